Background: an optimization exercise with open tools, aiming at small area and a short achievable clock period. Do not read the settings as production practice.
In this exercise RTL edits were held to simulation tests only and were not proved equivalent to the original.
Runs are listed by start time; runs that overlapped did not see each other's results, and the first one shown may already differ from the original design.
Some runs may be left out. An edit can pass the tests and still lose a function that they never use.
The clock cells of runs 4 to 9 come from the design's own scripts or RTL, not from TritonCTS.
No driver is modelled on the clock port, so clock power and skew are understated where the tree is cut down; a real chip needs a root buffer or a tree.
Power and IR drop assume default switching activity.

**run.sh**
```bash
#!/bin/bash
# synth_recipe.tcl (not shown) runs the flow's synth.tcl, then flattens the netlist and writes it again
# the make line also repeats each setting of config.mk as NAME=value (left out here)
make -C /OpenROAD-flow-scripts/flow DESIGN_CONFIG=/design/flow/config.mk WORK_HOME=/design/flow/orfs CLKGATE_MAP_FILE= SYNTH_SCRIPT=/design/flow/synth_recipe.tcl finish
```
**config.mk**
```make
export PLATFORM = sky130hd
export DESIGN_NAME = sort_top
export DESIGN_NICKNAME = sort_top
export VERILOG_FILES = /design/flow/design.v
export SDC_FILE = /design/flow/constraint.sdc
export NUM_CORES = 4
export LEC_CHECK = 0
export CAP_MARGIN = 20
export CORE_MARGIN = 2
export CORE_UTILIZATION = 40
export SLEW_MARGIN = 20
```
**constraint.sdc**
```tcl
create_clock -name core_clock -period 44.0 [get_ports {clk}]
set_input_delay 8.8000 -clock core_clock [delete_from_list [all_inputs] [get_ports {clk}]]
set_output_delay 8.8000 -clock core_clock [all_outputs]
set_load 0.01 [all_outputs]
```
**design.v**
```verilog
module sort_top (
  input             clk,
  input      [31:0] a, b, c, d, e, f,
  output reg [31:0] m, n, o, p, q, r
);
  reg  [31:0] a_q, b_q, c_q, d_q, e_q, f_q;
  wire [31:0] m_w, n_w, o_w, p_w, q_w, r_w;
  always @(posedge clk) begin
    a_q <= a; b_q <= b; c_q <= c; d_q <= d; e_q <= e; f_q <= f;
    m <= m_w; n <= n_w; o <= o_w; p <= p_w; q <= q_w; r <= r_w;
  end
  sort u_sort (
    .a(a_q), .b(b_q), .c(c_q), .d(d_q), .e(e_q), .f(f_q),
    .m(m_w), .n(n_w), .o(o_w), .p(p_w), .q(q_w), .r(r_w)
  );
endmodule

module sort(
  input [31:0]a,b,c,d,e,f,
  output reg [31:0]m,n,o,p,q,r);
  reg [31:0]mem[5:0];
  reg [31:0]t;
  always@(*)
    begin
      mem[0]=a;
      mem[1]=b;
      mem[2]=c;
      mem[3]=d;
      mem[4]=e;
      mem[5]=f;
      for(int i=0;i<6;i++)
        begin
          for(int j=0;j<5;j++)
            begin
              if(mem[j]<mem[j+1])
                begin
                  t = mem[j];
                  mem[j]=mem[j+1];
                  mem[j+1]=t;
                end
            end
        end
      m=mem[0];
      n=mem[1];
      o=mem[2];
      p=mem[3];
      q=mem[4];
      r=mem[5];
    end
endmodule
```
==> flow_metrics.py, run 1 <==
metrics = {
    "global_route": {
        "grt_pass1_vias": 56922,
        "met2_usage": 0.647,
        "overflow": 0,
        "use_met1": 0.447,
        "grt_pass1_wl_mm": 372,
        "grt_max_degree": 67,
        "antenna_found_initial": 9,
        "grt_busiest_layer": "met2",
        "use_met3": 0.0584,
        "grtUsageTotal": 0.385,
    },
    "floorplan": {
        "initial_core_util": 0.404,
        "core_area_mm2": 0.126,
        "ios": 385,
        "fp.dieW_um": 361,
        "die_h_um": 361,
        "dieArea_mm2": 0.130,
        "rows": 130,
    },
    "final_layout": {
        "layoutNonFillerInstCount": 10807,
        "syn2layout_area_growth_pct": 41.8,
        "layout.nets": 10208,
        "drive_above_1_share": 0.232,
        "layout_common_cells": "buf_4, a21oi_1, ha_1",
        "layout_commonest_cell": "buf_4",
    },
    "drt": {
        "drtAntennaViolNets": 0,
        "first_iter_violations": 5932,
        "via_per_inst": 5.71,
        "wl_per_cell_um": 24.5,
        "dr.pass1.iters": 7,
        "drc_errors": 0,
        "num_vias": 61709,
        "wl_mm": 265,
    },
    "yosys": {
        "syn_nets": 8354,
        "synth-seq-cells": 384,
        "ys.flop_type": "dfxtp_1",
        "syn_avg_cell_area_um2": 7.00,
        "synth_area_mm2": 0.0509,
        "synth_cell_type_count": 96,
        "synth.yosys.seq_area_share": 0.151,
        "synth_edf_count": 0,
        "synthArstFlopShare": 0,
        "synthCells": 7270,
        "yosysWarnings": 3,
    },
    "timing": {
        "slew_viol_final": 0,
        "max_slew_margin": 0.173,
        "worst_pin_slew_ps": 1230,
        "fmax_mhz": 23.9,
        "timing.final.crit_share": 0.952,
        "setup_viol": 0,
        "hold_viol": 0,
        "period_needed_ps": 41910,
        "skew_ps": 29.0,
    },
    "status": {
        "outcome": "no timing/DRC/antenna violations",
    },
    "place": {
        "dp_hpwl_mm": 231,
        "port_buffers": 384,
        "dp_cells": 10636,
        "gp_congestion": 1.09,
    },
    "job": {
        "maxCapViolations": 0,
    },
    "cts": {
        "ctsHoldBuffers": 0,
        "clkTransAtPathRegs_ps": 60,
        "htreeDepth": 2,
        "cts_buffer_depth": 3,
        "cts.sinks": 384,
        "clock-root-buffer": "clkbuf_16",
        "insertion_delay_ps": 620,
        "cts_buffers": 40,
        "cts_tree": "yes",
    },
    "min_path": {
        "hp-class": "flop to flop",
    },
    "critical_path": {
        "crit_path_start_kind": "flop",
        "critPathKind": "flop to flop",
        "cp.arrival_ps": 42420,
        "endpoint_kind": "flop",
        "crit_path_frequent_cell": "o21ai_0",
        "cpPeakStageDelay_ps": 890,
        "required_ps": 44510,
        "cpMaxStageDelayCell": "o21ai_0",
        "critPathMaxFanout": 53,
    },
}
-- critical path: cells and delay by family (launching register included) --
kind            cells  cell delay [ps]
buf+inv            33             5560
simple gates       61             8650
flops               1              330
mux                 4              950
compound gates    106            21650
fa+ha+maj          15             4500
-- layout make-up --
class	instances	area, µm²
Clock inverter	8	86.3
Clock buffer	62	1220
Inverter	459	1720
Multi-Input combinational cell	6083	41300
Antenna cell	5	12.5
Timing Repair Buffer	2156	18000
Tap cell	1650	2060
Sequential cell	384	7690
Fill cell	12133	53800
-- cell families (layout without fill, tap and decap cells) --
group,after synthesis,after routing,share of synthesized area
compound gates,2413,2420,0.271
fa+ha+maj,895,895,0.220
buf+inv,812,2685,0.0613
flops,384,384,0.151
mux,481,481,0.0957
other cells,0,5,0
simple gates,2285,2287,0.201
-- path summary, 6_finish.rpt --
path | cells after the start | slack, ps | from | endpoint
max | 219 | 2090 | b_q[30] | r[2]
min | 10 | 1870 | f_q[23] | q[23]
min reg2reg | 10 | 1870 | f_q[23] | q[23]
max reg2reg | 219 | 2090 | b_q[30] | r[2]
-- sequential cells by signal, indices dropped and copies added, names as in the netlist --
| register | flops |
|---|---|
| c_q | 32 |
| b_q | 32 |
| r | 32 |
| o | 32 |
| e_q | 32 |
| f_q | 32 |
| a_q | 32 |
| m | 32 |
| d_q | 32 |
| q | 32 |
| p | 32 |
| n | 32 |
-- synth_stat cells, drive strengths merged (9+ instances only) --
cell | n | share of area
nand2 | 781 | 0.058
a21oi | 1008 | 0.10
a31o | 10 | 0.0017
nand3 | 47 | 0.0046
a22oi | 10 | 0.0015
a2111oi | 10 | 0.0018
nor2b | 135 | 0.017
a31oi | 34 | 0.0044
inv | 459 | 0.034
a21o | 166 | 0.024
o31ai | 30 | 0.0052
nand4 | 178 | 0.022
o21a | 25 | 0.0037
o211ai | 22 | 0.0034
dfxtp | 384 | 0.15
o221ai | 9 | 0.0017
nor4 | 22 | 0.0027
mux2 | 36 | 0.0081
nand2b | 114 | 0.014
o21ai | 880 | 0.087
clkbuf | 275 | 0.020
nor2 | 852 | 0.063
a221oi | 18 | 0.0033
and4 | 21 | 0.0036
buf | 78 | 0.0072
nor3 | 44 | 0.0044
ha | 891 | 0.22
or2 | 18 | 0.0022
or3 | 22 | 0.0027
a211oi | 57 | 0.0090
a221o | 11 | 0.0022
and2 | 20 | 0.0025
mux2i | 445 | 0.088
o22ai | 10 | 0.0014
or4 | 10 | 0.0015
a211o | 14 | 0.0024
o2111ai | 10 | 0.0021
-- through the flow --
step | area (µm²) | hold WS, ps | setup WS [ps] | TNS, ps | utilization
2_1_floorplan | 50900 | 1190 | 136 | 0 | -
4_1_cts | 70200 | 1820 | 27.4 | 0 | 0.557
3_5_place_dp | 68800 | 1790 | -839 | -52220 | 0.546
6_report | 72100 | 1870 | 2090 | 0 | 0.573
3_3_place_gp | 68800 | 1760 | -202 | -11910 | 0.546
5_1_grt | 72100 | 1950 | -475 | -28580 | 0.573
-- repair_timing --
item / 4_1_cts / 5_1_grt
cloned: 0 / 17
pin swaps: 1 / 37
setup endpoints to repair: 64 / 96
setup buffers: 1 / 78
resized for setup: 17 / 294
-- per-layer routing --
layer	up-vias	part of all wire
met4	2	0.089
li1	29847	-
met5	-	0.000049
met3	747	0.073
met1	28397	0.39
met2	2716	0.45
Power of run 1 is left out: the tool's default activity adds up to more than one toggle a clock period on the data nets, which glitch-free logic cannot reach.
==> run 2: changes to the inputs <==
==> design.v (replaced) <==
module sort_top (
  input             clk,
  input      [31:0] a, b, c, d, e, f,
  output reg [31:0] m, n, o, p, q, r
);
  reg  [31:0] a_q, b_q, c_q, d_q, e_q, f_q;
  wire [31:0] m_w, n_w, o_w, p_w, q_w, r_w;
  always @(posedge clk) begin
    a_q <= a; b_q <= b; c_q <= c; d_q <= d; e_q <= e; f_q <= f;
    m <= m_w; n <= n_w; o <= o_w; p <= p_w; q <= q_w; r <= r_w;
  end
  sort u_sort (
    .a(a_q), .b(b_q), .c(c_q), .d(d_q), .e(e_q), .f(f_q),
    .m(m_w), .n(n_w), .o(o_w), .p(p_w), .q(q_w), .r(r_w)
  );
endmodule

module sort(
  input  [31:0] a, b, c, d, e, f,
  output [31:0] m, n, o, p, q, r);
  wire [31:0] x [0:5];
  assign x[0] = a; assign x[1] = b; assign x[2] = c;
  assign x[3] = d; assign x[4] = e; assign x[5] = f;
  wire [31:0] nx [0:5];
  genvar gi, gj, gk;
  generate
    for (gi = 0; gi < 6; gi = gi + 1) begin : g_inv
      assign nx[gi] = ~x[gi];
    end
  endgenerate
  wire [5:0] lt [0:5];
  generate
    for (gi = 0; gi < 6; gi = gi + 1) begin : g_row
      for (gj = 0; gj < 6; gj = gj + 1) begin : g_col
        if (gj > gi) begin : g_cmp
          sort_lt32 u_lt (.u(x[gi]), .nu(nx[gi]), .v(x[gj]), .nv(nx[gj]),
                          .lt(lt[gi][gj]));
        end else begin : g_no
          assign lt[gi][gj] = 1'b0;
        end
      end
    end
  endgenerate
  reg [5:0] ahead [0:5];
  reg [5:0] sel [0:5];    
  reg [2:0] pos;
  integer i, j, k;
  always @(*) begin
    for (i = 0; i < 6; i = i + 1) ahead[i] = 6'd0;
    for (i = 0; i < 6; i = i + 1)
      for (j = i + 1; j < 6; j = j + 1) begin
        ahead[i][j] = lt[i][j];
        ahead[j][i] = ~lt[i][j];
      end
    for (k = 0; k < 6; k = k + 1) sel[k] = 6'd0;
    for (i = 0; i < 6; i = i + 1) begin
      pos = 3'd0;
      for (j = 0; j < 6; j = j + 1)
        pos = pos + ahead[i][j];
      for (k = 0; k < 6; k = k + 1)
        sel[k][i] = (pos == k);
    end
  end
  wire [31:0] y [0:5];
  generate
    for (gk = 0; gk < 6; gk = gk + 1) begin : g_out
      for (gi = 0; gi < 32; gi = gi + 1) begin : g_bit
        sort_pick6 u_pick (.s(sel[gk]),
          .x({x[5][gi], x[4][gi], x[3][gi], x[2][gi], x[1][gi], x[0][gi]}),
          .y(y[gk][gi]));
      end
    end
  endgenerate
  assign m = y[0]; assign n = y[1]; assign o = y[2];
  assign p = y[3]; assign q = y[4]; assign r = y[5];
endmodule
module sort_lt32(input [31:0] u, nu, v, nv, output lt);
  wire [32:0] bw;
  sort_nand2 u_b0 (.a(nu[0]), .b(v[0]), .y(bw[1]));
  wire gn1, pn1;
  sort_nor2  u_g1 (.a(nu[1]), .b(v[1]), .y(pn1));
  sort_nand2 u_p1 (.a(nu[1]), .b(v[1]), .y(gn1));
  sort_oai21 u_b1 (.a1(pn1), .a2(bw[1]), .b1(gn1), .y(bw[2]));
  wire g2, p2;
  sort_nor2  u_g2 (.a(u[2]), .b(nv[2]), .y(g2));
  sort_nand2 u_p2 (.a(u[2]), .b(nv[2]), .y(p2));
  sort_oai21 u_b2 (.a1(g2), .a2(bw[2]), .b1(p2), .y(bw[3]));
  wire gn3, pn3;
  sort_nor2  u_g3 (.a(nu[3]), .b(v[3]), .y(pn3));
  sort_nand2 u_p3 (.a(nu[3]), .b(v[3]), .y(gn3));
  sort_oai21 u_b3 (.a1(pn3), .a2(bw[3]), .b1(gn3), .y(bw[4]));
  wire g4, p4;
  sort_nor2  u_g4 (.a(u[4]), .b(nv[4]), .y(g4));
  sort_nand2 u_p4 (.a(u[4]), .b(nv[4]), .y(p4));
  sort_oai21 u_b4 (.a1(g4), .a2(bw[4]), .b1(p4), .y(bw[5]));
  wire gn5, pn5;
  sort_nor2  u_g5 (.a(nu[5]), .b(v[5]), .y(pn5));
  sort_nand2 u_p5 (.a(nu[5]), .b(v[5]), .y(gn5));
  sort_oai21 u_b5 (.a1(pn5), .a2(bw[5]), .b1(gn5), .y(bw[6]));
  wire g6, p6;
  sort_nor2  u_g6 (.a(u[6]), .b(nv[6]), .y(g6));
  sort_nand2 u_p6 (.a(u[6]), .b(nv[6]), .y(p6));
  sort_oai21 u_b6 (.a1(g6), .a2(bw[6]), .b1(p6), .y(bw[7]));
  wire gn7, pn7;
  sort_nor2  u_g7 (.a(nu[7]), .b(v[7]), .y(pn7));
  sort_nand2 u_p7 (.a(nu[7]), .b(v[7]), .y(gn7));
  sort_oai21 u_b7 (.a1(pn7), .a2(bw[7]), .b1(gn7), .y(bw[8]));
  wire g8, p8;
  sort_nor2  u_g8 (.a(u[8]), .b(nv[8]), .y(g8));
  sort_nand2 u_p8 (.a(u[8]), .b(nv[8]), .y(p8));
  sort_oai21 u_b8 (.a1(g8), .a2(bw[8]), .b1(p8), .y(bw[9]));
  wire gn9, pn9;
  sort_nor2  u_g9 (.a(nu[9]), .b(v[9]), .y(pn9));
  sort_nand2 u_p9 (.a(nu[9]), .b(v[9]), .y(gn9));
  sort_oai21 u_b9 (.a1(pn9), .a2(bw[9]), .b1(gn9), .y(bw[10]));
  wire g10, p10;
  sort_nor2  u_g10 (.a(u[10]), .b(nv[10]), .y(g10));
  sort_nand2 u_p10 (.a(u[10]), .b(nv[10]), .y(p10));
  sort_oai21 u_b10 (.a1(g10), .a2(bw[10]), .b1(p10), .y(bw[11]));
  wire gn11, pn11;
  sort_nor2  u_g11 (.a(nu[11]), .b(v[11]), .y(pn11));
  sort_nand2 u_p11 (.a(nu[11]), .b(v[11]), .y(gn11));
  sort_oai21 u_b11 (.a1(pn11), .a2(bw[11]), .b1(gn11), .y(bw[12]));
  wire g12, p12;
  sort_nor2  u_g12 (.a(u[12]), .b(nv[12]), .y(g12));
  sort_nand2 u_p12 (.a(u[12]), .b(nv[12]), .y(p12));
  sort_oai21 u_b12 (.a1(g12), .a2(bw[12]), .b1(p12), .y(bw[13]));
  wire gn13, pn13;
  sort_nor2  u_g13 (.a(nu[13]), .b(v[13]), .y(pn13));
  sort_nand2 u_p13 (.a(nu[13]), .b(v[13]), .y(gn13));
  sort_oai21 u_b13 (.a1(pn13), .a2(bw[13]), .b1(gn13), .y(bw[14]));
  wire g14, p14;
  sort_nor2  u_g14 (.a(u[14]), .b(nv[14]), .y(g14));
  sort_nand2 u_p14 (.a(u[14]), .b(nv[14]), .y(p14));
  sort_oai21 u_b14 (.a1(g14), .a2(bw[14]), .b1(p14), .y(bw[15]));
  wire gn15, pn15;
  sort_nor2  u_g15 (.a(nu[15]), .b(v[15]), .y(pn15));
  sort_nand2 u_p15 (.a(nu[15]), .b(v[15]), .y(gn15));
  sort_oai21 u_b15 (.a1(pn15), .a2(bw[15]), .b1(gn15), .y(bw[16]));
  wire g16, p16;
  sort_nor2  u_g16 (.a(u[16]), .b(nv[16]), .y(g16));
  sort_nand2 u_p16 (.a(u[16]), .b(nv[16]), .y(p16));
  sort_oai21 u_b16 (.a1(g16), .a2(bw[16]), .b1(p16), .y(bw[17]));
  wire gn17, pn17;
  sort_nor2  u_g17 (.a(nu[17]), .b(v[17]), .y(pn17));
  sort_nand2 u_p17 (.a(nu[17]), .b(v[17]), .y(gn17));
  sort_oai21 u_b17 (.a1(pn17), .a2(bw[17]), .b1(gn17), .y(bw[18]));
  wire g18, p18;
  sort_nor2  u_g18 (.a(u[18]), .b(nv[18]), .y(g18));
  sort_nand2 u_p18 (.a(u[18]), .b(nv[18]), .y(p18));
  sort_oai21 u_b18 (.a1(g18), .a2(bw[18]), .b1(p18), .y(bw[19]));
  wire gn19, pn19;
  sort_nor2  u_g19 (.a(nu[19]), .b(v[19]), .y(pn19));
  sort_nand2 u_p19 (.a(nu[19]), .b(v[19]), .y(gn19));
  sort_oai21 u_b19 (.a1(pn19), .a2(bw[19]), .b1(gn19), .y(bw[20]));
  wire g20, p20;
  sort_nor2  u_g20 (.a(u[20]), .b(nv[20]), .y(g20));
  sort_nand2 u_p20 (.a(u[20]), .b(nv[20]), .y(p20));
  sort_oai21 u_b20 (.a1(g20), .a2(bw[20]), .b1(p20), .y(bw[21]));
  wire gn21, pn21;
  sort_nor2  u_g21 (.a(nu[21]), .b(v[21]), .y(pn21));
  sort_nand2 u_p21 (.a(nu[21]), .b(v[21]), .y(gn21));
  sort_oai21 u_b21 (.a1(pn21), .a2(bw[21]), .b1(gn21), .y(bw[22]));
  wire g22, p22;
  sort_nor2  u_g22 (.a(u[22]), .b(nv[22]), .y(g22));
  sort_nand2 u_p22 (.a(u[22]), .b(nv[22]), .y(p22));
  sort_oai21 u_b22 (.a1(g22), .a2(bw[22]), .b1(p22), .y(bw[23]));
  wire gn23, pn23;
  sort_nor2  u_g23 (.a(nu[23]), .b(v[23]), .y(pn23));
  sort_nand2 u_p23 (.a(nu[23]), .b(v[23]), .y(gn23));
  sort_oai21 u_b23 (.a1(pn23), .a2(bw[23]), .b1(gn23), .y(bw[24]));
  wire g24, p24;
  sort_nor2  u_g24 (.a(u[24]), .b(nv[24]), .y(g24));
  sort_nand2 u_p24 (.a(u[24]), .b(nv[24]), .y(p24));
  sort_oai21 u_b24 (.a1(g24), .a2(bw[24]), .b1(p24), .y(bw[25]));
  wire gn25, pn25;
  sort_nor2  u_g25 (.a(nu[25]), .b(v[25]), .y(pn25));
  sort_nand2 u_p25 (.a(nu[25]), .b(v[25]), .y(gn25));
  sort_oai21 u_b25 (.a1(pn25), .a2(bw[25]), .b1(gn25), .y(bw[26]));
  wire g26, p26;
  sort_nor2  u_g26 (.a(u[26]), .b(nv[26]), .y(g26));
  sort_nand2 u_p26 (.a(u[26]), .b(nv[26]), .y(p26));
  sort_oai21 u_b26 (.a1(g26), .a2(bw[26]), .b1(p26), .y(bw[27]));
  wire gn27, pn27;
  sort_nor2  u_g27 (.a(nu[27]), .b(v[27]), .y(pn27));
  sort_nand2 u_p27 (.a(nu[27]), .b(v[27]), .y(gn27));
  sort_oai21 u_b27 (.a1(pn27), .a2(bw[27]), .b1(gn27), .y(bw[28]));
  wire g28, p28;
  sort_nor2  u_g28 (.a(u[28]), .b(nv[28]), .y(g28));
  sort_nand2 u_p28 (.a(u[28]), .b(nv[28]), .y(p28));
  sort_oai21 u_b28 (.a1(g28), .a2(bw[28]), .b1(p28), .y(bw[29]));
  wire gn29, pn29;
  sort_nor2  u_g29 (.a(nu[29]), .b(v[29]), .y(pn29));
  sort_nand2 u_p29 (.a(nu[29]), .b(v[29]), .y(gn29));
  sort_oai21 u_b29 (.a1(pn29), .a2(bw[29]), .b1(gn29), .y(bw[30]));
  wire g30, p30;
  sort_nor2  u_g30 (.a(u[30]), .b(nv[30]), .y(g30));
  sort_nand2 u_p30 (.a(u[30]), .b(nv[30]), .y(p30));
  sort_oai21 u_b30 (.a1(g30), .a2(bw[30]), .b1(p30), .y(bw[31]));
  wire gn31, pn31;
  sort_nor2  u_g31 (.a(nu[31]), .b(v[31]), .y(pn31));
  sort_nand2 u_p31 (.a(nu[31]), .b(v[31]), .y(gn31));
  sort_oai21 u_b31 (.a1(pn31), .a2(bw[31]), .b1(gn31), .y(bw[32]));
  assign lt = bw[32];
endmodule
module sort_pick6(input [5:0] s, input [5:0] x, output y);
  wire lo_n, hi_n;
  sort_aoi222 u_lo (.a1(s[0]), .a2(x[0]), .b1(s[1]), .b2(x[1]), .c1(s[2]), .c2(x[2]), .y(lo_n));
  sort_aoi222 u_hi (.a1(s[3]), .a2(x[3]), .b1(s[4]), .b2(x[4]), .c1(s[5]), .c2(x[5]), .y(hi_n));
  sort_nand2 u_or (.a(lo_n), .b(hi_n), .y(y));
endmodule
module sort_aoi222(input a1, a2, b1, b2, c1, c2, output y);
  assign y = ~((a1 & a2) | (b1 & b2) | (c1 & c2));
endmodule
module sort_oai21(input a1, a2, b1, output y);
  assign y = ~((a1 | a2) & b1);
endmodule
module sort_nand2(input a, b, output y);
  assign y = ~(a & b);
endmodule
module sort_nor2(input a, b, output y);
  assign y = ~(a | b);
endmodule
--- a/config.mk
+++ b/config.mk
@@ -9,3 +9,5 @@
 export CORE_MARGIN = 2
 export CORE_UTILIZATION = 40
 export SLEW_MARGIN = 20
+export SYNTH_HIERARCHICAL = 1
+export SYNTH_MINIMUM_KEEP_SIZE = 0
==> flow_metrics.py, run 2 <==
metrics = {
    "cts": {
        "cts_resized": 0,
        "cts_buffers": 40,
        "cts_tree": "yes",
        "postCtsSetupBuffers": 0,
        "cts.sinks": 384,
        "htreeDepth": 2,
        "insertion_delay_ps": 590,
        "ctsHoldBuffers": 0,
        "clock-root-buffer": "clkbuf_16",
        "cts_buffer_depth": 3,
        "clkTransAtPathRegs_ps": 60,
    },
    "final_layout": {
        "layout_common_cells": "nand2_1, o21ai_1, nor2_1",
        "drive_above_1_share": 0.0449,
        "fin_area_mm2": 0.0260,
        "layout_commonest_cell": "nand2_1",
        "multiInputGateArea_mm2": 0.0113,
        "fillCellCount": 4429,
        "syn2layout_area_growth_pct": 33.4,
        "seqCellArea_mm2": 0.00769,
        "layout.nets": 3286,
    },
    "timing": {
        "hold_viol": 0,
        "setup_viol": 0,
        "rsz0062_at_grt": "false",
        "timing.final.crit_share": 0.238,
        "worst_pin_slew_ps": 1410,
        "slew_viol_final": 0,
        "period_needed_ps": 10460,
        "worst_slack_ps": 33540,
        "fmax_mhz": 95.6,
        "skew_ps": 36.8,
        "max_slew_margin": 0.0590,
        "tns_ps": 0,
    },
    "yosys": {
        "syn_nets": 2824,
        "syn_avg_cell_area_um2": 7.47,
        "synthCells": 2607,
        "yosysWarnings": 12,
        "synth_area_mm2": 0.0195,
    },
    "power_and_ir_drop": {
        "total_power_uw": 1760,
        "ir_drop_mv": 0.0435,
        "seqPwrFrac": 0.294,
        "power.internal_uw": 1030,
        "clkPwrFrac": 0.202,
        "p_leak_uw": 0.0111,
        "p_sw_frac": 0.416,
        "powerDensity_mw_per_mm2": 67.7,
        "p_comb_frac": 0.504,
        "p_switching_uw": 732,
    },
    "drt": {
        "num_vias": 24071,
        "wl_per_cell_um": 26.2,
        "dr.pass1.iters": 17,
        "wl_mm": 97.4,
        "drtAntennaViolNets": 0,
        "drc_errors": 0,
        "first_iter_violations": 6378,
        "via_per_inst": 6.48,
    },
    "place": {
        "port_buffers": 384,
        "gp_congestion": 0.929,
        "dp_hpwl_mm": 63.4,
        "place_ws_ps": 34250,
        "detailed_place.area_mm2": 0.0246,
    },
    "critical_path": {
        "path_depth": 1,
        "critPathMaxFanout": 1,
        "cp.arrival_ps": 1660,
        "r2r_end": "n[1]",
        "crit_path_start_kind": "flop",
        "required_ps": 35200,
        "r2r_cells": 41,
        "critPathKind": "flop to output port",
        "cpPeakStageDelay_ps": 600,
        "cpMaxStageDelayCell": "clkdlybuf4s50_1",
        "cp-startpoint": "o[10]",
        "reg2reg_setup_slack_ps": 34860,
        "crit_buf_inv": 1,
        "rr_startpoint": "f_q[0]",
        "endpoint_kind": "output port",
        "cp-endpoint": "o[10]",
        "cp_top_family": "buffers and inverters",
        "crit_chain": "clkdlybuf4s50_1",
    },
    "global_route": {
        "grt_max_degree": 33,
        "grt_pass1_wl_mm": 139,
        "grtUsageTotal": 0.367,
        "overflow": 0,
        "grt_busiest_layer": "met2",
        "use_met3": 0.110,
        "grt_pass1_vias": 21910,
        "antenna_found_initial": 4,
        "use_met1": 0.485,
        "met2_usage": 0.548,
    },
    "floorplan": {
        "die_h_um": 225,
        "fp.dieW_um": 225,
        "core_area_mm2": 0.0478,
        "dieArea_mm2": 0.0504,
        "initial_core_util": 0.407,
        "rows": 80,
        "ios": 385,
    },
    "job": {
        "maxCapViolations": 0,
    },
    "min_path": {
        "hp-class": "flop to flop",
    },
    "status": {
        "outcome": "no timing/DRC/antenna violations",
    },
}
## run 2: cell type report
| cell class | count | area share |
|---|---|---|
| multi-input combinational | 2046 | 0.436 |
| sequential | 384 | 0.296 |
| timing repair buffer | 420 | 0.159 |
| clock buffer | 49 | 0.0430 |
| tap | 615 | 0.0296 |
| inverter | 177 | 0.0256 |
| clock inverter | 20 | 0.00968 |
| antenna | 3 | 0.000289 |
## run 2: metrics by stage
stage	hold slack, ps	utilization	instances
CTS	654	0.542	3710
finish	679	0.543	3714
floorplan	570	-	2607
global route	698	0.543	3712
global placement	634	0.513	3639
detailed placement	644	0.513	3641
## run 2: tightest hold or removal path: cells and delay by family, from the launching register on
| family | cells | cell delay (ps) |
|---|---|---|
| AO/OA/AOI/OAI | 1 | 130 |
| flip-flops | 1 | 450 |
| AND/OR/NAND/NOR | 1 | 80 |
## run 2: power groups by stage
stage	clock, µW	combinational, µW	sequential (µW)
after floorplan	0	333	555
after global placement	0	834	518
after detailed placement	0	836	522
after CTS	359	840	516
after global routing	371	904	526
final	355	888	517
## run 2: worst min-delay path by stage
stage	from	end	slack, ps	depth (start not counted)
4_1_cts	f_q[4]	p[4]	650	2
3_5_place_dp	f_q[2]	q[2]	640	2
2_1_floorplan	f_q[10]	m[10]	570	2
3_3_place_gp	f_q[20]	m[20]	630	2
6_report	f_q[2]	p[2]	680	2
5_1_grt	f_q[2]	q[2]	700	2
## run 2: layer usage
metal	vias to the layer above	part of all wire
li1	10658	-
met1	10961	0.38
met2	2064	0.42
met3	388	0.15
met4	0	0.051
met5	-	0
==> run 3: changes to the inputs <==
==> design.v (replaced) <==
module sort_top (
  input             clk,
  input      [31:0] a, b, c, d, e, f,
  output reg [31:0] m, n, o, p, q, r
);
  reg  [31:0] a_q, b_q, c_q, d_q, e_q, f_q;
  wire [31:0] m_w, n_w, o_w, p_w, q_w, r_w;
  always @(posedge clk) begin
    a_q <= a; b_q <= b; c_q <= c; d_q <= d; e_q <= e; f_q <= f;
    m <= m_w; n <= n_w; o <= o_w; p <= p_w; q <= q_w; r <= r_w;
  end
  sort u_sort (
    .a(a_q), .b(b_q), .c(c_q), .d(d_q), .e(e_q), .f(f_q),
    .m(m_w), .n(n_w), .o(o_w), .p(p_w), .q(q_w), .r(r_w)
  );
endmodule

module sort(
  input  [31:0] a, b, c, d, e, f,
  output [31:0] m, n, o, p, q, r);
  wire [31:0] x [0:5];
  assign x[0] = a; assign x[1] = b; assign x[2] = c;
  assign x[3] = d; assign x[4] = e; assign x[5] = f;
  localparam [31:0] INV_U = 32'hbaebaebb;
  wire [31:0] nx [0:5];
  genvar gi, gj, gk;
  generate
    for (gi = 0; gi < 6; gi = gi + 1) begin : g_inv
      assign nx[gi] = ~x[gi];
    end
  endgenerate
  wire [5:0] lt [0:5];
  generate
    for (gi = 0; gi < 6; gi = gi + 1) begin : g_row
      for (gj = 0; gj < 6; gj = gj + 1) begin : g_col
        if (gj > gi) begin : g_cmp
          sort_lt32 u_lt (.u(x[gi]), .v(x[gj]),
                          .n((nx[gi] & INV_U) | (nx[gj] & ~INV_U)),
                          .lt(lt[gi][gj]));
        end else begin : g_no
          assign lt[gi][gj] = 1'b0;
        end
      end
    end
  endgenerate
  reg [5:0] ahead [0:5];
  reg [5:0] sel [0:5];    
  reg [2:0] pos;
  integer i, j, k;
  always @(*) begin
    for (i = 0; i < 6; i = i + 1) ahead[i] = 6'd0;
    for (i = 0; i < 6; i = i + 1)
      for (j = i + 1; j < 6; j = j + 1) begin
        ahead[i][j] = lt[i][j];
        ahead[j][i] = ~lt[i][j];
      end
    for (k = 0; k < 6; k = k + 1) sel[k] = 6'd0;
    for (i = 0; i < 6; i = i + 1) begin
      pos = 3'd0;
      for (j = 0; j < 6; j = j + 1)
        pos = pos + ahead[i][j];
      for (k = 0; k < 6; k = k + 1)
        sel[k][i] = (pos == k);
    end
  end
  wire [31:0] y [0:5];
  generate
    for (gk = 0; gk < 6; gk = gk + 1) begin : g_out
      for (gi = 0; gi < 32; gi = gi + 1) begin : g_bit
        sort_pick6 u_pick (.s(sel[gk]),
          .x({x[5][gi], x[4][gi], x[3][gi], x[2][gi], x[1][gi], x[0][gi]}),
          .y(y[gk][gi]));
      end
    end
  endgenerate
  assign m = y[0]; assign n = y[1]; assign o = y[2];
  assign p = y[3]; assign q = y[4]; assign r = y[5];
endmodule
module sort_lt32(input [31:0] u, v, n, output lt);
  wire [32:0] bw;
  sort_nand2 u_b0 (.a(n[0]), .b(v[0]), .y(bw[1]));
  wire gn1, pn1;
  sort_nor2  u_g1 (.a(n[1]), .b(v[1]), .y(pn1));
  sort_nand2 u_p1 (.a(n[1]), .b(v[1]), .y(gn1));
  sort_oai21 u_b1 (.a1(pn1), .a2(bw[1]), .b1(gn1), .y(bw[2]));
  wire g2, p2;
  sort_nor2  u_g2 (.a(u[2]), .b(n[2]), .y(g2));
  sort_nand2 u_p2 (.a(u[2]), .b(n[2]), .y(p2));
  sort_oai21 u_b2 (.a1(g2), .a2(bw[2]), .b1(p2), .y(bw[3]));
  wire gn3, pn3;
  sort_nor2  u_g3 (.a(n[3]), .b(v[3]), .y(pn3));
  sort_nand2 u_p3 (.a(n[3]), .b(v[3]), .y(gn3));
  sort_oai21 u_b3 (.a1(pn3), .a2(bw[3]), .b1(gn3), .y(bw[4]));
  sort_aoi222 u_b4 (.a1(n[4]), .a2(v[4]), .b1(n[4]), .b2(bw[4]), .c1(v[4]), .c2(bw[4]), .y(bw[5]));
  wire gn5, pn5;
  sort_nor2  u_g5 (.a(n[5]), .b(v[5]), .y(pn5));
  sort_nand2 u_p5 (.a(n[5]), .b(v[5]), .y(gn5));
  sort_oai21 u_b5 (.a1(pn5), .a2(bw[5]), .b1(gn5), .y(bw[6]));
  wire g6, p6;
  sort_nor2  u_g6 (.a(u[6]), .b(n[6]), .y(g6));
  sort_nand2 u_p6 (.a(u[6]), .b(n[6]), .y(p6));
  sort_oai21 u_b6 (.a1(g6), .a2(bw[6]), .b1(p6), .y(bw[7]));
  wire gn7, pn7;
  sort_nor2  u_g7 (.a(n[7]), .b(v[7]), .y(pn7));
  sort_nand2 u_p7 (.a(n[7]), .b(v[7]), .y(gn7));
  sort_oai21 u_b7 (.a1(pn7), .a2(bw[7]), .b1(gn7), .y(bw[8]));
  wire g8, p8;
  sort_nor2  u_g8 (.a(u[8]), .b(n[8]), .y(g8));
  sort_nand2 u_p8 (.a(u[8]), .b(n[8]), .y(p8));
  sort_oai21 u_b8 (.a1(g8), .a2(bw[8]), .b1(p8), .y(bw[9]));
  wire gn9, pn9;
  sort_nor2  u_g9 (.a(n[9]), .b(v[9]), .y(pn9));
  sort_nand2 u_p9 (.a(n[9]), .b(v[9]), .y(gn9));
  sort_oai21 u_b9 (.a1(pn9), .a2(bw[9]), .b1(gn9), .y(bw[10]));
  sort_aoi222 u_b10 (.a1(n[10]), .a2(v[10]), .b1(n[10]), .b2(bw[10]), .c1(v[10]), .c2(bw[10]), .y(bw[11]));
  wire gn11, pn11;
  sort_nor2  u_g11 (.a(n[11]), .b(v[11]), .y(pn11));
  sort_nand2 u_p11 (.a(n[11]), .b(v[11]), .y(gn11));
  sort_oai21 u_b11 (.a1(pn11), .a2(bw[11]), .b1(gn11), .y(bw[12]));
  wire g12, p12;
  sort_nor2  u_g12 (.a(u[12]), .b(n[12]), .y(g12));
  sort_nand2 u_p12 (.a(u[12]), .b(n[12]), .y(p12));
  sort_oai21 u_b12 (.a1(g12), .a2(bw[12]), .b1(p12), .y(bw[13]));
  wire gn13, pn13;
  sort_nor2  u_g13 (.a(n[13]), .b(v[13]), .y(pn13));
  sort_nand2 u_p13 (.a(n[13]), .b(v[13]), .y(gn13));
  sort_oai21 u_b13 (.a1(pn13), .a2(bw[13]), .b1(gn13), .y(bw[14]));
  wire g14, p14;
  sort_nor2  u_g14 (.a(u[14]), .b(n[14]), .y(g14));
  sort_nand2 u_p14 (.a(u[14]), .b(n[14]), .y(p14));
  sort_oai21 u_b14 (.a1(g14), .a2(bw[14]), .b1(p14), .y(bw[15]));
  wire gn15, pn15;
  sort_nor2  u_g15 (.a(n[15]), .b(v[15]), .y(pn15));
  sort_nand2 u_p15 (.a(n[15]), .b(v[15]), .y(gn15));
  sort_oai21 u_b15 (.a1(pn15), .a2(bw[15]), .b1(gn15), .y(bw[16]));
  sort_aoi222 u_b16 (.a1(n[16]), .a2(v[16]), .b1(n[16]), .b2(bw[16]), .c1(v[16]), .c2(bw[16]), .y(bw[17]));
  wire gn17, pn17;
  sort_nor2  u_g17 (.a(n[17]), .b(v[17]), .y(pn17));
  sort_nand2 u_p17 (.a(n[17]), .b(v[17]), .y(gn17));
  sort_oai21 u_b17 (.a1(pn17), .a2(bw[17]), .b1(gn17), .y(bw[18]));
  wire g18, p18;
  sort_nor2  u_g18 (.a(u[18]), .b(n[18]), .y(g18));
  sort_nand2 u_p18 (.a(u[18]), .b(n[18]), .y(p18));
  sort_oai21 u_b18 (.a1(g18), .a2(bw[18]), .b1(p18), .y(bw[19]));
  wire gn19, pn19;
  sort_nor2  u_g19 (.a(n[19]), .b(v[19]), .y(pn19));
  sort_nand2 u_p19 (.a(n[19]), .b(v[19]), .y(gn19));
  sort_oai21 u_b19 (.a1(pn19), .a2(bw[19]), .b1(gn19), .y(bw[20]));
  wire g20, p20;
  sort_nor2  u_g20 (.a(u[20]), .b(n[20]), .y(g20));
  sort_nand2 u_p20 (.a(u[20]), .b(n[20]), .y(p20));
  sort_oai21 u_b20 (.a1(g20), .a2(bw[20]), .b1(p20), .y(bw[21]));
  wire gn21, pn21;
  sort_nor2  u_g21 (.a(n[21]), .b(v[21]), .y(pn21));
  sort_nand2 u_p21 (.a(n[21]), .b(v[21]), .y(gn21));
  sort_oai21 u_b21 (.a1(pn21), .a2(bw[21]), .b1(gn21), .y(bw[22]));
  sort_aoi222 u_b22 (.a1(n[22]), .a2(v[22]), .b1(n[22]), .b2(bw[22]), .c1(v[22]), .c2(bw[22]), .y(bw[23]));
  wire gn23, pn23;
  sort_nor2  u_g23 (.a(n[23]), .b(v[23]), .y(pn23));
  sort_nand2 u_p23 (.a(n[23]), .b(v[23]), .y(gn23));
  sort_oai21 u_b23 (.a1(pn23), .a2(bw[23]), .b1(gn23), .y(bw[24]));
  wire g24, p24;
  sort_nor2  u_g24 (.a(u[24]), .b(n[24]), .y(g24));
  sort_nand2 u_p24 (.a(u[24]), .b(n[24]), .y(p24));
  sort_oai21 u_b24 (.a1(g24), .a2(bw[24]), .b1(p24), .y(bw[25]));
  wire gn25, pn25;
  sort_nor2  u_g25 (.a(n[25]), .b(v[25]), .y(pn25));
  sort_nand2 u_p25 (.a(n[25]), .b(v[25]), .y(gn25));
  sort_oai21 u_b25 (.a1(pn25), .a2(bw[25]), .b1(gn25), .y(bw[26]));
  wire g26, p26;
  sort_nor2  u_g26 (.a(u[26]), .b(n[26]), .y(g26));
  sort_nand2 u_p26 (.a(u[26]), .b(n[26]), .y(p26));
  sort_oai21 u_b26 (.a1(g26), .a2(bw[26]), .b1(p26), .y(bw[27]));
  wire gn27, pn27;
  sort_nor2  u_g27 (.a(n[27]), .b(v[27]), .y(pn27));
  sort_nand2 u_p27 (.a(n[27]), .b(v[27]), .y(gn27));
  sort_oai21 u_b27 (.a1(pn27), .a2(bw[27]), .b1(gn27), .y(bw[28]));
  sort_aoi222 u_b28 (.a1(n[28]), .a2(v[28]), .b1(n[28]), .b2(bw[28]), .c1(v[28]), .c2(bw[28]), .y(bw[29]));
  wire gn29, pn29;
  sort_nor2  u_g29 (.a(n[29]), .b(v[29]), .y(pn29));
  sort_nand2 u_p29 (.a(n[29]), .b(v[29]), .y(gn29));
  sort_oai21 u_b29 (.a1(pn29), .a2(bw[29]), .b1(gn29), .y(bw[30]));
  wire g30, p30;
  sort_nor2  u_g30 (.a(u[30]), .b(n[30]), .y(g30));
  sort_nand2 u_p30 (.a(u[30]), .b(n[30]), .y(p30));
  sort_oai21 u_b30 (.a1(g30), .a2(bw[30]), .b1(p30), .y(bw[31]));
  wire gn31, pn31;
  sort_nor2  u_g31 (.a(n[31]), .b(v[31]), .y(pn31));
  sort_nand2 u_p31 (.a(n[31]), .b(v[31]), .y(gn31));
  sort_oai21 u_b31 (.a1(pn31), .a2(bw[31]), .b1(gn31), .y(bw[32]));
  assign lt = bw[32];
endmodule
module sort_pick6(input [5:0] s, input [5:0] x, output y);
  wire lo_n, hi_n;
  sort_aoi222 u_lo (.a1(s[0]), .a2(x[0]), .b1(s[1]), .b2(x[1]), .c1(s[2]), .c2(x[2]), .y(lo_n));
  sort_aoi222 u_hi (.a1(s[3]), .a2(x[3]), .b1(s[4]), .b2(x[4]), .c1(s[5]), .c2(x[5]), .y(hi_n));
  sort_nand2 u_or (.a(lo_n), .b(hi_n), .y(y));
endmodule
module sort_aoi222(input a1, a2, b1, b2, c1, c2, output y);
  assign y = ~((a1 & a2) | (b1 & b2) | (c1 & c2));
endmodule
module sort_oai21(input a1, a2, b1, output y);
  assign y = ~((a1 | a2) & b1);
endmodule
module sort_nand2(input a, b, output y);
  assign y = ~(a & b);
endmodule
module sort_nor2(input a, b, output y);
  assign y = ~(a | b);
endmodule
==> flow/run.sh (new file) <==
#!/bin/bash
# Layout flow: the standard flow (standard.sh), with
#  - the smallest buffer (buf_1) as the port buffers,
#  - CTS without dummy loads and with larger sink clusters.
# Each tool's output goes to the ORFS logs under orfs/logs; make's to standard.log.
set -e
cat >> config.mk <<'EOC'
export BUFFER_PORTS_ARGS = -buffer_cell sky130_fd_sc_hd__buf_1
export CTS_ARGS = -sink_clustering_enable -repair_clock_nets -dont_use_dummy_load -sink_clustering_size 25 -sink_clustering_max_diameter 150
EOC
bash standard.sh > standard.log 2>&1
==> standard.sh (new file) <==
#!/bin/bash
# synth_recipe.tcl (not shown) runs the flow's synth.tcl, then flattens the netlist and writes it again
# the make line also repeats each setting of config.mk as NAME=value (left out here)
make -C /OpenROAD-flow-scripts/flow DESIGN_CONFIG=/design/flow/config.mk WORK_HOME=/design/flow/orfs CLKGATE_MAP_FILE= SYNTH_SCRIPT=/design/flow/synth_recipe.tcl "${@:-finish}"
--- a/config.mk
+++ b/config.mk
@@ -11,3 +11,5 @@
 export SLEW_MARGIN = 20
 export SYNTH_HIERARCHICAL = 1
 export SYNTH_MINIMUM_KEEP_SIZE = 0
+export BUFFER_PORTS_ARGS = -buffer_cell sky130_fd_sc_hd__buf_1
+export CTS_ARGS = -sink_clustering_enable -repair_clock_nets -dont_use_dummy_load -sink_clustering_size 25 -sink_clustering_max_diameter 150
removed: run.sh
==> flow_metrics.py, run 3 <==
metrics = {
    "drt": {
        "num_vias": 23004,
        "drc_errors": 0,
        "dr_wl_met3_mm": 12.1,
        "wl_met1_mm": 34.7,
        "dr.max_layer_used": "met4",
        "via_per_inst": 6.54,
        "dr.pass1.iters": 22,
        "wl_met2_mm": 40.2,
        "wl_mm": 91.7,
        "first_iter_violations": 6239,
        "wl_per_cell_um": 26.1,
        "drtAntennaViolNets": 0,
    },
    "cts": {
        "ctsHoldBuffers": 0,
        "clock-root-buffer": "clkbuf_16",
        "cts_tree": "yes",
        "htreeDepth": 1,
        "cts_resized": 0,
        "postCtsSetupBuffers": 0,
        "clkTransAtPathRegs_ps": 100,
        "cts.sinks": 384,
        "cts_buffers": 19,
        "cts_buffer_depth": 3,
        "insertion_delay_ps": 570,
    },
    "power_and_ir_drop": {
        "p_switching_uw": 679,
        "power.internal_uw": 772,
        "p_leak_uw": 0.00942,
        "powerDensity_mw_per_mm2": 64.7,
        "seqPwrFrac": 0.360,
        "ir_drop_mv": 0.0406,
        "clkPwrFrac": 0.129,
        "total_power_uw": 1450,
        "p_sw_frac": 0.468,
        "p_comb_frac": 0.511,
    },
    "final_layout": {
        "layoutNonFillerInstCount": 3516,
        "layout_commonest_cell": "nand2_1",
        "fin_area_mm2": 0.0224,
        "layout_common_cells": "nand2_1, a222oi_1, o21ai_1, nor2_1",
        "drive_above_1_share": 0.0324,
        "syn2layout_area_growth_pct": 16.5,
        "layout.nets": 3119,
    },
    "critical_path": {
        "crit_chain": "buf_1",
        "cp_top_family": "flip-flops",
        "crit_buf_inv": 1,
        "required_ps": 35200,
        "critPathKind": "flop to output port",
        "cp.arrival_ps": 1240,
        "cpPeakStageDelay_ps": 480,
        "crit_path_start_kind": "flop",
        "cpMaxStageDelayCell": "dfxtp_1",
        "endpoint_kind": "output port",
        "critPathMaxFanout": 1,
    },
    "yosys": {
        "synth_compound_area_frac": 0.340,
        "synth-seq-cells": 384,
        "synth_top_cell_by_area": "dfxtp_1",
        "yosys.area_share.simple": 0.207,
        "netlist_top_cells_count": "nand2_1, a222oi_1, nor2_1, o21ai_1, dfxtp_1",
        "synthCells": 2457,
        "yosys-mux-area-fraction": 0,
        "synth_top_area_share": 0.399,
        "ys_top_cells_by_area": "dfxtp_1, a222oi_1, nand2_1",
        "syn_nets": 2674,
        "yosys.area_share.adder": 0.0203,
        "synth_cell_type_count": 12,
        "synth_top_family_by_area": "compound AO/OA/AOI/OAI gates",
        "syn_avg_cell_area_um2": 7.85,
        "synth_area_mm2": 0.0193,
        "synth_edf_count": 0,
        "yosysMostFrequentCell": "nand2_1",
        "ys.flop_type": "dfxtp_1",
        "synthArstFlopShare": 0,
        "yosysWarnings": 12,
        "synth.yosys.seq_area_share": 0.399,
        "synth_xor_area_frac": 0,
    },
    "job": {
        "maxCapViolations": 0,
    },
    "place": {
        "gp_congestion": 0.923,
        "dp_hpwl_mm": 59.8,
        "dp_cells": 3496,
        "detailed_place.area_mm2": 0.0220,
        "place_ws_ps": 34620,
        "port_buffers": 384,
    },
    "global_route": {
        "grtUsageTotal": 0.347,
        "antenna_found_initial": 0,
        "grt_pass1_vias": 20790,
        "grt_pass1_wl_mm": 132,
        "grt_max_degree": 33,
        "overflow": 0,
    },
    "timing": {
        "setup_viol": 0,
        "worst_slack_ps": 33960,
        "max_slew_margin": 0.0893,
        "hold_viol": 0,
        "timing.final.crit_share": 0.228,
        "skew_ps": 59.8,
        "rsz0062_at_grt": "false",
        "fmax_mhz": 99.6,
        "worst_pin_slew_ps": 1370,
        "period_needed_ps": 10040,
        "slew_viol_final": 0,
        "tns_ps": 0,
    },
    "floorplan": {
        "rows": 80,
        "dieArea_mm2": 0.0500,
        "initial_core_util": 0.405,
        "core_area_mm2": 0.0476,
        "ios": 385,
        "die_h_um": 224,
        "fp.dieW_um": 224,
    },
    "status": {
        "outcome": "no timing/DRC/antenna violations",
    },
    "min_path": {
        "hp-class": "flop to flop",
    },
}
-- run 3: cell types whose count changed in the layout (fill, tap and decap cells not counted), sizes merged, moves of 9 or more --
cell and change:
nand2 -75, a222oi +75, clkdlybuf4s50 -384, buf +388, o21ai -75, clkbuf -30, clkinv -9, nor2 -75
-- run 3: area by class of cell --
cell class | instances | area (µm²)
Multi-Input combinational cell | 1896 | 11100
Fill cell | 4747 | 25200
Antenna cell | 1 | 2.50
Sequential cell | 384 | 7690
Timing Repair Buffer | 424 | 1740
Inverter | 177 | 664
Clock buffer | 19 | 475
Tap cell | 615 | 769
-- run 3: per-stage QoR --
step           hold WS [ps]   util
2_1_floorplan           570      -
3_3_place_gp            635  0.461
3_5_place_dp            643  0.461
4_1_cts                 669  0.471
5_1_grt                 701  0.471
6_report                688  0.471
-- run 3: layer usage --
| metal | track usage | up-vias |
|---|---|---|
| met5 | 0 | - |
| met4 | 0.151 | 0 |
| met3 | 0.0868 | 315 |
| met2 | 0.546 | 1828 |
| met1 | 0.451 | 10495 |
| li1 | - | 10366 |
-- run 3: power groups by stage --
| stage | logic [µW] | clock network, µW | registers [µW] |
|---|---|---|---|
| 3_3_place_gp | 701 | 0 | 525 |
| 3_5_place_dp | 701 | 0 | 528 |
| 4_1_cts | 704 | 191 | 521 |
| 6_report | 742 | 187 | 522 |
| 5_1_grt | 768 | 202 | 532 |
| 2_1_floorplan | 337 | 0 | 556 |
-- run 3: final timing paths --
| path | from | end | slack (ps) | depth (start not counted) |
|---|---|---|---|---|
| hold / removal | a_q[4] | n[4] | 690 | 2 |
| setup / recovery | o[3] | o[3] | 33960 | 1 |
| hold reg to reg | a_q[4] | n[4] | 690 | 2 |
| setup reg to reg | d_q[1] | q[3] | 34420 | 41 |
-- run 3: cells by family after synthesis --
family,count (synthesis)
buffers and inverters,177
AOI/OAI and AO/OA,849
and+or+nand+nor,1023
adders and majority gates,24
DFF,384
-- run 3: modules after synthesis, one instance, submodules excluded, excerpt --
| module | flip-flops and latches | copies in the design | cell area [µm²] |
|---|---|---|---|
| sort | 0 | 1 | 1340 |
| sort_nor2 | 0 | 390 | 3.75 |
| sort_nand2 | 0 | 597 | 3.75 |
| sort_oai21 | 0 | 390 | 5.00 |
| sort_top | 384 | 1 | 7690 |
| sort_aoi222 | 0 | 459 | 10.0 |
==> run 4: changes to the inputs <==
==> flow/run.sh (replaced) <==
#!/bin/bash
# Layout flow: the standard flow (standard.sh) with two changes:
#  - the port buffers are the smallest buffer, buf_1;
#  - the clock tree is a two-level tree of clkbuf_16 built by flow/cts_hook.tcl
#    (run as ORFS's PRE_CTS hook) instead of TritonCTS.
# ORFS writes each tool's log under orfs/logs/; make's output goes to standard.log.
set -e
HERE=$(pwd)
cat >> config.mk <<EOC
export BUFFER_PORTS_ARGS = -buffer_cell sky130_fd_sc_hd__buf_1
export PRE_CTS_TCL = $HERE/flow/cts_hook.tcl
EOC
bash standard.sh > standard.log 2>&1
==> flow/clock_tree.tcl (new file) <==
# Two-level clock tree built by hand, in place of TritonCTS.
# The clock port drives NROOT root buffers; each root buffer drives a group of
# leaf buffers; each leaf buffer drives a cluster of flip-flops. Clusters come
# from k-means on the flip-flops' placed positions, so every flip-flop sees
# the same two buffer stages.
proc ct_kmeans {pts k iters} {
  # pts: list of {x y}; returns list of cluster index per point
  set n [llength $pts]
  set sorted [lsort -real -index 0 $pts]
  set cents {}
  for {set i 0} {$i < $k} {incr i} {
    lappend cents [lindex $sorted [expr {int(($i + 0.5) * $n / $k)}]]
  }
  set asg {}
  for {set it 0} {$it < $iters} {incr it} {
    set asg {}
    foreach p $pts {
      set best 0; set bd 1e30; set ci 0
      foreach c $cents {
        set d [expr {abs([lindex $p 0] - [lindex $c 0]) + abs([lindex $p 1] - [lindex $c 1])}]
        if {$d < $bd} { set bd $d; set best $ci }
        incr ci
      }
      lappend asg $best
    }
    set sx [lrepeat $k 0.0]; set sy [lrepeat $k 0.0]; set sn [lrepeat $k 0]
    foreach p $pts a $asg {
      lset sx $a [expr {[lindex $sx $a] + [lindex $p 0]}]
      lset sy $a [expr {[lindex $sy $a] + [lindex $p 1]}]
      lset sn $a [expr {[lindex $sn $a] + 1}]
    }
    set nc {}
    for {set i 0} {$i < $k} {incr i} {
      if {[lindex $sn $i] > 0} {
        lappend nc [list [expr {[lindex $sx $i] / [lindex $sn $i]}] [expr {[lindex $sy $i] / [lindex $sn $i]}]]
      } else { lappend nc [lindex $cents $i] }
    }
    set cents $nc
  }
  return [list $asg $cents]
}

# Assign each point to the nearest centre that still has room (at most cap
# points per centre), most constrained points first.
proc ct_balance {pts cents cap} {
  set k [llength $cents]
  set order {}
  set i 0
  foreach p $pts {
    set ds {}
    foreach c $cents {
      lappend ds [expr {abs([lindex $p 0] - [lindex $c 0]) + abs([lindex $p 1] - [lindex $c 1])}]
    }
    set s [lsort -real $ds]
    lappend order [list $i [expr {[lindex $s 1] - [lindex $s 0]}] $ds]
    incr i
  }
  set asg [lrepeat [llength $pts] 0]
  set cnt [lrepeat $k 0]
  foreach e [lsort -real -decreasing -index 1 $order] {
    lassign $e i regret ds
    set best -1; set bd 1e30
    for {set c 0} {$c < $k} {incr c} {
      if {[lindex $cnt $c] < $cap && [lindex $ds $c] < $bd} { set bd [lindex $ds $c]; set best $c }
    }
    lset asg $i $best
    lset cnt $best [expr {[lindex $cnt $best] + 1}]
  }
  return $asg
}

proc ct_build {nleaf nroot rootcell leafcell} {
  set db [ord::get_db]
  set block [ord::get_db_block]
  set clknet [$block findNet clk]
  set sinks {}
  set pts {}
  foreach it [$clknet getITerms] {
    lappend sinks $it
    set inst [$it getInst]
    set bb [$inst getBBox]
    lappend pts [list [expr {([$bb xMin] + [$bb xMax]) / 2.0}] [expr {([$bb yMin] + [$bb yMax]) / 2.0}]]
  }
  puts "clock_tree: [llength $sinks] sinks"
  lassign [ct_kmeans $pts $nleaf 30] asg cents
  set asg [ct_balance $pts $cents [expr {int(ceil(1.15 * [llength $pts] / $nleaf))}]]
  # move each leaf to the centroid of the flip-flops it ended up with
  set sx [lrepeat $nleaf 0.0]; set sy [lrepeat $nleaf 0.0]; set sn [lrepeat $nleaf 0]
  foreach p $pts a $asg {
    lset sx $a [expr {[lindex $sx $a] + [lindex $p 0]}]
    lset sy $a [expr {[lindex $sy $a] + [lindex $p 1]}]
    lset sn $a [expr {[lindex $sn $a] + 1}]
  }
  set cents {}
  for {set i 0} {$i < $nleaf} {incr i} {
    lappend cents [list [expr {[lindex $sx $i] / max(1, [lindex $sn $i])}] [expr {[lindex $sy $i] / max(1, [lindex $sn $i])}]]
  }
  lassign [ct_kmeans $cents $nroot 30] rasg rcents
  set rm [$db findMaster $rootcell]
  set lm [$db findMaster $leafcell]
  set roots {}
  for {set r 0} {$r < $nroot} {incr r} {
    set inst [odb::dbInst_create $block $rm "ctree_root_$r"]
    set c [lindex $rcents $r]
    $inst setLocation [expr {int([lindex $c 0])}] [expr {int([lindex $c 1])}]
    $inst setPlacementStatus PLACED
    set net [odb::dbNet_create $block "ctree_rnet_$r"]
    $net setSigType CLOCK
    [$inst findITerm A] connect $clknet
    [$inst findITerm X] connect $net
    lappend roots $net
  }
  set leaves {}
  for {set l 0} {$l < $nleaf} {incr l} {
    set inst [odb::dbInst_create $block $lm "ctree_leaf_$l"]
    set c [lindex $cents $l]
    $inst setLocation [expr {int([lindex $c 0])}] [expr {int([lindex $c 1])}]
    $inst setPlacementStatus PLACED
    set net [odb::dbNet_create $block "ctree_lnet_$l"]
    $net setSigType CLOCK
    [$inst findITerm A] connect [lindex $roots [lindex $rasg $l]]
    [$inst findITerm X] connect $net
    lappend leaves $net
  }
  foreach it $sinks a $asg {
    $it disconnect
    $it connect [lindex $leaves $a]
  }
  set counts [lrepeat $nleaf 0]
  foreach a $asg { lset counts $a [expr {[lindex $counts $a] + 1}] }
  puts "clock_tree: $nroot roots, $nleaf leaves, flops per leaf: $counts"
}
==> flow/cts_hook.tcl (new file) <==
# PRE_CTS hook: build a two-level clock tree by hand (clock_tree.tcl) and
# skip TritonCTS. The clock port drives 4 root clkbuf_16, each driving a
# group of the 20 leaf clkbuf_16; each leaf drives a balanced cluster of
# flip-flops. Every flip-flop's clock goes through exactly two buffers.
source [file join [file dirname [info script]] clock_tree.tcl]
ct_build 20 4 sky130_fd_sc_hd__clkbuf_16 sky130_fd_sc_hd__clkbuf_16
set_propagated_clock [all_clocks]
proc clock_tree_synthesis {args} {
  puts "clock_tree_synthesis skipped: the clock tree was built by cts_hook.tcl"
}
--- a/config.mk
+++ b/config.mk
@@ -12,4 +12,4 @@
 export SYNTH_HIERARCHICAL = 1
 export SYNTH_MINIMUM_KEEP_SIZE = 0
 export BUFFER_PORTS_ARGS = -buffer_cell sky130_fd_sc_hd__buf_1
-export CTS_ARGS = -sink_clustering_enable -repair_clock_nets -dont_use_dummy_load -sink_clustering_size 25 -sink_clustering_max_diameter 150
+export PRE_CTS_TCL = /design/flow/flow/cts_hook.tcl
==> flow_metrics.py, run 4 <==
metrics = {
    "critical_path": {
        "endpoint_kind": "output port",
        "required_ps": 35200,
        "crit_path_start_kind": "flop",
        "crit_chain": "buf_1",
        "crit_buf_inv": 1,
        "cp.arrival_ps": 970,
        "critPathMaxFanout": 1,
        "cp_top_family": "flip-flops",
        "cpPeakStageDelay_ps": 460,
        "critPathKind": "flop to output port",
        "cpMaxStageDelayCell": "dfxtp_1",
    },
    "final_layout": {
        "postLayoutCoreUtil": 0.474,
        "layoutNonFillerInstCount": 3520,
        "diodes": 0,
        "layout_common_cells": "nand2_1, a222oi_1, o21ai_1, nor2_1",
        "drive_above_1_share": 0.0341,
        "layout.nets": 3124,
        "fin_area_mm2": 0.0226,
        "layout_commonest_cell": "nand2_1",
        "syn2layout_area_growth_pct": 17.1,
    },
    "yosys": {
        "yosysWarnings": 12,
        "synthArstFlopShare": 0,
        "netlist_top_cells_count": "nand2_1, a222oi_1, nor2_1, o21ai_1, dfxtp_1",
        "synth_edf_count": 0,
        "ys.flop_type": "dfxtp_1",
        "syn_avg_cell_area_um2": 7.85,
        "synth_area_mm2": 0.0193,
        "synth_cell_type_count": 12,
        "syn_nets": 2674,
        "synth_top_area_share": 0.399,
        "ys_top_cells_by_area": "dfxtp_1, a222oi_1, nand2_1",
        "yosysMostFrequentCell": "nand2_1",
        "synth-seq-cells": 384,
        "synth.yosys.seq_area_share": 0.399,
        "synthCells": 2457,
        "synth_top_cell_by_area": "dfxtp_1",
    },
    "timing": {
        "slew_viol_final": 0,
        "setup_viol": 0,
        "period_needed_ps": 9770,
        "timing.final.crit_share": 0.222,
        "max_slew_margin": 0.116,
        "skew_ps": 36.8,
        "tns_ps": 0,
        "rsz0062_at_grt": "false",
        "fmax_mhz": 102,
        "hold_viol": 0,
        "worst_pin_slew_ps": 1330,
    },
    "power_and_ir_drop": {
        "powerDensity_mw_per_mm2": 64.9,
        "ir_drop_mv": 0.0366,
        "total_power_uw": 1470,
        "p_leak_uw": 0.00948,
    },
    "global_route": {
        "grt_pass1_vias": 20837,
        "grt_pass1_wl_mm": 131,
        "grtUsageTotal": 0.342,
        "antenna_found_initial": 0,
        "grt_max_degree": 33,
        "overflow": 0,
    },
    "drt": {
        "via_per_inst": 6.54,
        "wl_mm": 91.2,
        "dr.pass1.iters": 19,
        "num_vias": 23012,
        "drc_errors": 0,
        "wl_per_cell_um": 25.9,
        "drtAntennaViolNets": 0,
        "first_iter_violations": 6045,
    },
    "floorplan": {
        "rows": 80,
        "initial_core_util": 0.405,
        "fp.dieW_um": 224,
        "dieArea_mm2": 0.0500,
        "core_area_mm2": 0.0476,
        "die_h_um": 224,
        "ios": 385,
    },
    "cts": {
        "insertion_delay_ps": 340,
        "cts_resized": 0,
        "clkTransAtPathRegs_ps": 90,
        "postCtsSetupBuffers": 0,
        "ctsHoldBuffers": 0,
    },
    "status": {
        "outcome": "no timing/DRC/antenna violations",
    },
    "place": {
        "dp_cells": 3496,
        "gp_congestion": 0.923,
        "port_buffers": 384,
        "dp_hpwl_mm": 59.8,
        "detailed_place.area_mm2": 0.0220,
    },
    "min_path": {
        "hp-class": "flop to flop",
    },
    "job": {
        "maxCapViolations": 0,
    },
}
## run 4: cells by family (layout without fill, tap and decap cells)
family	after synthesis	in the layout	share of synthesized area
buf+inv	177	625	0.0345
fa+ha+maj	24	24	0.0203
flops	384	384	0.399
simple gates	1023	1023	0.207
compound gates	849	849	0.340
## run 4: final cells by class
cell class	instances	area (µm²)
plain buffers	24	601
fillers	4731	25100
inverters	177	664
multi-input cells	1896	11100
flip-flops and latches	384	7690
well taps	615	769
repair buffers	424	1740
## run 4: where the power goes
part / internal [µW] / leakage [µW] / switching, µW
clock: 97.7 / 0.000296 / 106
sequential: 455 / 0.00323 / 67.0
combinational: 240 / 0.00595 / 499
total: 793 / 0.00948 / 673
## run 4: final timing paths
| check | startpoint | endpoint | slack (ps) | cells after the start |
|---|---|---|---|---|
| worst max-delay path | o[3] | o[3] | 34230 | 1 |
| worst min-delay path | f_q[14] | n[14] | 660 | 2 |
| worst max register to register | b_q[1] | q[3] | 34360 | 41 |
| worst min register to register | f_q[14] | n[14] | 660 | 2 |
## run 4: Yosys stat by module (local to each module, per instance), a selection
module       cells inside  flops+latches  cell area [µm²]  times used
sort_top              384            384             7690           1
sort                  237              0             1340           1
sort_nand2              1              0             3.75         597
sort_oai21              1              0             5.00         390
sort_aoi222             1              0             10.0         459
sort_nor2               1              0             3.75         390
## run 4: metal layers
layer / GRT usage / up-vias / wire (µm)
li1: - / 10378 / -
met1: 0.449 / 10522 / 34600
met2: 0.543 / 1805 / 39900
met3: 0.0809 / 307 / 12300
met4: 0.139 / 0 / 4390
met5: 0 / - / 0
## run 4: stage by stage
stage	worst slack, ps	hold slack [ps]
after floorplan	34870	570
after global placement	34610	635
after detailed placement	34620	643
after CTS	34270	655
after global routing	33930	688
final	34230	665
==> run 5: changes to the inputs <==
==> flow/run.sh (replaced) <==
#!/bin/bash
# Layout flow: the standard flow (standard.sh) with three changes:
#  - the port buffers are the smallest buffer, buf_1;
#  - before detailed placement, each output flip-flop and its port buffer are
#    moved next to their port (flow/place_io_flops.tcl, ORFS's PRE_DETAIL_PLACE
#    hook); detailed placement then legalizes them;
#  - the clock tree is a two-level tree of clkbuf_16 built by flow/cts_hook.tcl
#    (ORFS's PRE_CTS hook) instead of TritonCTS.
# ORFS writes each tool's log under orfs/logs/; make's output goes to standard.log.
set -e
HERE=$(pwd)
cat >> config.mk <<EOC
export BUFFER_PORTS_ARGS = -buffer_cell sky130_fd_sc_hd__buf_1
export PRE_DETAIL_PLACE_TCL = $HERE/flow/place_io_flops.tcl
export PRE_CTS_TCL = $HERE/flow/cts_hook.tcl
EOC
bash standard.sh > standard.log 2>&1
==> flow/place_io_flops.tcl (new file) <==
# Put each output port's buffer at the port, just inside the core, and the
# flip-flop that drives it right next to the buffer, so that the path from
# the flip-flop to the port is short. Detailed placement then legalizes.
proc io_flops_place {} {
  set block [ord::get_db_block]
  set core [$block getCoreArea]
  set cx0 [$core xMin]; set cy0 [$core yMin]; set cx1 [$core xMax]; set cy1 [$core yMax]
  set n 0
  foreach bterm [$block getBTerms] {
    if {[$bterm getIoType] != "OUTPUT"} { continue }
    set net [$bterm getNet]
    set buf ""
    foreach it [$net getITerms] { if {[$it isOutputSignal]} { set buf [$it getInst] } }
    if {$buf == ""} { continue }
    set ff ""
    foreach it [$buf getITerms] {
      if {[$it isInputSignal]} {
        foreach it2 [[$it getNet] getITerms] { if {[$it2 isOutputSignal]} { set ff [$it2 getInst] } }
      }
    }
    if {$ff == "" || ![[$ff getMaster] isSequential]} { continue }
    set bb [$bterm getBBox]
    set px [expr {([$bb xMin] + [$bb xMax]) / 2}]
    set py [expr {([$bb yMin] + [$bb yMax]) / 2}]
    set bw [[$buf getMaster] getWidth]
    set fw [[$ff getMaster] getWidth]
    # clamp the port into the core; step inwards from the edge it sits on
    set x [expr {min(max($px, $cx0), $cx1 - $bw - $fw)}]
    set y [expr {min(max($py, $cy0), $cy1 - 2720)}]
    if {$px <= $cx0} {
      $buf setLocation $cx0 $y; $ff setLocation [expr {$cx0 + $bw}] $y
    } elseif {$px >= $cx1} {
      $buf setLocation [expr {$cx1 - $bw}] $y; $ff setLocation [expr {$cx1 - $bw - $fw}] $y
    } elseif {$py <= $cy0} {
      $buf setLocation $x $cy0; $ff setLocation [expr {$x + $bw}] $cy0
    } else {
      $buf setLocation $x [expr {$cy1 - 2720}]; $ff setLocation [expr {$x + $bw}] [expr {$cy1 - 2720}]
    }
    incr n
  }
  puts "io_flops_place: moved $n output flip-flops and buffers"
}
io_flops_place
--- a/config.mk
+++ b/config.mk
@@ -12,4 +12,5 @@
 export SYNTH_HIERARCHICAL = 1
 export SYNTH_MINIMUM_KEEP_SIZE = 0
 export BUFFER_PORTS_ARGS = -buffer_cell sky130_fd_sc_hd__buf_1
+export PRE_DETAIL_PLACE_TCL = /design/flow/flow/place_io_flops.tcl
 export PRE_CTS_TCL = /design/flow/flow/cts_hook.tcl
==> flow_metrics.py, run 5 <==
metrics = {
    "drt": {
        "wl_met1_mm": 34.7,
        "dr.pass1.iters": 20,
        "via_per_inst": 6.62,
        "first_iter_violations": 6420,
        "drc_errors": 0,
        "wl_mm": 93.6,
        "wl_met2_mm": 40.8,
        "wl_per_cell_um": 26.6,
        "drtAntennaViolNets": 0,
        "dr_wl_met3_mm": 12.3,
        "num_vias": 23310,
        "dr.max_layer_used": "met5",
    },
    "yosys": {
        "yosys-mux-area-fraction": 0,
        "synth_area_mm2": 0.0193,
        "synth_xor_area_frac": 0,
        "netlist_top_cells_count": "nand2_1, a222oi_1, nor2_1, o21ai_1, dfxtp_1",
        "synth.yosys.seq_area_share": 0.399,
        "synth_edf_count": 0,
        "synthArstFlopShare": 0,
        "synth_cell_type_count": 12,
        "syn_nets": 2674,
        "yosys.area_share.simple": 0.207,
        "yosysMostFrequentCell": "nand2_1",
        "yosys.area_share.adder": 0.0203,
        "yosysWarnings": 12,
        "synthCells": 2457,
        "ys_top_cells_by_area": "dfxtp_1, a222oi_1, nand2_1",
        "synth_top_area_share": 0.399,
        "ys.flop_type": "dfxtp_1",
        "synth_compound_area_frac": 0.340,
        "syn_avg_cell_area_um2": 7.85,
        "synth_top_family_by_area": "compound AO/OA/AOI/OAI gates",
        "synth_top_cell_by_area": "dfxtp_1",
        "synth-seq-cells": 384,
    },
    "final_layout": {
        "drive_above_1_share": 0.0341,
        "diodes": 0,
        "fillCellCount": 4663,
        "layout_commonest_cell": "nand2_1",
        "postLayoutCoreUtil": 0.474,
        "layout.nets": 3124,
        "layout_common_cells": "nand2_1, a222oi_1, o21ai_1, nor2_1",
        "syn2layout_area_growth_pct": 17.1,
    },
    "place": {
        "port_buffers": 384,
        "place_ws_ps": 34730,
        "dp_hpwl_mm": 60.3,
        "gp_congestion": 0.923,
    },
    "cts": {
        "postCtsSetupBuffers": 0,
        "insertion_delay_ps": 370,
        "clkTransAtPathRegs_ps": 110,
        "cts_resized": 0,
        "ctsHoldBuffers": 0,
    },
    "critical_path": {
        "path_depth": 41,
        "cpPeakStageDelay_ps": 840,
        "critPathKind": "flop to flop",
        "cp_top_family": "compound AO/OA/AOI/OAI gates",
        "cp.arrival_ps": 9940,
        "required_ps": 44260,
        "crit_path_start_kind": "flop",
        "crit_path_frequent_cell": "o21ai_1",
        "endpoint_kind": "flop",
        "r2r_cells": 41,
        "critPathMaxFanout": 20,
        "cpMaxStageDelayCell": "nor3b_4",
        "crit_buf_inv": 3,
    },
    "timing": {
        "hold_viol": 0,
        "period_needed_ps": 9680,
        "tns_ps": 0,
        "worst_slack_ps": 34320,
        "timing.final.crit_share": 0.220,
        "max_slew_margin": 0.130,
        "slew_viol_final": 0,
        "skew_ps": 61.0,
        "setup_viol": 0,
        "fmax_mhz": 103,
        "worst_pin_slew_ps": 1310,
        "rsz0062_at_grt": "false",
    },
    "floorplan": {
        "core_area_mm2": 0.0476,
        "initial_core_util": 0.405,
        "die_h_um": 224,
        "ios": 385,
        "dieArea_mm2": 0.0500,
        "fp.dieW_um": 224,
        "rows": 80,
    },
    "global_route": {
        "grt_pass1_wl_mm": 134,
        "grt_max_degree": 33,
        "grt_pass1_vias": 20987,
        "grtUsageTotal": 0.351,
        "antenna_found_initial": 5,
        "overflow": 0,
    },
    "min_path": {
        "hp-class": "flop to flop",
        "worstHoldPathCells": 2,
    },
    "job": {
        "maxCapViolations": 0,
    },
    "power_and_ir_drop": {
        "total_power_uw": 1500,
        "ir_drop_mv": 0.0430,
        "p_leak_uw": 0.00948,
        "powerDensity_mw_per_mm2": 66.4,
    },
    "status": {
        "outcome": "no timing/DRC/antenna violations",
    },
}
-- run 5: final timing paths --
kind | start | end | slack (ps)
worst max register to register | a_q[1] | q[3] | 34320
worst min-delay path | f_q[20] | r[20] | 680
worst min register to register | f_q[20] | r[20] | 680
worst max-delay path | a_q[1] | q[3] | 34320
-- run 5: area by class of cell --
cell class                 count  area, µm²  share of cell area
multi-input combinational   1896      11100               0.492
sequential                   384       7690               0.341
timing repair buffer         424       1740              0.0772
tap                          615        769              0.0341
inverter                     177        664              0.0294
buffer                        24        601              0.0266
-- run 5: layer usage --
metal | GRT usage | up-vias
met5 | 0 | -
met4 | 0.169 | 4
met3 | 0.0837 | 397
met2 | 0.561 | 1937
met1 | 0.447 | 10596
li1 | - | 10376
-- run 5: cell families (layout without fill, tap and decap cells) --
logic type | after synthesis | in the layout
AND/OR/NAND/NOR | 1023 | 1023
AO/OA/AOI/OAI | 849 | 849
flip-flops | 384 | 384
buffers and inverters | 177 | 625
adder cells (fa/ha/maj) | 24 | 24
-- run 5: stage by stage --
step,cells,instance area (µm²),hold WS [ps]
after detailed placement,3496,22000,633
after global placement,3496,22000,635
final,3520,22600,678
after floorplan,2457,19300,570
after CTS,3520,22600,638
after global routing,3520,22600,706
-- run 5: worst reg2reg max path: cells and delay by family, from the launching register on --
kind                       cells  cell delay, ps
DFF                            1             470
buffers and inverters          3             900
adders and majority gates      3            1240
and+or+nand+nor                3            1220
AOI/OAI and AO/OA             32            5720
-- run 5: modules after synthesis, one instance, submodules excluded, a selection --
module,copies in the design,cell area (µm²),flip-flops and latches,cells inside
sort_nand2,597,3.75,0,1
sort_top,1,7690,384,384
sort_nor2,390,3.75,0,1
sort_aoi222,459,10.0,0,1
sort_oai21,390,5.00,0,1
sort,1,1340,0,237
-- run 5: power by group --
group / leakage [µW] / internal, µW / switching (µW) / total (µW)
Combinational: 0.00595 / 240 / 526 / 766
Clock: 0.000296 / 98.2 / 120 / 218
Sequential: 0.00323 / 455 / 60.5 / 516
Total: 0.00948 / 793 / 706 / 1500
==> run 6: changes to the inputs <==
--- a/design.v
+++ b/design.v
@@ -63,11 +63,19 @@
         sel[k][i] = (pos == k);
     end
   end
+  wire [5:0] seld [0:5];
+  generate
+    for (gk = 0; gk < 6; gk = gk + 1) begin : g_sd
+      for (gi = 0; gi < 6; gi = gi + 1) begin : g_si
+        sort_inv u_sd (.a(~sel[gk][gi]), .y(seld[gk][gi]));
+      end
+    end
+  endgenerate
   wire [31:0] y [0:5];
   generate
     for (gk = 0; gk < 6; gk = gk + 1) begin : g_out
       for (gi = 0; gi < 32; gi = gi + 1) begin : g_bit
-        sort_pick6 u_pick (.s(sel[gk]),
+        sort_pick6 u_pick (.s(seld[gk]),
           .x({x[5][gi], x[4][gi], x[3][gi], x[2][gi], x[1][gi], x[0][gi]}),
           .y(y[gk][gi]));
       end
@@ -205,6 +213,9 @@
 module sort_nand2(input a, b, output y);
   assign y = ~(a & b);
 endmodule
+module sort_inv(input a, output y);
+  assign y = ~a;
+endmodule
 module sort_nor2(input a, b, output y);
   assign y = ~(a | b);
 endmodule
==> flow_metrics.py, run 6 <==
metrics = {
    "drt": {
        "drc_errors": 0,
        "wl_mm": 88.6,
        "num_vias": 23115,
        "dr.pass1.iters": 17,
        "via_per_inst": 6.57,
        "wl_per_cell_um": 25.2,
        "first_iter_violations": 6315,
        "drtAntennaViolNets": 0,
    },
    "final_layout": {
        "fillCellCount": 4669,
        "layout_common_cells": "nand2_1, a222oi_1, o21ai_1, nor2_1",
        "layout_commonest_cell": "nand2_1",
        "syn2layout_area_growth_pct": 14.5,
        "layout.nets": 3120,
        "drive_above_1_share": 0.0207,
        "fin_area_mm2": 0.0222,
    },
    "timing": {
        "tns_ps": 0,
        "skew_ps": 55.6,
        "rsz0062_at_grt": "false",
        "period_needed_ps": 9660,
        "fin_hold_ws_ps": 671,
        "slew_viol_final": 0,
        "hold_viol": 0,
        "fmax_mhz": 103,
        "worst_pin_slew_ps": 1230,
        "timing.final.crit_share": 0.220,
        "setup_viol": 0,
        "max_slew_margin": 0.176,
    },
    "critical_path": {
        "r2r_end": "q[3]",
        "crit_path_start_kind": "flop",
        "critPathMaxFanout": 1,
        "cp-endpoint": "p[9]",
        "cp-startpoint": "p[9]",
        "critPathKind": "flop to output port",
        "crit_buf_inv": 1,
        "cpPeakStageDelay_ps": 330,
        "crit_chain": "buf_1",
        "reg2reg_setup_slack_ps": 34420,
        "required_ps": 35200,
        "rr_startpoint": "a_q[1]",
        "path_depth": 1,
        "cp_top_family": "flip-flops",
        "cpMaxStageDelayCell": "dfxtp_1",
        "endpoint_kind": "output port",
        "r2r_cells": 41,
        "cp.arrival_ps": 860,
    },
    "power_and_ir_drop": {
        "p_leak_uw": 0.00943,
        "p_sw_frac": 0.464,
        "p_switching_uw": 665,
        "power.internal_uw": 769,
        "powerDensity_mw_per_mm2": 64.5,
        "p_comb_frac": 0.502,
        "ir_drop_mv": 0.0482,
        "clkPwrFrac": 0.139,
        "seqPwrFrac": 0.359,
    },
    "global_route": {
        "grt_pass1_wl_mm": 127,
        "antenna_found_initial": 2,
        "overflow": 0,
        "grt_pass1_vias": 20891,
        "grt_max_degree": 33,
        "grtUsageTotal": 0.327,
    },
    "floorplan": {
        "rows": 80,
        "ios": 385,
        "initial_core_util": 0.406,
        "die_h_um": 224,
        "dieArea_mm2": 0.0503,
        "fp.dieW_um": 224,
        "core_area_mm2": 0.0478,
    },
    "yosys": {
        "synth_top_area_share": 0.396,
        "synthArstFlopShare": 0,
        "netlist_top_cells_count": "nand2_1, a222oi_1, nor2_1, o21ai_1, dfxtp_1",
        "synth_edf_count": 0,
        "yosysMostFrequentCell": "nand2_1",
        "yosysWarnings": 12,
        "syn_nets": 2710,
        "synth-seq-cells": 384,
        "syn_avg_cell_area_um2": 7.79,
        "synth_top_cell_by_area": "dfxtp_1",
        "synth_area_mm2": 0.0194,
        "synth_cell_type_count": 11,
        "ys_top_cells_by_area": "dfxtp_1, a222oi_1, nand2_1",
        "synthCells": 2493,
        "ys.flop_type": "dfxtp_1",
        "synth.yosys.seq_area_share": 0.396,
    },
    "place": {
        "gp_congestion": 0.893,
        "detailed_place.area_mm2": 0.0216,
        "port_buffers": 384,
        "dp_hpwl_mm": 53.6,
    },
    "cts": {
        "cts_resized": 0,
        "clkTransAtPathRegs_ps": 80,
        "postCtsSetupBuffers": 0,
        "ctsHoldBuffers": 0,
        "insertion_delay_ps": 350,
    },
    "min_path": {
        "hp-class": "flop to flop",
    },
    "job": {
        "maxCapViolations": 0,
    },
    "status": {
        "outcome": "no timing/DRC/antenna violations",
    },
}
## run 6: area by class of cell
type / count / area, µm² / share of cell area
tap: 615 / 769 / 0.0346
sequential: 384 / 7690 / 0.346
inverter: 213 / 800 / 0.0360
buffer: 24 / 601 / 0.0270
timing repair buffer: 384 / 1440 / 0.0648
multi-input combinational: 1896 / 10900 / 0.491
antenna: 3 / 7.51 / 0.000338
## run 6: cell families after synthesis
| kind of cell | share of synthesized area |
|---|---|
| compound gates | 0.337 |
| fa+ha+maj | 0.0201 |
| buf+inv | 0.0412 |
| flops | 0.396 |
| simple gates | 0.206 |
## run 6: power by group through the flow
stage	Combinational (µW)	Clock, µW	Sequential, µW
after floorplan	335	0	556
after global placement	673	0	517
after detailed placement	682	0	519
after CTS	686	202	514
after global routing	742	215	525
final	720	199	515
## run 6: stage by stage
stage,power (µW),instances,utilization,setup WS [ps]
after floorplan,890,2493,-,34870
after global placement,1190,3492,0.452,34690
after detailed placement,1200,3492,0.452,34720
after CTS,1400,3516,0.465,34340
after global routing,1480,3516,0.465,33980
final,1430,3519,0.465,34340
## run 6: worst min-delay path by stage
stage / from / end / cells after the start
after floorplan: f_q[12] / m[12] / 2
after global placement: f_q[2] / m[2] / 2
after detailed placement: f_q[2] / r[2] / 2
after CTS: f_q[2] / r[2] / 2
after global routing: f_q[2] / r[2] / 2
final: f_q[2] / r[2] / 2
## run 6: Yosys stat by module, one instance, submodules excluded, a selection
module       times used  cells inside  area [µm²]  flip-flops and latches
sort_nand2          597             1        3.75                       0
sort                  1           237        1340                       0
sort_nor2           390             1        3.75                       0
sort_top              1           384        7690                     384
sort_aoi222         459             1        10.0                       0
sort_inv             36             1        3.75                       0
sort_oai21          390             1        5.00                       0
## run 6: layer usage
layer | up-vias | track usage | wire length (µm)
met5 | - | 0 | 0
met4 | 0 | 0.138 | 4240
met3 | 350 | 0.0789 | 12200
met2 | 1881 | 0.507 | 37800
met1 | 10501 | 0.435 | 34400
li1 | 10383 | - | -
==> run 7: changes to the inputs <==
--- a/design.v
+++ b/design.v
@@ -21,7 +21,7 @@
   wire [31:0] x [0:5];
   assign x[0] = a; assign x[1] = b; assign x[2] = c;
   assign x[3] = d; assign x[4] = e; assign x[5] = f;
-  localparam [31:0] INV_U = 32'hbaebaebb;
+  localparam [31:0] INV_U = 32'haaeaaeab;
   wire [31:0] nx [0:5];
   genvar gi, gj, gk;
   generate
@@ -99,7 +99,10 @@
   sort_nor2  u_g3 (.a(n[3]), .b(v[3]), .y(pn3));
   sort_nand2 u_p3 (.a(n[3]), .b(v[3]), .y(gn3));
   sort_oai21 u_b3 (.a1(pn3), .a2(bw[3]), .b1(gn3), .y(bw[4]));
-  sort_aoi222 u_b4 (.a1(n[4]), .a2(v[4]), .b1(n[4]), .b2(bw[4]), .c1(v[4]), .c2(bw[4]), .y(bw[5]));
+  wire g4, p4;
+  sort_nor2  u_g4 (.a(u[4]), .b(n[4]), .y(g4));
+  sort_nand2 u_p4 (.a(u[4]), .b(n[4]), .y(p4));
+  sort_oai21 u_b4 (.a1(g4), .a2(bw[4]), .b1(p4), .y(bw[5]));
   wire gn5, pn5;
   sort_nor2  u_g5 (.a(n[5]), .b(v[5]), .y(pn5));
   sort_nand2 u_p5 (.a(n[5]), .b(v[5]), .y(gn5));
@@ -141,7 +144,10 @@
   sort_nor2  u_g15 (.a(n[15]), .b(v[15]), .y(pn15));
   sort_nand2 u_p15 (.a(n[15]), .b(v[15]), .y(gn15));
   sort_oai21 u_b15 (.a1(pn15), .a2(bw[15]), .b1(gn15), .y(bw[16]));
-  sort_aoi222 u_b16 (.a1(n[16]), .a2(v[16]), .b1(n[16]), .b2(bw[16]), .c1(v[16]), .c2(bw[16]), .y(bw[17]));
+  wire g16, p16;
+  sort_nor2  u_g16 (.a(u[16]), .b(n[16]), .y(g16));
+  sort_nand2 u_p16 (.a(u[16]), .b(n[16]), .y(p16));
+  sort_oai21 u_b16 (.a1(g16), .a2(bw[16]), .b1(p16), .y(bw[17]));
   wire gn17, pn17;
   sort_nor2  u_g17 (.a(n[17]), .b(v[17]), .y(pn17));
   sort_nand2 u_p17 (.a(n[17]), .b(v[17]), .y(gn17));
@@ -183,7 +189,10 @@
   sort_nor2  u_g27 (.a(n[27]), .b(v[27]), .y(pn27));
   sort_nand2 u_p27 (.a(n[27]), .b(v[27]), .y(gn27));
   sort_oai21 u_b27 (.a1(pn27), .a2(bw[27]), .b1(gn27), .y(bw[28]));
-  sort_aoi222 u_b28 (.a1(n[28]), .a2(v[28]), .b1(n[28]), .b2(bw[28]), .c1(v[28]), .c2(bw[28]), .y(bw[29]));
+  wire g28, p28;
+  sort_nor2  u_g28 (.a(u[28]), .b(n[28]), .y(g28));
+  sort_nand2 u_p28 (.a(u[28]), .b(n[28]), .y(p28));
+  sort_oai21 u_b28 (.a1(g28), .a2(bw[28]), .b1(p28), .y(bw[29]));
   wire gn29, pn29;
   sort_nor2  u_g29 (.a(n[29]), .b(v[29]), .y(pn29));
   sort_nand2 u_p29 (.a(n[29]), .b(v[29]), .y(gn29));
==> flow/run.sh (replaced) <==
#!/bin/bash
# Layout flow: the standard flow (standard.sh) with these changes:
#  - the port buffers are the smallest buffer, buf_1;
#  - before global placement, the inverters that drive the mux selects
#    (fanout 32) are set to inv_2 (flow/size_fanout.tcl, ORFS's
#    PRE_GLOBAL_PLACE hook), so placement's slew repair need not buffer them;
#  - before detailed placement, each output flip-flop and its port buffer are
#    moved next to their port (flow/place_io_flops.tcl, PRE_DETAIL_PLACE
#    hook); detailed placement then legalizes them;
#  - the clock tree is a two-level buffer tree built by flow/cts_hook.tcl
#    (PRE_CTS hook) instead of TritonCTS.
# ORFS writes each tool's log under orfs/logs/; make's output goes to standard.log.
set -e
HERE=$(pwd)
cat >> config.mk <<EOC
export BUFFER_PORTS_ARGS = -buffer_cell sky130_fd_sc_hd__buf_1
export PRE_GLOBAL_PLACE_TCL = $HERE/flow/size_fanout.tcl
export PRE_DETAIL_PLACE_TCL = $HERE/flow/place_io_flops.tcl
export PRE_CTS_TCL = $HERE/flow/cts_hook.tcl
EOC
bash standard.sh > standard.log 2>&1
--- a/flow/clock_tree.tcl
+++ b/flow/clock_tree.tcl
@@ -130,3 +130,49 @@
   foreach a $asg { lset counts $a [expr {[lindex $counts $a] + 1}] }
   puts "clock_tree: $nroot roots, $nleaf leaves, flops per leaf: $counts"
 }
+
+# Undo ct_build: flip-flops back on the clock net, tree buffers and nets removed.
+proc ct_teardown {} {
+  set block [ord::get_db_block]
+  set clknet [$block findNet clk]
+  foreach inst [$block getInsts] {
+    if {![string match "ctree_leaf_*" [$inst getName]]} { continue }
+    set net [[$inst findITerm X] getNet]
+    foreach it [$net getITerms] {
+      if {[$it getInst] != $inst} { $it disconnect; $it connect $clknet }
+    }
+  }
+  foreach inst [$block getInsts] {
+    if {[string match "ctree_*" [$inst getName]]} { odb::dbInst_destroy $inst }
+  }
+  foreach net [$block getNets] {
+    if {[string match "ctree_*" [$net getName]]} { odb::dbNet_destroy $net }
+  }
+}
+
+proc ct_max_clk_slew {} {
+  estimate_parasitics -placement
+  set mx 0
+  foreach p [get_pins -hierarchical */CLK] {
+    set s [get_property $p slew_max]
+    if {$s > $mx} { set mx $s }
+  }
+  return $mx
+}
+
+# Try tree shapes in order; keep the first whose worst flip-flop clock slew,
+# estimated from placement, is at most limit (ns). The last one is kept anyway.
+proc ct_build_best {configs limit} {
+  set n [llength $configs]
+  set i 0
+  foreach cfg $configs {
+    incr i
+    lassign $cfg nleaf nroot rootcell leafcell
+    ct_build $nleaf $nroot $rootcell $leafcell
+    set_propagated_clock [all_clocks]
+    set s [ct_max_clk_slew]
+    puts "clock_tree: $cfg: worst clock slew [format %.4f $s] ns"
+    if {$s <= $limit || $i == $n} { return }
+    ct_teardown
+  }
+}
==> flow/cts_hook.tcl (replaced) <==
# PRE_CTS hook: build a two-level clock tree by hand (clock_tree.tcl) and
# skip TritonCTS. The clock port drives 4 root clkbuf_16, each driving a
# group of leaf buffers; each leaf drives a balanced cluster of flip-flops.
# Every flip-flop's clock goes through exactly two buffers. The first tree
# shape whose worst clock slew (estimated from placement) is at most 0.1 ns
# is kept.
source [file join [file dirname [info script]] clock_tree.tcl]
ct_build_best {
  {28 4 sky130_fd_sc_hd__clkbuf_16 sky130_fd_sc_hd__clkbuf_8}
  {30 4 sky130_fd_sc_hd__clkbuf_16 sky130_fd_sc_hd__clkbuf_8}
  {26 4 sky130_fd_sc_hd__clkbuf_16 sky130_fd_sc_hd__clkbuf_8}
  {20 4 sky130_fd_sc_hd__clkbuf_16 sky130_fd_sc_hd__clkbuf_16}
  {22 4 sky130_fd_sc_hd__clkbuf_16 sky130_fd_sc_hd__clkbuf_16}
  {24 4 sky130_fd_sc_hd__clkbuf_16 sky130_fd_sc_hd__clkbuf_16}
} 0.1
set_propagated_clock [all_clocks]
proc clock_tree_synthesis {args} {
  puts "clock_tree_synthesis skipped: the clock tree was built by cts_hook.tcl"
}
==> flow/size_fanout.tcl (new file) <==
# PRE_GLOBAL_PLACE hook: give the inverters that drive the mux selects (32
# loads each) a stronger size up front, so that placement's slew repair has
# nothing left to fix on those nets.
proc size_fanout_drivers {minfanout cell} {
  set n 0
  foreach inst [get_cells *] {
    set m [get_property $inst ref_name]
    if {$m ne "sky130_fd_sc_hd__inv_1"} { continue }
    set pin [get_pins -of_objects $inst -filter "direction == output"]
    set net [get_nets -of_objects $pin]
    set fo [llength [get_pins -of_objects $net -filter "direction == input"]]
    if {$fo >= $minfanout} { replace_cell $inst $cell; incr n }
  }
  puts "size_fanout_drivers: $n inverters set to $cell"
}
size_fanout_drivers 24 sky130_fd_sc_hd__inv_2
--- a/config.mk
+++ b/config.mk
@@ -12,5 +12,6 @@
 export SYNTH_HIERARCHICAL = 1
 export SYNTH_MINIMUM_KEEP_SIZE = 0
 export BUFFER_PORTS_ARGS = -buffer_cell sky130_fd_sc_hd__buf_1
+export PRE_GLOBAL_PLACE_TCL = /design/flow/flow/size_fanout.tcl
 export PRE_DETAIL_PLACE_TCL = /design/flow/flow/place_io_flops.tcl
 export PRE_CTS_TCL = /design/flow/flow/cts_hook.tcl
==> flow_metrics.py, run 7 <==
metrics = {
    "status": {
        "outcome": "no timing/DRC/antenna violations",
    },
    "yosys": {
        "synth-seq-cells": 384,
        "syn_nets": 2800,
        "yosysMostFrequentCell": "nand2_1",
        "synth_area_mm2": 0.0195,
        "yosysWarnings": 12,
        "synth.yosys.seq_area_share": 0.394,
        "yosys.area_share.adder": 0.0200,
        "synthCells": 2583,
        "synth_top_family_by_area": "compound AO/OA/AOI/OAI gates",
        "syn_avg_cell_area_um2": 7.56,
        "yosys-mux-area-fraction": 0,
        "synth_edf_count": 0,
        "netlist_top_cells_count": "nand2_1, nor2_1, o21ai_1, a222oi_1, dfxtp_1",
        "synth_top_area_share": 0.394,
        "synth_top_cell_by_area": "dfxtp_1",
        "synth_xor_area_frac": 0,
        "ys.flop_type": "dfxtp_1",
        "ys_top_cells_by_area": "dfxtp_1, a222oi_1, nand2_1",
        "synthArstFlopShare": 0,
        "synth_compound_area_frac": 0.324,
        "synth_cell_type_count": 11,
        "yosys.area_share.simple": 0.222,
    },
    "drt": {
        "drtAntennaViolNets": 0,
        "wl_per_cell_um": 25.3,
        "via_per_inst": 6.51,
        "first_iter_violations": 6116,
        "wl_mm": 91.5,
        "dr.pass1.iters": 17,
        "drc_errors": 0,
        "num_vias": 23505,
    },
    "critical_path": {
        "crit_path_start_kind": "flop",
        "path_depth": 1,
        "rr_startpoint": "a_q[1]",
        "critPathKind": "flop to output port",
        "required_ps": 35200,
        "cpPeakStageDelay_ps": 340,
        "cp.arrival_ps": 850,
        "r2r_cells": 42,
        "critPathMaxFanout": 1,
        "crit_chain": "buf_1",
        "cp_top_family": "flip-flops",
        "endpoint_kind": "output port",
        "crit_buf_inv": 1,
        "cp-startpoint": "r[11]",
        "cpMaxStageDelayCell": "dfxtp_1",
    },
    "cts": {
        "ctsHoldBuffers": 0,
        "cts_resized": 0,
        "clkTransAtPathRegs_ps": 100,
        "postCtsSetupBuffers": 0,
        "insertion_delay_ps": 360,
    },
    "floorplan": {
        "dieArea_mm2": 0.0506,
        "rows": 80,
        "die_h_um": 225,
        "core_area_mm2": 0.0479,
        "fp.dieW_um": 225,
        "initial_core_util": 0.407,
        "ios": 385,
    },
    "timing": {
        "hold_viol": 0,
        "slew_viol_final": 0,
        "period_needed_ps": 9650,
        "worst_slack_ps": 34350,
        "max_slew_margin": 0.168,
        "fmax_mhz": 104,
        "setup_viol": 0,
        "worst_pin_slew_ps": 1250,
        "skew_ps": 55.2,
        "rsz0062_at_grt": "false",
        "tns_ps": 0,
        "timing.final.crit_share": 0.219,
    },
    "global_route": {
        "antenna_found_initial": 5,
        "grt_pass1_wl_mm": 131,
        "grt_pass1_vias": 21013,
        "grt_max_degree": 33,
        "overflow": 0,
        "grtUsageTotal": 0.340,
    },
    "final_layout": {
        "layout_commonest_cell": "nand2_1",
        "layout_common_cells": "nand2_1, o21ai_1, nor2_1",
        "layout.nets": 3215,
        "syn2layout_area_growth_pct": 15.0,
        "postLayoutCoreUtil": 0.468,
        "fin_area_mm2": 0.0225,
        "drive_above_1_share": 0.0217,
    },
    "place": {
        "dp_hpwl_mm": 54.6,
        "place_ws_ps": 34730,
        "detailed_place.area_mm2": 0.0217,
        "gp_congestion": 0.919,
        "port_buffers": 384,
    },
    "min_path": {
        "hp-start": "f_q[18]",
        "worstHoldPathCells": 2,
        "hp-class": "flop to flop",
    },
    "power_and_ir_drop": {
        "powerDensity_mw_per_mm2": 64.7,
        "ir_drop_mv": 0.0482,
        "p_leak_uw": 0.00962,
    },
    "job": {
        "maxCapViolations": 0,
    },
}
[run 7: changes by cell type after synthesis, sizes merged]
cell,before,now
a222oi,459,414
nand2,597,642
nor2,390,435
o21ai,390,435
[run 7: layer usage]
layer	track usage	share of wire	up-vias
li1	-	-	10522
met2	0.530	0.43	1910
met3	0.0927	0.14	352
met1	0.447	0.38	10721
met5	0	0	-
met4	0.130	0.049	0
[run 7: kinds of logic after synthesis]
kind of cell	count (synthesis)
and+or+nand+nor	1113
buffers and inverters	213
DFF	384
AOI/OAI and AO/OA	849
adders and majority gates	24
[run 7: path summary, 6_finish.rpt]
path                 to  slack (ps)
setup / recovery  r[11]       34350
hold / removal    p[18]         680
setup reg to reg  r[19]       34910
hold reg to reg   p[18]         680
[run 7: modules after synthesis, one instance, submodules excluded, excerpt]
module | flops+latches | cells inside
sort_top | 384 | 384
sort | 0 | 237
sort_aoi222 | 0 | 1
sort_oai21 | 0 | 1
sort_inv | 0 | 1
sort_nand2 | 0 | 1
sort_nor2 | 0 | 1
[run 7: cell type report]
cell class                      instances  area, µm²
Fill cell                            4690      25500
Tap cell                              615        769
Multi-Input combinational cell       1986      11000
Inverter                              213        803
Antenna cell                            1       2.50
Buffer                                 26        651
Sequential cell                       384       7690
Timing Repair Buffer                  387       1510
[run 7: power by group]
| group | switching (µW) | leakage, µW | internal (µW) | total, µW |
|---|---|---|---|---|
| sequential | 59.7 | 0.00323 | 455 | 515 |
| combinational | 507 | 0.00607 | 216 | 723 |
| clock | 110 | 0.000320 | 105 | 215 |
[run 7: metrics by stage]
| stage | power [µW] | instances | hold WS, ps |
|---|---|---|---|
| after floorplan | 887 | 2583 | 570 |
| after global placement | 1190 | 3582 | 643 |
| after detailed placement | 1200 | 3582 | 653 |
| after CTS | 1410 | 3608 | 651 |
| after global routing | 1500 | 3611 | 682 |
| final | 1450 | 3612 | 677 |
==> run 8: changes to the inputs <==
==> flow/run.sh (replaced) <==
#!/bin/bash
# Layout flow: the standard flow (standard.sh) with these changes:
#  - the port buffers are the smallest buffer, buf_1;
#  - before global placement, the inverters that drive the mux selects
#    (fanout 32) are set to inv_2 (flow/size_fanout.tcl, ORFS's
#    PRE_GLOBAL_PLACE hook), so placement's slew repair need not buffer them;
#  - before detailed placement, each output port's buffer is put on free
#    sites next to its port and its flip-flop right behind it
#    (flow/place_io_flops.tcl, PRE_DETAIL_PLACE hook), held there while
#    detailed placement legalizes the rest, then released
#    (flow/place_io_release.tcl, POST_DETAIL_PLACE hook);
#  - the clock tree is a two-level buffer tree built by flow/cts_hook.tcl
#    (PRE_CTS hook) instead of TritonCTS.
# ORFS writes each tool's log under orfs/logs/; make's output goes to standard.log.
set -e
HERE=$(pwd)
cat >> config.mk <<EOC
export BUFFER_PORTS_ARGS = -buffer_cell sky130_fd_sc_hd__buf_1
export PRE_GLOBAL_PLACE_TCL = $HERE/flow/size_fanout.tcl
export PRE_DETAIL_PLACE_TCL = $HERE/flow/place_io_flops.tcl
export POST_DETAIL_PLACE_TCL = $HERE/flow/place_io_release.tcl
export PRE_CTS_TCL = $HERE/flow/cts_hook.tcl
EOC
bash standard.sh > standard.log 2>&1
--- a/flow/cts_hook.tcl
+++ b/flow/cts_hook.tcl
@@ -2,7 +2,7 @@
 # skip TritonCTS. The clock port drives 4 root clkbuf_16, each driving a
 # group of leaf buffers; each leaf drives a balanced cluster of flip-flops.
 # Every flip-flop's clock goes through exactly two buffers. The first tree
-# shape whose worst clock slew (estimated from placement) is at most 0.1 ns
+# shape whose worst clock slew (estimated from placement) is at most 0.115 ns
 # is kept.
 source [file join [file dirname [info script]] clock_tree.tcl]
 ct_build_best {
@@ -12,7 +12,7 @@
   {20 4 sky130_fd_sc_hd__clkbuf_16 sky130_fd_sc_hd__clkbuf_16}
   {22 4 sky130_fd_sc_hd__clkbuf_16 sky130_fd_sc_hd__clkbuf_16}
   {24 4 sky130_fd_sc_hd__clkbuf_16 sky130_fd_sc_hd__clkbuf_16}
-} 0.1
+} 0.115
 set_propagated_clock [all_clocks]
 proc clock_tree_synthesis {args} {
   puts "clock_tree_synthesis skipped: the clock tree was built by cts_hook.tcl"
==> flow/place_io_flops.tcl (replaced) <==
# PRE_DETAIL_PLACE hook: put each output port's buffer in the core row next
# to its port, on free sites as close to the port as possible, and the
# flip-flop that drives it just inside of it, so that the flip-flop-to-port
# path is short. Both are held (FIRM) while detailed placement
# legalizes everything else around them; place_io_release.tcl
# (POST_DETAIL_PLACE) makes them ordinary placed cells again.
proc io_rows {block} {
  set rows {}
  foreach row [$block getRows] {
    set o [$row getOrigin]
    lappend rows [list [lindex $o 1] [lindex $o 0] [$row getSiteCount] [$row getOrient] [[$row getSite] getWidth]]
  }
  return [lsort -integer -index 0 $rows]
}

# Put inst on the free sites nearest to (px, py), mark them used and hold
# the cell there (FIRM). Returns {x y row} or "" when nothing is free nearby.
proc io_slot {occvar rows rowh sitew x0 nsites nrows inst px py} {
  upvar $occvar occ
  set ws [expr {([[$inst getMaster] getWidth] + $sitew - 1) / $sitew}]
  set ps [expr {($px - $x0) / $sitew - $ws / 2}]
  set pr [expr {($py - [lindex $rows 0 0]) / $rowh}]
  set ps [expr {min(max($ps, 0), $nsites - $ws)}]
  set pr [expr {min(max($pr, 0), $nrows - 1)}]
  set best ""; set bd 1e18
  for {set dr -8} {$dr <= 8} {incr dr} {
    set r [expr {$pr + $dr}]
    if {$r < 0 || $r >= $nrows} { continue }
    for {set ds -60} {$ds <= 60} {incr ds} {
      set s [expr {$ps + $ds}]
      if {$s < 0 || $s + $ws > $nsites} { continue }
      set free 1
      for {set k 0} {$k < $ws} {incr k} { if {[info exists occ($r,[expr {$s + $k}])]} { set free 0; break } }
      if {!$free} { continue }
      set cx [expr {$x0 + $s * $sitew + $ws * $sitew / 2}]
      set cy [expr {[lindex $rows $r 0] + $rowh / 2}]
      set d [expr {abs($cx - $px) + abs($cy - $py)}]
      if {$d < $bd} { set bd $d; set best [list $r $s] }
    }
  }
  if {$best == ""} { return "" }
  lassign $best r s
  for {set k 0} {$k < $ws} {incr k} { set occ($r,[expr {$s + $k}]) 1 }
  set x [expr {$x0 + $s * $sitew}]
  set y [lindex $rows $r 0]
  $inst setOrient [lindex $rows $r 3]
  $inst setLocation $x $y
  $inst setPlacementStatus FIRM
  return [list $x $y $r]
}

proc io_flops_place {} {
  set block [ord::get_db_block]
  set rows [io_rows $block]
  set nrows [llength $rows]
  set rowh [expr {[lindex $rows 1 0] - [lindex $rows 0 0]}]
  set sitew [lindex $rows 0 4]
  set x0 [lindex $rows 0 1]
  set nsites [lindex $rows 0 2]
  # occupied sites per row, from the fixed cells (tap cells)
  array set occ {}
  foreach inst [$block getInsts] {
    if {[$inst getPlacementStatus] ne "FIRM" && [$inst getPlacementStatus] ne "LOCKED" && ![$inst isFixed]} { continue }
    set bb [$inst getBBox]
    set r [expr {([$bb yMin] - [lindex $rows 0 0]) / $rowh}]
    for {set s [expr {([$bb xMin] - $x0) / $sitew}]} {$s < ([$bb xMax] - $x0 + $sitew - 1) / $sitew} {incr s} {
      set occ($r,$s) 1
    }
  }
  set n 0
  foreach bterm [$block getBTerms] {
    if {[$bterm getIoType] != "OUTPUT"} { continue }
    set net [$bterm getNet]
    set buf ""
    foreach it [$net getITerms] { if {[$it isOutputSignal]} { set buf [$it getInst] } }
    if {$buf == ""} { continue }
    set ff ""
    foreach it [$buf getITerms] {
      if {[$it isInputSignal]} {
        foreach it2 [[$it getNet] getITerms] { if {[$it2 isOutputSignal]} { set ff [$it2 getInst] } }
      }
    }
    if {$ff == "" || ![[$ff getMaster] isSequential]} { continue }
    set bb [$bterm getBBox]
    set px [expr {([$bb xMin] + [$bb xMax]) / 2}]
    set py [expr {([$bb yMin] + [$bb yMax]) / 2}]
    set slot [io_slot occ $rows $rowh $sitew $x0 $nsites $nrows $buf $px $py]
    if {$slot == ""} { continue }
    lassign $slot bx by r
    # the flip-flop goes one row (or one buffer width) further in from the
    # edge the port is on
    set xmax [expr {$x0 + $nsites * $sitew}]
    set ymax [expr {[lindex $rows end 0] + $rowh}]
    set dl [expr {$px - $x0}]; set dr2 [expr {$xmax - $px}]
    set db [expr {$py - [lindex $rows 0 0]}]; set dt [expr {$ymax - $py}]
    set m [expr {min($dl, $dr2, $db, $dt)}]
    set bw [[$buf getMaster] getWidth]
    set fw [[$ff getMaster] getWidth]
    if {$m == $db} {
      set tx [expr {$bx + $bw / 2}]; set ty [expr {$by + $rowh + $rowh / 2}]
    } elseif {$m == $dt} {
      set tx [expr {$bx + $bw / 2}]; set ty [expr {$by - $rowh / 2}]
    } elseif {$m == $dl} {
      set tx [expr {$bx + $bw + $fw / 2}]; set ty [expr {$by + $rowh / 2}]
    } else {
      set tx [expr {$bx - $fw / 2}]; set ty [expr {$by + $rowh / 2}]
    }
    io_slot occ $rows $rowh $sitew $x0 $nsites $nrows $ff $tx $ty
    incr n
  }
  puts "io_flops_place: placed $n output buffers at their ports and their flip-flops beside them"
}
io_flops_place
==> flow/place_io_release.tcl (new file) <==
# POST_DETAIL_PLACE hook: the output buffers held by place_io_flops.tcl
# become ordinary placed cells again.
set n 0
foreach inst [[ord::get_db_block] getInsts] {
  if {[$inst getPlacementStatus] eq "FIRM"} { $inst setPlacementStatus PLACED; incr n }
}
puts "io_flops_release: $n cells back to PLACED"
--- a/config.mk
+++ b/config.mk
@@ -14,4 +14,5 @@
 export BUFFER_PORTS_ARGS = -buffer_cell sky130_fd_sc_hd__buf_1
 export PRE_GLOBAL_PLACE_TCL = /design/flow/flow/size_fanout.tcl
 export PRE_DETAIL_PLACE_TCL = /design/flow/flow/place_io_flops.tcl
+export POST_DETAIL_PLACE_TCL = /design/flow/flow/place_io_release.tcl
 export PRE_CTS_TCL = /design/flow/flow/cts_hook.tcl
==> flow_metrics.py, run 8 <==
metrics = {
    "status": {
        "outcome": "no timing/DRC/antenna violations",
    },
    "power_and_ir_drop": {
        "ir_drop_mv": 0.0445,
        "seqPwrFrac": 0.361,
        "p_switching_uw": 675,
        "p_sw_frac": 0.476,
        "power.internal_uw": 744,
        "p_comb_frac": 0.514,
        "p_leak_uw": 0.00953,
        "powerDensity_mw_per_mm2": 63.7,
        "clkPwrFrac": 0.125,
    },
    "timing": {
        "setup_viol": 0,
        "worst_pin_slew_ps": 1290,
        "skew_ps": 71.3,
        "worst_slack_ps": 34350,
        "slew_viol_final": 0,
        "max_slew_margin": 0.140,
        "hold_viol": 0,
        "period_needed_ps": 9650,
        "tns_ps": 0,
        "rsz0062_at_grt": "false",
        "fmax_mhz": 104,
        "fin_hold_ws_ps": 683,
        "timing.final.crit_share": 0.219,
    },
    "place": {
        "gp_congestion": 0.919,
        "port_buffers": 384,
        "dp_hpwl_mm": 55.3,
        "place_ws_ps": 34740,
        "dp_cells": 3582,
    },
    "yosys": {
        "synthArstFlopShare": 0,
        "synth_xor_area_frac": 0,
        "synth_area_mm2": 0.0195,
        "synth_cell_type_count": 11,
        "syn_avg_cell_area_um2": 7.56,
        "synth_edf_count": 0,
        "yosysMostFrequentCell": "nand2_1",
        "syn_nets": 2800,
        "yosysWarnings": 12,
        "synth-seq-cells": 384,
        "synth_compound_area_frac": 0.324,
        "ys_top_cells_by_area": "dfxtp_1, a222oi_1, nand2_1",
        "ys.flop_type": "dfxtp_1",
        "synth_top_area_share": 0.394,
        "synth_top_cell_by_area": "dfxtp_1",
        "yosys-mux-area-fraction": 0,
        "yosys.area_share.adder": 0.0200,
        "synth_top_family_by_area": "compound AO/OA/AOI/OAI gates",
        "synth.yosys.seq_area_share": 0.394,
        "yosys.area_share.simple": 0.222,
        "synthCells": 2583,
        "netlist_top_cells_count": "nand2_1, nor2_1, o21ai_1, a222oi_1, dfxtp_1",
    },
    "cts": {
        "clkTransAtPathRegs_ps": 110,
        "insertion_delay_ps": 360,
        "cts_resized": 0,
        "postCtsSetupBuffers": 0,
        "ctsHoldBuffers": 0,
    },
    "critical_path": {
        "crit_chain": "buf_1",
        "cp_top_family": "flip-flops",
        "crit_path_start_kind": "flop",
        "endpoint_kind": "output port",
        "cp.arrival_ps": 850,
        "critPathKind": "flop to output port",
        "required_ps": 35200,
        "critPathMaxFanout": 1,
        "cpPeakStageDelay_ps": 340,
        "crit_buf_inv": 1,
        "cpMaxStageDelayCell": "dfxtp_1",
    },
    "global_route": {
        "grt_pass1_wl_mm": 131,
        "grt_max_degree": 33,
        "antenna_found_initial": 3,
        "overflow": 0,
        "grtUsageTotal": 0.339,
        "grt_pass1_vias": 20907,
    },
    "drt": {
        "drtAntennaViolNets": 0,
        "wl_mm": 91.9,
        "via_per_inst": 6.48,
        "wl_per_cell_um": 25.4,
        "drc_errors": 0,
        "dr.pass1.iters": 22,
        "num_vias": 23441,
        "first_iter_violations": 5836,
    },
    "floorplan": {
        "die_h_um": 225,
        "ios": 385,
        "core_area_mm2": 0.0479,
        "initial_core_util": 0.407,
        "dieArea_mm2": 0.0506,
        "rows": 80,
        "fp.dieW_um": 225,
    },
    "min_path": {
        "hp-class": "flop to flop",
    },
    "final_layout": {
        "layout_commonest_cell": "nand2_1",
        "postLayoutCoreUtil": 0.464,
        "layout.nets": 3219,
        "layout_common_cells": "nand2_1, o21ai_1, nor2_1",
        "layoutNonFillerInstCount": 3616,
        "syn2layout_area_growth_pct": 14.0,
        "drive_above_1_share": 0.0230,
        "fillCellCount": 4626,
    },
    "job": {
        "maxCapViolations": 0,
    },
}
[run 8: final cells by class]
cell class | count | area (µm²) | area share
multi-input cells | 1986 | 11000 | 0.496
repair buffers | 385 | 1470 | 0.0660
plain buffers | 32 | 485 | 0.0218
inverters | 213 | 802 | 0.0360
well taps | 615 | 769 | 0.0346
flip-flops and latches | 384 | 7690 | 0.345
diodes | 1 | 2.50 | 0.000112
[run 8: final timing paths]
path	startpoint	slack (ps)	cells after the start	endpoint
setup / recovery	q[16]	34350	1	q[16]
hold reg to reg	f_q[16]	680	2	r[16]
setup reg to reg	a_q[1]	34930	42	n[6]
hold / removal	f_q[16]	680	2	r[16]
[run 8: metal layers]
layer | GRT usage | share of wire | vias up
li1 | - | - | 10532
met1 | 0.451 | 0.38 | 10657
met2 | 0.527 | 0.43 | 1904
met3 | 0.0850 | 0.14 | 346
met4 | 0.134 | 0.047 | 2
met5 | 0.0166 | 0.0012 | -
[run 8: kinds of logic (layout without fill, tap and decap cells)]
kind of cell	after synthesis	count (layout)
compound gates	849	849
fa+ha+maj	24	24
buf+inv	213	630
flops	384	384
other cells	0	1
simple gates	1113	1113
[run 8: power by group through the flow]
stage | registers (µW) | clock network [µW] | logic [µW]
detailed placement | 519 | 0 | 684
floorplan | 555 | 0 | 332
finish | 512 | 178 | 729
CTS | 510 | 181 | 686
global placement | 516 | 0 | 670
global route | 522 | 195 | 749
[run 8: metrics by stage]
step,power [µW],area [µm²]
2_1_floorplan,887,19500
3_3_place_gp,1190,21700
3_5_place_dp,1200,21700
4_1_cts,1380,22200
5_1_grt,1470,22300
6_report,1420,22300
[run 8: per-module statistics from Yosys, one instance, submodules excluded, a selection]
module       flops+latches  cell area (µm²)  cells inside
sort_oai21               0             5.00             1
sort_nand2               0             3.75             1
sort_nor2                0             3.75             1
sort                     0             1340           237
sort_inv                 0             3.75             1
sort_aoi222              0             10.0             1
sort_top               384             7690           384
[run 8: worst min-delay path, stage by stage (launching register included)]
cell      delay (ps)
dfxtp_1          480
a222oi_1         130
nand2_1           80
==> run 9: changes to the inputs <==
--- a/design.v
+++ b/design.v
@@ -21,7 +21,7 @@
   wire [31:0] x [0:5];
   assign x[0] = a; assign x[1] = b; assign x[2] = c;
   assign x[3] = d; assign x[4] = e; assign x[5] = f;
-  localparam [31:0] INV_U = 32'haaeaaeab;
+  localparam [31:0] INV_U = 32'ha8a8abab;
   wire [31:0] nx [0:5];
   genvar gi, gj, gk;
   generate
@@ -115,15 +115,15 @@
   sort_nor2  u_g7 (.a(n[7]), .b(v[7]), .y(pn7));
   sort_nand2 u_p7 (.a(n[7]), .b(v[7]), .y(gn7));
   sort_oai21 u_b7 (.a1(pn7), .a2(bw[7]), .b1(gn7), .y(bw[8]));
-  wire g8, p8;
-  sort_nor2  u_g8 (.a(u[8]), .b(n[8]), .y(g8));
-  sort_nand2 u_p8 (.a(u[8]), .b(n[8]), .y(p8));
-  sort_oai21 u_b8 (.a1(g8), .a2(bw[8]), .b1(p8), .y(bw[9]));
+  sort_aoi222 u_b8 (.a1(n[8]), .a2(v[8]), .b1(n[8]), .b2(bw[8]), .c1(v[8]), .c2(bw[8]), .y(bw[9]));
   wire gn9, pn9;
   sort_nor2  u_g9 (.a(n[9]), .b(v[9]), .y(pn9));
   sort_nand2 u_p9 (.a(n[9]), .b(v[9]), .y(gn9));
   sort_oai21 u_b9 (.a1(pn9), .a2(bw[9]), .b1(gn9), .y(bw[10]));
-  sort_aoi222 u_b10 (.a1(n[10]), .a2(v[10]), .b1(n[10]), .b2(bw[10]), .c1(v[10]), .c2(bw[10]), .y(bw[11]));
+  wire g10, p10;
+  sort_nor2  u_g10 (.a(u[10]), .b(n[10]), .y(g10));
+  sort_nand2 u_p10 (.a(u[10]), .b(n[10]), .y(p10));
+  sort_oai21 u_b10 (.a1(g10), .a2(bw[10]), .b1(p10), .y(bw[11]));
   wire gn11, pn11;
   sort_nor2  u_g11 (.a(n[11]), .b(v[11]), .y(pn11));
   sort_nand2 u_p11 (.a(n[11]), .b(v[11]), .y(gn11));
@@ -148,10 +148,7 @@
   sort_nor2  u_g16 (.a(u[16]), .b(n[16]), .y(g16));
   sort_nand2 u_p16 (.a(u[16]), .b(n[16]), .y(p16));
   sort_oai21 u_b16 (.a1(g16), .a2(bw[16]), .b1(p16), .y(bw[17]));
-  wire gn17, pn17;
-  sort_nor2  u_g17 (.a(n[17]), .b(v[17]), .y(pn17));
-  sort_nand2 u_p17 (.a(n[17]), .b(v[17]), .y(gn17));
-  sort_oai21 u_b17 (.a1(pn17), .a2(bw[17]), .b1(gn17), .y(bw[18]));
+  sort_aoi222 u_b17 (.a1(u[17]), .a2(n[17]), .b1(u[17]), .b2(bw[17]), .c1(n[17]), .c2(bw[17]), .y(bw[18]));
   wire g18, p18;
   sort_nor2  u_g18 (.a(u[18]), .b(n[18]), .y(g18));
   sort_nand2 u_p18 (.a(u[18]), .b(n[18]), .y(p18));
@@ -168,7 +165,10 @@
   sort_nor2  u_g21 (.a(n[21]), .b(v[21]), .y(pn21));
   sort_nand2 u_p21 (.a(n[21]), .b(v[21]), .y(gn21));
   sort_oai21 u_b21 (.a1(pn21), .a2(bw[21]), .b1(gn21), .y(bw[22]));
-  sort_aoi222 u_b22 (.a1(n[22]), .a2(v[22]), .b1(n[22]), .b2(bw[22]), .c1(v[22]), .c2(bw[22]), .y(bw[23]));
+  wire g22, p22;
+  sort_nor2  u_g22 (.a(u[22]), .b(n[22]), .y(g22));
+  sort_nand2 u_p22 (.a(u[22]), .b(n[22]), .y(p22));
+  sort_oai21 u_b22 (.a1(g22), .a2(bw[22]), .b1(p22), .y(bw[23]));
   wire gn23, pn23;
   sort_nor2  u_g23 (.a(n[23]), .b(v[23]), .y(pn23));
   sort_nand2 u_p23 (.a(n[23]), .b(v[23]), .y(gn23));
@@ -177,10 +177,7 @@
   sort_nor2  u_g24 (.a(u[24]), .b(n[24]), .y(g24));
   sort_nand2 u_p24 (.a(u[24]), .b(n[24]), .y(p24));
   sort_oai21 u_b24 (.a1(g24), .a2(bw[24]), .b1(p24), .y(bw[25]));
-  wire gn25, pn25;
-  sort_nor2  u_g25 (.a(n[25]), .b(v[25]), .y(pn25));
-  sort_nand2 u_p25 (.a(n[25]), .b(v[25]), .y(gn25));
-  sort_oai21 u_b25 (.a1(pn25), .a2(bw[25]), .b1(gn25), .y(bw[26]));
+  sort_aoi222 u_b25 (.a1(u[25]), .a2(n[25]), .b1(u[25]), .b2(bw[25]), .c1(n[25]), .c2(bw[25]), .y(bw[26]));
   wire g26, p26;
   sort_nor2  u_g26 (.a(u[26]), .b(n[26]), .y(g26));
   sort_nand2 u_p26 (.a(u[26]), .b(n[26]), .y(p26));
--- a/flow/cts_hook.tcl
+++ b/flow/cts_hook.tcl
@@ -9,6 +9,8 @@
   {28 4 sky130_fd_sc_hd__clkbuf_16 sky130_fd_sc_hd__clkbuf_8}
   {30 4 sky130_fd_sc_hd__clkbuf_16 sky130_fd_sc_hd__clkbuf_8}
   {26 4 sky130_fd_sc_hd__clkbuf_16 sky130_fd_sc_hd__clkbuf_8}
+  {32 4 sky130_fd_sc_hd__clkbuf_16 sky130_fd_sc_hd__clkbuf_8}
+  {34 4 sky130_fd_sc_hd__clkbuf_16 sky130_fd_sc_hd__clkbuf_8}
   {20 4 sky130_fd_sc_hd__clkbuf_16 sky130_fd_sc_hd__clkbuf_16}
   {22 4 sky130_fd_sc_hd__clkbuf_16 sky130_fd_sc_hd__clkbuf_16}
   {24 4 sky130_fd_sc_hd__clkbuf_16 sky130_fd_sc_hd__clkbuf_16}
==> flow_metrics.py, run 9 <==
metrics = {
    "status": {
        "outcome": "no timing/DRC/antenna violations",
    },
    "global_route": {
        "grtUsageTotal": 0.346,
        "grt_max_degree": 33,
        "antenna_found_initial": 3,
        "grt_pass1_wl_mm": 133,
        "overflow": 0,
        "grt_pass1_vias": 21235,
    },
    "yosys": {
        "synthArstFlopShare": 0,
        "yosysMostFrequentCell": "nand2_1",
        "yosysWarnings": 12,
        "synthCells": 2553,
        "ys_top_cells_by_area": "dfxtp_1, a222oi_1, nand2_1",
        "synth_cell_type_count": 11,
        "synth_edf_count": 0,
        "synth_area_mm2": 0.0195,
        "synth_top_cell_by_area": "dfxtp_1",
        "synth.yosys.seq_area_share": 0.394,
        "syn_avg_cell_area_um2": 7.63,
        "synth-seq-cells": 384,
        "syn_nets": 2770,
        "synth_top_area_share": 0.394,
        "ys.flop_type": "dfxtp_1",
        "netlist_top_cells_count": "nand2_1, a222oi_1, nor2_1, o21ai_1, dfxtp_1",
    },
    "final_layout": {
        "layout_common_cells": "nand2_1, a222oi_1, o21ai_1, nor2_1",
        "postLayoutCoreUtil": 0.463,
        "multiInputGateArea_mm2": 0.0110,
        "fillCellCount": 4687,
        "layoutNonFillerInstCount": 3585,
        "layout.nets": 3189,
        "seqCellArea_mm2": 0.00769,
        "diodes": 0,
        "syn2layout_area_growth_pct": 14.0,
        "layout_commonest_cell": "nand2_1",
        "drive_above_1_share": 0.0232,
    },
    "timing": {
        "max_slew_margin": 0.115,
        "period_needed_ps": 9640,
        "fmax_mhz": 104,
        "hold_viol": 0,
        "timing.final.crit_share": 0.219,
        "skew_ps": 63.5,
        "worst_slack_ps": 34360,
        "slew_viol_final": 0,
        "rsz0062_at_grt": "false",
        "tns_ps": 0,
        "setup_viol": 0,
        "worst_pin_slew_ps": 1330,
    },
    "drt": {
        "first_iter_violations": 6410,
        "drc_errors": 0,
        "num_vias": 23403,
        "dr.pass1.iters": 22,
        "via_per_inst": 6.53,
        "wl_mm": 92.6,
        "drtAntennaViolNets": 0,
        "wl_per_cell_um": 25.8,
    },
    "floorplan": {
        "initial_core_util": 0.406,
        "core_area_mm2": 0.0479,
        "fp.dieW_um": 225,
        "rows": 80,
        "dieArea_mm2": 0.0505,
        "ios": 385,
        "die_h_um": 225,
    },
    "critical_path": {
        "r2r_cells": 40,
        "crit_path_start_kind": "flop",
        "crit_buf_inv": 1,
        "rr_startpoint": "f_q[1]",
        "critPathMaxFanout": 1,
        "cp_top_family": "flip-flops",
        "cp.arrival_ps": 840,
        "cpPeakStageDelay_ps": 340,
        "endpoint_kind": "output port",
        "critPathKind": "flop to output port",
        "reg2reg_setup_slack_ps": 34760,
        "crit_chain": "buf_1",
        "cpMaxStageDelayCell": "dfxtp_1",
        "required_ps": 35200,
        "r2r_end": "o[26]",
    },
    "cts": {
        "clkTransAtPathRegs_ps": 90,
        "cts_resized": 0,
        "insertion_delay_ps": 350,
        "ctsHoldBuffers": 0,
        "postCtsSetupBuffers": 0,
    },
    "power_and_ir_drop": {
        "total_power_uw": 1420,
        "powerDensity_mw_per_mm2": 64.1,
        "ir_drop_mv": 0.0414,
        "p_leak_uw": 0.00948,
    },
    "min_path": {
        "hp-class": "flop to flop",
        "worstHoldPathCells": 2,
        "hold_end": "q[20]",
        "hp-start": "f_q[20]",
    },
    "place": {
        "dp_hpwl_mm": 55.8,
        "dp_cells": 3552,
        "place_ws_ps": 34740,
        "gp_congestion": 0.897,
        "port_buffers": 384,
    },
    "job": {
        "maxCapViolations": 0,
    },
}
run 9: cell count changes in the layout (fill, tap and decap cells not counted), sizes merged:
cell	delta
nand2	-15
o21ai	-15
a222oi	+15
diode	-1
nor2	-15
run 9: worst max path at each step:
stage	slack, ps	start	to	cells past startpoint
2_1_floorplan	34870	m[0]	m[0]	0
3_5_place_dp	34740	q[21]	q[21]	1
6_report	34360	r[13]	r[13]	1
4_1_cts	34360	r[4]	r[4]	1
3_3_place_gp	34650	m[4]	m[4]	1
5_1_grt	34320	q[28]	q[28]	1
run 9: final cells by class:
class | count | share of cell area
inverter | 213 | 0.0361
sequential | 384 | 0.346
multi-input combinational | 1956 | 0.495
timing repair buffer | 385 | 0.0658
tap | 615 | 0.0346
buffer | 32 | 0.0219
run 9: cell families after synthesis:
family	share of synthesized area
buffers and inverters	0.0410
AOI/OAI and AO/OA	0.328
adders and majority gates	0.0200
DFF	0.394
and+or+nand+nor	0.216
run 9: power breakdown:
group	switching, µW	leakage, µW	internal [µW]	total (µW)
clock	101	0.000251	73.8	174
combinational	522	0.00600	216	738
sequential	57.4	0.00323	455	512
run 9: through the flow:
stage | instance area (µm²) | hold slack, ps
finish | 22200 | 678
global route | 22200 | 683
CTS | 22200 | 636
detailed placement | 21700 | 645
global placement | 21700 | 641
floorplan | 19500 | 570
run 9: layer usage:
metal | track usage | vias up | wire length, µm
li1 | - | 10486 | -
met3 | 0.0997 | 385 | 13200
met5 | 0.000978 | - | 81
met4 | 0.166 | 6 | 5150
met1 | 0.441 | 10611 | 34400
met2 | 0.536 | 1915 | 39700
run 9: per-module statistics from Yosys (local to each module, per instance), excerpt:
module	area, µm²	cells inside	times used
sort_nor2	3.75	1	420
sort_top	7690	384	1
sort_nand2	3.75	1	627
sort	1340	237	1
sort_oai21	5.00	1	420
sort_aoi222	10.0	1	429
sort_inv	3.75	1	36

static timing again, ports no longer ideal:
In the flow no input, the clock included, has a driving cell. The finished layouts below were timed again as built, in two steps.
Step 1 sets driving cells, clkbuf_16 on the clock port and buf_2 on the other inputs (assumed; they add their load-dependent delay and slew).
Step 2 also shifts input and output timing later by t, the mid clock arrival at the registers, as if the neighbouring blocks saw the same clock.
a / b / c = ideal / step 1 / step 2; a / b = the first two.
run	t (ns)	slack for setup (ns)	hold slack, ns	worst setup path at the end	worst register clock-pin slew, ns
run 1	0.684	2.094 / 2.094 / 2.094	1.867 / 1.867 / 1.867	register to register	0.06 / 0.06
run 2	0.633	33.538 / 33.479 / 34.112	0.679 / 0.679 / 0.679	register to output	0.08 / 0.08
run 3	0.604	33.960 / 33.901 / 34.417	0.688 / 0.688 / 0.688	register to register	0.11 / 0.11
run 4	0.452	34.232 / 34.099 / 34.358	0.665 / 0.665 / 0.665	register to register	0.09 / 0.09
run 5	0.486	34.320 / 34.182 / 34.320	0.678 / 0.678 / 0.678	register to register	0.11 / 0.11
run 6	0.453	34.337 / 34.202 / 34.418	0.671 / 0.671 / 0.671	register to register	0.09 / 0.09
run 7	0.490	34.345 / 34.192 / 34.682	0.677 / 0.677 / 0.677	register to output	0.10 / 0.10
run 8	0.473	34.350 / 34.201 / 34.674	0.683 / 0.683 / 0.683	register to output	0.11 / 0.11
run 9	0.467	34.364 / 34.211 / 34.678	0.678 / 0.678 / 0.678	register to output	0.11 / 0.11
After both steps setup and hold are still met in every run listed.
